Background: an optimization exercise with open tools, aiming at small area. Do not read the settings as production practice.
Where RTL was checked, it was by simulation tests only, not by an equivalence proof against the original.
Runs are listed by start time; runs that overlapped did not see each other's results, and the first one shown may already differ from the original design.
Some runs may be left out. An edit can pass the tests and still lose a function that they never use.
Function not checked in runs 3 to 5: the RTL went through the layout flow alone.
Power figures rest on the tool's default switching activity, not on a simulated workload.

### design/flow/run.sh
#!/bin/bash
# synth_recipe.tcl (not shown) runs the flow's synth.tcl, then flattens the netlist and writes it again
# the make line also repeats each setting of config.mk as NAME=value (left out here)
make -C /OpenROAD-flow-scripts/flow DESIGN_CONFIG=/design/flow/config.mk WORK_HOME=/design/flow/orfs CLKGATE_MAP_FILE= SYNTH_SCRIPT=/design/flow/synth_recipe.tcl finish
### design/flow/design.v
module ir_rx #(
    parameter CNT_WIDTH = 25
)(
    input clk,
    input rst,
    input rx,
    output rx_edge,
    output reg pulse,
    output reg [CNT_WIDTH-1:0]cnt
);
wire rise = ~pulse && rx;
wire fall = pulse && ~rx;
assign rx_edge = rise || fall;
always @(posedge clk) begin
    if (rst)
        pulse <= 1'b0;
    else if (rise)
        pulse <= 1'b1;
    else if (fall)
        pulse <= 1'b0;
    if (rst)
        cnt <= 0;
    else if (rx_edge)
        cnt <= 0;
    else
        cnt <= cnt + 1;
end
endmodule
module uart_tx #(
    parameter BAUDRATE = 9600,
    parameter F_CLK = 50_000_000
) (
    input clk,
    input rst,
    input start,
    input [7:0]data,
    output idle,
    output reg q
);
reg [32:0]cnt;
reg [3:0]bit_num;
assign idle = (bit_num == 4'hF);
wire bit_start = (cnt == (F_CLK / BAUDRATE) - 1);
always @(posedge clk) begin
    if (rst)
        cnt <= 32'b0;
    else if (start && idle)
        cnt <= 32'b0;
    else if (bit_start)
        cnt <= 32'b0;
    else
        cnt <= cnt + 32'b1;
end
always @(posedge clk) begin
    if (rst) begin
        bit_num <= 4'hF;
        q <= 1'b1;
    end
    else if (start && idle) begin
        bit_num <= 4'h0;
        q <= 1'b0;  
    end
    else if (bit_start) begin
        case (bit_num)
        4'h0: begin bit_num <= 4'h1; q <= data[0]; end
        4'h1: begin bit_num <= 4'h2; q <= data[1]; end
        4'h2: begin bit_num <= 4'h3; q <= data[2]; end
        4'h3: begin bit_num <= 4'h4; q <= data[3]; end
        4'h4: begin bit_num <= 4'h5; q <= data[4]; end
        4'h5: begin bit_num <= 4'h6; q <= data[5]; end
        4'h6: begin bit_num <= 4'h7; q <= data[6]; end
        4'h7: begin bit_num <= 4'h8; q <= data[7]; end
        4'h8: begin bit_num <= 4'h9; q <= 1'b1; end  
        default: begin bit_num <= 4'hF; end
        endcase
    end
end
endmodule
module hex_display (
    input clk,
    input rst,
    input [15:0]data,
    output [3:0]anodes,
    output [6:0]segments
);
reg [11:0]cnt;
reg [1:0]i;
assign anodes = (4'b1 << i);
always @(posedge clk) begin
    if (rst) begin
        cnt <= 0;
        i <= 0;
    end
    else begin
        cnt <= cnt + 'b1;
        if (&cnt)
            i <= i + 2'b1;
    end
end
wire [3:0]b = data[i * 4 +: 4];
hex_to_seg hex_to_seg(.data(b), .segments(segments));
endmodule
module hex_to_seg(
    input [3:0]data,
    output reg [6:0]segments
);
always @(*) begin
    case (data)
        4'h0: segments = 7'b1111110;
        4'h1: segments = 7'b0110000;
        4'h2: segments = 7'b1101101;
        4'h3: segments = 7'b1111001;
        4'h4: segments = 7'b0110011;
        4'h5: segments = 7'b1011011;
        4'h6: segments = 7'b1011111;
        4'h7: segments = 7'b1110000;
        4'h8: segments = 7'b1111111;
        4'h9: segments = 7'b1111011;
        4'hA: segments = 7'b1110111;
        4'hB: segments = 7'b0011111;
        4'hC: segments = 7'b1001110;
        4'hD: segments = 7'b0111101;
        4'hE: segments = 7'b1101111;
        4'hF: segments = 7'b1000111;
    endcase
end
endmodule
module top (
    input CLK,
    input RST,
    input IRDA,
    output DS_EN1, DS_EN2, DS_EN3, DS_EN4,
    output DS_A, DS_B, DS_C, DS_D, DS_E, DS_F, DS_G,
    output TXD
);
assign {DS_EN1, DS_EN2, DS_EN3, DS_EN4} = ~anodes;
assign {DS_A, DS_B, DS_C, DS_D, DS_E, DS_F, DS_G} = segments;
wire [15:0]hd_data = 16'b0;
wire [3:0]anodes;
wire [6:0]segments;
hex_display hex_display (
    .clk(CLK),
    .rst(RST),
    .data(hd_data),
    .anodes(anodes),
    .segments(segments)
);
reg uart_start;
reg [7:0]uart_data;
wire uart_idle;
uart_tx #(.BAUDRATE(5_000_000)) uart_tx (
    .clk(CLK),
    .rst(RST),
    .start(uart_start),
    .data(uart_data),
    .idle(uart_idle),
    .q(TXD)
);
reg ir_in;
always @(posedge CLK)
    if (RST)
        ir_in <= 1'b0;
    else
        ir_in <= ~IRDA;
wire ir_edge;
wire ir_pulse;
wire [24:0]ir_cnt;
ir_rx ir_rx (
    .clk(CLK),
    .rst(RST),
    .rx(ir_in),
    .rx_edge(ir_edge),
    .pulse(ir_pulse),
    .cnt(ir_cnt)
);
reg [19:0]ir_cnt_buf;
wire [39:0]dur_chars;
cnt_to_chars ctc(
    .cnt(ir_cnt_buf / 50),
    .chars(dur_chars)
);
reg pulse_buf;
always @(posedge CLK) begin
    if (RST) begin
        ir_cnt_buf <= 20'b0;
        pulse_buf <= 1'b0;
    end
    else if (ir_edge) begin
        ir_cnt_buf <= ir_cnt;
        pulse_buf <= ir_pulse;
    end
end
reg [2:0]idle_cnt;
always @(posedge CLK) begin
    if (RST)
        idle_cnt <= 0;
    else if (uart_idle)
        idle_cnt <= idle_cnt + 1;
    else
        idle_cnt <= 0;
end
reg [2:0]char_cnt;
always @(posedge CLK) begin
    if (RST) begin
        char_cnt <= 3'h0;
        uart_start <= 1'b0;
        uart_data <= 8'b0;
    end
    else begin
        if (ir_edge)
            char_cnt <= 3'h1;
        if (idle_cnt == 3'b111) begin
            if (char_cnt)
                uart_start <= 1'b1;
            case (char_cnt)
            'h0: begin uart_data <= 8'h2b; end
            'h1: begin char_cnt <= 3'h2; uart_data <= pulse_buf ? 8'h2b : 8'h2d; end
            'h2: begin char_cnt <= 3'h3; uart_data <= dur_chars[31:24]; end
            'h3: begin char_cnt <= 3'h4; uart_data <= dur_chars[23:16]; end
            'h4: begin char_cnt <= 3'h5; uart_data <= dur_chars[15:8]; end
            'h5: begin char_cnt <= 3'h6; uart_data <= dur_chars[7:0]; end
            'h6: begin char_cnt <= 3'h7; uart_data <= 8'b00001101; end
            'h7: begin char_cnt <= 3'h0; uart_data <= 8'b00001010; end
            endcase
        end
        else
            uart_start <= 1'b0;
    end
end
endmodule
module cnt_to_chars (
    input [19:0]cnt,
    output [39:0]chars
);
genvar i;
generate
    for (i = 0; i < 5; i = i + 1) begin : genchar
        assign chars[i * 8 +: 8] = ((cnt[i * 4 +: 4] < 10) ? 8'h30 : 8'h57) + cnt[i * 4 +: 4];
    end
endgenerate
endmodule
### design/flow/config.mk
export PLATFORM = sky130hd
export DESIGN_NAME = top
export DESIGN_NICKNAME = top
export VERILOG_FILES = /design/flow/design.v
export SDC_FILE = /design/flow/constraint.sdc
export NUM_CORES = 4
export LEC_CHECK = 0
export CAP_MARGIN = 20
export CORE_MARGIN = 2
export CORE_UTILIZATION = 40
export PLACE_DENSITY = 0.6
export SLEW_MARGIN = 20
### design/flow/constraint.sdc
create_clock -name core_clock -period 20.0 [get_ports {CLK}]
set_input_delay 4.0000 -clock core_clock [delete_from_list [all_inputs] [get_ports {CLK}]]
set_output_delay 4.0000 -clock core_clock [all_outputs]
set_load 0.01 [all_outputs]
==> results of run 1 <==
==> layout make-up <==
class	instances	area (um^2)
inverters	36	135
fillers	2157	12000
clock buffers	9	225
clock inverters	7	50.0
flip-flops and latches	108	2160
repair buffers	8	72.6
multi-input cells	914	6050
well taps	275	344
==> synthesized netlist by cell type (5+ instances only) <==
cell and instances:
a211o_1 9, a211oi_1 11, a211oi_2 5, a21boi_0 5
a21o_1 12, a21oi_1 77, a31oi_1 18, and2_1 12
and3_1 20, buf_2 15, buf_4 10, clkbuf_1 36
dfxtp_1 108, ha_1 17, inv_1 33, mux2_2 6
mux2i_1 28, nand2_1 82, nand2b_1 8, nand3_1 48
nand4_1 14, nor2_1 149, nor2b_1 7, nor3_1 30
nor4_1 10, nor4_2 5, o211a_1 9, o211ai_1 11
o21a_1 9, o21ai_0 51, o21ai_1 15, o221ai_1 5
o31ai_1 15, or2_2 8, or3_1 28, xnor2_1 20
xor2_1 34
==> routing by layer <==
metal,share of wire [%],wire [um]
met1,50,10400
met2,45,9300
met3,3.8,786
met4,1.6,333
met5,0,0
==> cells by family (layout without fill, tap and decap cells) <==
logic type | after synthesis | after routing | share of synthesized area, %
other | 2 | 7 | 0.0870
flip-flops | 108 | 108 | 25.0
AO/OA/AOI/OAI | 339 | 339 | 29.6
XOR/XNOR | 55 | 55 | 5.67
AND/OR/NAND/NOR | 455 | 455 | 26.6
adder cells (fa/ha/maj) | 21 | 21 | 3.28
buffers and inverters | 99 | 60 | 5.04
multiplexers | 37 | 37 | 4.62
==> worst max-delay path: cells and delay by family (launching register included) <==
kind / cells / cell delay, ns
AO/OA/AOI/OAI: 19 / 6.01
flip-flops: 1 / 0.82
AND/OR/NAND/NOR: 11 / 3.00
adder cells (fa/ha/maj): 2 / 0.71
multiplexers: 2 / 0.47
==> through the flow <==
stage	util (%)	setup slack (ns)	std cells
after floorplan	-	10.92	1121
after global placement	41.6	9.12	1341
after detailed placement	41.6	9.07	1341
after CTS	42.9	9.07	1357
after global routing	42.9	7.90	1357
final	42.9	8.89	1357
==> how the worst max path moves through the flow <==
| stage | slack, ns | depth (start not counted) | endpoint |
|---|---|---|---|
| 6_report | 8.89 | 34 | uart_data[1] |
| 5_1_grt | 7.90 | 33 | uart_data[2] |
| 4_1_cts | 9.07 | 34 | uart_data[1] |
| 3_5_place_dp | 9.07 | 34 | uart_data[1] |
| 3_3_place_gp | 9.12 | 35 | uart_data[1] |
| 2_1_floorplan | 10.92 | 36 | uart_data[1] |
==> sequential cells by signal (all words and copies together) (netlist names), 2 cells and up <==
signal,flops
ir_rx.cnt,20
idle_cnt,3
uart_tx.cnt,33
hex_display.i,2
ir_cnt_buf,19
uart_data,7
uart_tx.bit_num,4
char_cnt,3
hex_display.cnt,12
==> power by group <==
part | internal, mW | total, mW | switching (mW)
Combinational | 0.00561 | 0.0161 | 0.0104
Sequential | 0.218 | 0.220 | 0.00291
Clock | 0.0852 | 0.170 | 0.0844
==> summary.txt, run 1 <==
status=no timing/DRC/antenna violations; first-pass GRT wire length=35.0 mm; GRT overflow=0; Port-buffer cells=7; CP Launch Type=register; setup repair after global routing missed its margin=false; Tmin final=11.11 ns; Avg Cell Area, Syn=7.73 um^2; Die W=151 um; routed len/inst=15.4 um; Design Area, Final=0.00904 mm^2; Slew @ Worst Pin=0.850 ns; Worst-path clk slew=0.08 ns; Worst-Skew Late Latency=0.35 ns; CTS tree=yes; worst hold path class=reg -> reg; met3 Usage GRT=2.47%; Synth area leaders=dfxtp_1, nor2_1, a21oi_1; grt met2 use=28.4%; Leak=3.20 nW; H-tree Lvls=3; CP most frequent cell=a21oi_1; # IOs=15; vias in the first global route=7,035; sink of the worst hold path=idle_cnt[0]; Cell variety after synth=107; commonest non-fill, non-tap cell in the layout=nor2_1; Hold Vio Cnt, Final=0; Worst Clk Skew=0.00995 ns; synthesized area=0.00863 mm^2; postcts setup bufs=0; pin count of the biggest net entering global routing=45; critical path class=reg -> reg; leading area contributor after synthesis=dfxtp_1; nets=1,100; Max Clock Freq=90.0 MHz; CP peak stage delay=0.82 ns; relative slew slack=43.3%; placed cell areas=0.00877 mm^2; CP Max Fanout=22; PostCTS Resize Cnt=0; drt pass-1 iters=5; DP HPWL=15.2 mm; Layout area overhead=4.77%; hold slack=0.431 ns; critical path data required time=20.26 ns; Worst R2R End=uart_data[1]; Critical R2R Launch=ir_cnt_buf[18]; Final Cycle Share=55.6%; yosys warns=6; Final Max Tran Viols=0; Vias/cell=5.85; Crit. Startpoint=ir_cnt_buf[18]; Crit-path slowest cell=dfxtp_1; layout cell share with drive strength beyond 1=7.86%; routability cong.=0.877; # rows=53; Max-Cap Viols=0; min-delay src=idle_cnt[0]; CTS max path bufs=2; flop and latch count out of synthesis=108; initial core utilization=40.9%; area share of the largest cell type after synthesis=25.0%; vias=7,938; Setup TNS=0 ns; ys flop type=dfxtp_1; core area=0.0211 mm^2; Worst setup EP type=register; # diodes=0; Power Total=406 uW; Seq/Total Area, Yosys=25.0%; FF-to-FF setup slack=8.89 ns; Tot GR Track Use=18.5%; clk sink count=108; Remaining DRCs=0; initial DRC count=799; grt met1 use=27.1%; initial antenna violation count=0; height of the die=151 um; CTS Buf Count=9; Worst VDD drop=0.0397 mV; R2R cell count=34; Die Footprint=0.0228 mm^2; Hold Buf Count CTS=0; CTS root buffer=clkbuf_16; Routed Antenna Nets=0; cells after synthesis=1,116; asr flop ratio synth=0%; WHS Path Cells=1; Setup-failing EPs final=0; DRT Wirelength=20.9 mm; pwr/cell area=44.9 mW/mm^2; Post-synth EDFFs=0; Top Usage Layer GRT=met2; critical path arrival=11.37 ns; most frequent cells in the layout=nor2_1, dfxtp_1, nand2_1
==> inputs of run 2 (changes only) <==
==> design/flow/design.v (replaced) <==
module top (
    input CLK,
    input RST,
    input IRDA,
    output DS_EN1, DS_EN2, DS_EN3, DS_EN4,
    output DS_A, DS_B, DS_C, DS_D, DS_E, DS_F, DS_G,
    output TXD
);
reg [13:0] dcnt;
always @(posedge CLK)
    if (RST) dcnt <= 14'd0;
    else     dcnt <= dcnt + 14'd1;
wire [1:0] di = dcnt[13:12];
assign DS_EN1 = ~(di == 2'd3);
assign DS_EN2 = ~(di == 2'd2);
assign DS_EN3 = ~(di == 2'd1);
assign DS_EN4 = ~(di == 2'd0);
assign {DS_A, DS_B, DS_C, DS_D, DS_E, DS_F, DS_G} = 7'b1111110;
reg ir_in, pulse;
always @(posedge CLK)
    if (RST) begin
        ir_in <= 1'b0;
        pulse <= 1'b0;
    end else begin
        ir_in <= ~IRDA;
        pulse <= ir_in;
    end
wire ir_edge = ir_in ^ pulse;
reg [5:0]  cr;
reg [14:0] cq;
wire cr_last = cr[5] & cr[4] & cr[0];                  
wire wrap = cr[4] & cr[3] & cr[0] &                    
            cq[14] & cq[12] & cq[8] & cq[7] & cq[6] &  
            cq[5] & cq[3] & cq[1] & cq[0];
always @(posedge CLK)
    if (RST | ir_edge | wrap) begin
        cr <= 6'd0;
        cq <= 15'd0;
    end else if (cr_last) begin
        cr <= 6'd0;
        cq <= cq + 15'd1;
    end else
        cr <= cr + 6'd1;
reg [14:0] dur;
always @(posedge CLK)
    if (ir_edge)
        dur <= cq;
reg [3:0] b;
reg [3:0] c;
reg [2:0] char_cnt;
reg [6:0] data;
wire idle = (b == 4'd9);
wire load = idle & (c == 4'd7);
wire bit_end = (c == 4'd9);
assign TXD = b[3] ? ~b[1] : (b[2:0] == 3'd7 ? 1'b0 : data[b[2:0]]);
always @(posedge CLK)
    if (RST) begin
        b <= 4'd9;
        c <= 4'd0;
    end else if (idle) begin
        if (c[3]) begin
            b <= 4'd15;
            c <= 4'd0;
        end else
            c <= {load & (char_cnt != 3'd0), c[2:0] + 3'd1};
    end else if (bit_end) begin
        b <= b + 4'd1;
        c <= 4'd0;
    end else
        c <= c + 4'd1;
wire [3:0] nib = char_cnt == 3'd2 ? {1'b0, dur[14:12]} :
                 char_cnt == 3'd3 ? dur[11:8] :
                 char_cnt == 3'd4 ? dur[7:4] : dur[3:0];
wire [6:0] hex = nib < 4'd10 ? {3'b011, nib} : {4'b1100, nib[2:0] + 3'd7};
always @(posedge CLK)
    if (RST)
        char_cnt <= 3'd0;
    else if (load & (char_cnt != 3'd0))
        char_cnt <= char_cnt + 3'd1;
    else if (ir_edge)
        char_cnt <= 3'd1;
always @(posedge CLK)
    if (load)
        case (char_cnt)
        3'd1: data <= pulse ? 7'h2d : 7'h2b;
        3'd6: data <= 7'h0d;
        3'd7: data <= 7'h0a;
        default: data <= hex;
        endcase
endmodule
==> run 2 against run 1 <==
Effect of this change:
- still clean
- hold slack improved by 0.032 ns
- core utilization up 1.8 points
- clock-buffer cell count increased by 3
- wire length fell by 75%
==> summary.txt, run 2 <==
status=no timing/DRC/antenna violations; worst hold path class=reg -> reg; biggest registers after layout=cq: 15 flops, dur: 15 flops, dcnt: 14 flops; setup repair after global routing missed its margin=false; height of the die=94.6 um (-37%); Design Area, Final=0.00361 mm^2 (-60%); critical path arrival=2.05 ns (-9.32 ns); Avg Cell Area, Syn=9.89 um^2 (+28%); routability cong.=0.726 (-17%); cells after synthesis=332 (-70%); relative slew slack=33.9% (-9.4 points); fin cells=449 (-67%); Tot GR Track Use=12.7% (-5.8 points); Tmin final=6.05 ns (-5.06 ns); Vias/cell=4.95 (-15%); routed len/inst=11.6 um (-25%); flop and latch count out of synthesis=70 (-35%); Worst VDD drop=0.0418 mV (+5.1%); P_sw=64.0 uW (-35%); area share of the largest cell type after synthesis=29.3% (+4.2 points); Setup WS pre-CTS=13.84 ns (+4.77 ns); critical path data required time=16.00 ns (-4.26 ns); worst setup margin=13.95 ns (+5.06 ns); # IOs=15 (unchanged); clk sink count=70 (-35%); Clock power frac=40.3% (-1.5 points); pwr/cell area=77.3 mW/mm^2 (+72%); Seq/Total Area, Yosys=49.4% (+24 points); fillcell total=826 (-62%); CP Launch Type=register; Synth area leaders=dfxtp_1, edfxtp_1, xor2_1; CTS tree=yes; vias=2,222 (-72%); H-tree Lvls=3 (unchanged); placed cell areas=0.00341 mm^2 (-61%); Cell variety after synth=44 (-59%); Die Footprint=0.00895 mm^2 (-61%); initial antenna violation count=0 (unchanged); CTS Buf Count=9 (unchanged); layout cell share with drive strength beyond 1=6.69% (-1.2 points); first-pass GRT wire length=8.91 mm (-75%); asr flop ratio synth=0% (unchanged); leading area contributor after synthesis=dfxtp_1; Final Max Tran Viols=0 (unchanged); Hold Buf Count CTS=0 (unchanged); Power Total=279 uW (-31%); hold slack=0.462 ns (+0.0316 ns); critical path class=reg -> out; PostCTS Resize Cnt=0 (unchanged); GRT overflow=0 (unchanged); internal power=215 uW (-30%); Final Cycle Share=30.2% (-25 points); most frequent cells in the layout=dfxtp_1, nor2_1, nand2_1, xor2_1, edfxtp_1; Gate power share=5.1% (+1.1 points); initial core utilization=40.6% (-0.35 points); CP Max Fanout=7 (-68%); Post-synth EDFFs=22 (+22); # rows=33 (-38%); DP Cell Count=433 (-68%); ys flop type=dfxtp_1; Worst Clk Skew=0.0143 ns (+0.00436 ns); Worst-Skew Late Latency=0.35 ns (about the same); Max-Cap Viols=0 (unchanged); sequential power share=54.6% (+0.3 points); initial DRC count=62 (-92%); pin count of the biggest net entering global routing=29 (-36%); Setup-failing EPs final=0 (unchanged); vias in the first global route=2,036 (-71%); Layout area overhead=10.1%; DRT Wirelength=5.21 mm (-75%); Hold Vio Cnt, Final=0 (unchanged); nets=357 (-68%); Max Clock Freq=165 MHz (+84%); Worst-path clk slew=0.07 ns (about the same); Layout Utilization=44.7% (+1.8 points); drt pass-1 iters=4 (-1); Routed Antenna Nets=0 (unchanged); Setup TNS=0 ns (unchanged); Synth top cells by count=dfxtp_1, nor2_1, edfxtp_1, nand2_1, xor2_1; commonest non-fill, non-tap cell in the layout=dfxtp_1; Leak=1.32 nW (-59%); synthesized area=0.00328 mm^2 (-62%); Worst setup EP type=primary output; Port-buffer cells=7 (unchanged); Die W=94.6 um (-37%); core area=0.00809 mm^2 (-62%); Remaining DRCs=0 (unchanged); yosys warns=1 (-5); # diodes=0 (unchanged); switch share=22.9% (-1.2 points); CTS max path bufs=2 (unchanged); most numerous cell in the Yosys netlist=dfxtp_1; CTS root buffer=clkbuf_8; Slew @ Worst Pin=0.988 ns (+0.139 ns); postcts setup bufs=0 (unchanged); DP HPWL=3.73 mm (-76%)
-- run 2: changes by cell type after synthesis, sizes merged, moves of 27 or more --
cell    before  now
dfxtp      108   48
o21ai       67    5
nand2       83   22
nor2       150   44
or3         29    2
clkbuf      36    3
a21oi       79   11
inv         36    9
nand3       48   15
-- run 2: cell families (layout without fill, tap and decap cells) --
kind of cell / count (synthesis) / count (layout) / synth area share, %
AOI/OAI and AO/OA: 32 / 32 / 6.40
other: 2 / 7 / 0.229
adders and majority gates: 15 / 15 / 5.71
and+or+nand+nor: 147 / 147 / 22.8
DFF: 70 / 70 / 49.4
muxes: 9 / 9 / 3.20
buffers and inverters: 26 / 33 / 4.04
xor gates and xnor gates: 31 / 31 / 8.27
-- run 2: power by group through the flow --
stage	combinational (mW)	clock [mW]	sequential, mW
floorplan	0.0127	0	0.155
global placement	0.0140	0	0.156
detailed placement	0.0143	0	0.156
CTS	0.0144	0.115	0.153
global route	0.0163	0.121	0.153
finish	0.0142	0.113	0.153
-- run 2: per-layer routing --
metal,global-route usage [%],share of wire [%],vias to the layer above
li1,-,-,1157
met1,15.0,47,1033
met2,21.0,48,20
met3,4.07,2.9,12
met4,6.04,2.0,0
met5,0,0,-
-- run 2: final cells by class --
type,instances,area (um^2),area share (%)
Sequential cell,70,1620,44.9
Tap cell,105,131,3.63
Inverter,9,33.8,0.935
Multi-Input combinational cell,241,1550,42.9
Clock buffer,12,176,4.88
Timing Repair Buffer,8,77.6,2.15
Clock inverter,4,25.0,0.692
-- run 2: critical path, cell delays in order, from the launching register on --
cell,delay (ns)
dfxtp_1,0.46
mux4_2,0.52
o21ai_0,0.17
o31ai_1,0.08
clkdlybuf4s50_1,0.47
-- run 2: final timing paths --
path | end | start | depth (start not counted) | slack [ns]
worst max register to register | data[2] | char_cnt[2] | 8 | 17.16
worst min-delay path | dcnt[0] | dcnt[0] | 1 | 0.46
worst min register to register | dcnt[0] | dcnt[0] | 1 | 0.46
worst max-delay path | TXD | b[0] | 4 | 13.95
==> inputs of run 3 (changes only) <==
--- a/design/flow/design.v
+++ b/design/flow/design.v
@@ -8,7 +8,14 @@
 );
-reg [13:0] dcnt;
+reg [11:0] dl;
+reg [1:0] di;
+wire dl_z = ~|dl[10:0];
 always @(posedge CLK)
-    if (RST) dcnt <= 14'd0;
-    else     dcnt <= dcnt + 14'd1;
-wire [1:0] di = dcnt[13:12];
+    if (RST) begin
+        dl <= 12'd0;
+        di <= 2'd0;
+    end else begin
+        dl <= {dl[10:0], dl[11] ^ dl[5] ^ dl[3] ^ dl[0] ^ dl_z};
+        if (dl[11] & dl_z)
+            di <= di + 2'd1;
+    end
 assign DS_EN1 = ~(di == 2'd3);
@@ -30,4 +37,4 @@
 reg [14:0] cq;
-wire cr_last = cr[5] & cr[4] & cr[0];                  
-wire wrap = cr[4] & cr[3] & cr[0] &                    
+wire cr_last = cr[5] & cr[4] & cr[1] & cr[0];
+wire wrap = cr[4] & cr[3] & cr[1] &                    
             cq[14] & cq[12] & cq[8] & cq[7] & cq[6] &  
@@ -35,10 +42,11 @@
 always @(posedge CLK)
-    if (RST | ir_edge | wrap) begin
+    if (RST | ir_edge | wrap | cr_last)
         cr <= 6'd0;
+    else
+        cr <= {cr[4:0], ~(cr[5] ^ cr[0])};
+always @(posedge CLK)
+    if (RST | ir_edge | wrap)
         cq <= 15'd0;
-    end else if (cr_last) begin
-        cr <= 6'd0;
+    else if (cr_last)
         cq <= cq + 15'd1;
-    end else
-        cr <= cr + 6'd1;
 reg [14:0] dur;
--- a/design/flow/config.mk
+++ b/design/flow/config.mk
@@ -9,4 +9,7 @@
 export CORE_MARGIN = 2
-export CORE_UTILIZATION = 40
-export PLACE_DENSITY = 0.6
+export CORE_UTILIZATION = 70
+export CTS_BUF_LIST = sky130_fd_sc_hd__clkbuf_4 sky130_fd_sc_hd__clkbuf_8
+export CTS_CLUSTER_DIAMETER = 500
+export CTS_CLUSTER_SIZE = 100
+export PLACE_DENSITY = 0.8
 export SLEW_MARGIN = 20
==> run 3 against run 2 <==
Effect of this change:
- setup slack got worse by 0.050 ns
- still clean
- power grew 10%
- sequential power is essentially flat
- largest cell class unchanged
- core utilization increased by 35 points
- sequential cell count unchanged
- clock power grew 21%
- sequential share of layout area up 2.4 points
- maximum frequency fell by 0.82%
==> summary.txt, run 3 <==
max layer used=met4; # IOs=15 (unchanged); Worst-path clk slew=0.07 ns (about the same); core area=0.00432 mm^2 (-47%); Slew @ Worst Pin=0.929 ns (-0.0590 ns); CP Buf/Inv Count=1 (unchanged); DRT met1 WL=2.31 mm (-5.6%); Layout area overhead=10.4%; Final Cycle Share=30.5% (+0.25 points); asr flop ratio synth=0% (unchanged); met2 routed WL=2.51 mm (+0.56%); post-synthesis mux area share=2.01% (-1.2 points); Max-Cap Viols=0 (unchanged); initial DRC count=90 (+45%); yosys warns=1 (unchanged); Post-synth EDFFs=22 (unchanged); critical path class=reg -> out; CP peak stage delay=0.53 ns (about the same); setup repair after global routing missed its margin=false; initial antenna violation count=0 (unchanged); most frequent cells in the layout=dfxtp_1, nor2_1, nand2_1, edfxtp_1; Worst Clk Skew=0.0103 ns (-0.00399 ns); critical path data required time=16.00 ns (about the same); initial core utilization=71.9% (+31 points); ys flop type=dfxtp_1; layout cell share with drive strength beyond 1=7.86% (+1.2 points); leading area contributor after synthesis=dfxtp_1; Leak=1.36 nW (+2.7%); CP top delay family=multiplexers; vias in the first global route=1,960 (-3.7%); Hold Vio Cnt, Final=0 (unchanged); H-tree Lvls=3 (unchanged); CTS root buffer=clkbuf_8; CP Max Fanout=8 (+1); nets=333 (-6.7%); height of the die=70.6 um (-25%); relative slew slack=37.9% (+3.9 points); CTS max path bufs=2 (unchanged); Tmin final=6.10 ns (+0.0500 ns); Compound-Gate Fraction of Synth Area=7.81% (+1.4 points); Max Clock Freq=164 MHz (-0.82%); Clock power frac=44.3% (+4.0 points); # diodes=0 (unchanged); Synth area leaders=dfxtp_1, edfxtp_1, ha_1; P_sw=65.2 uW (+1.8%); Die W=70.6 um (-25%); flop and latch count out of synthesis=70 (unchanged); largest family of logic cells by synthesized area=simple AND/OR/NAND/NOR gates; Hold Buf Count CTS=0 (unchanged); Port-buffer cells=7 (unchanged); Remaining DRCs=0 (unchanged); PostCTS Resize Cnt=0 (unchanged); cells after synthesis=302 (-9.0%); clk sink count=70 (unchanged); synthesized area=0.00311 mm^2 (-5.4%); critical path arrival=2.10 ns (+0.05 ns); # rows=24 (-27%); worst hold path class=reg -> reg; CTS Buf Count=9 (unchanged); Routed Antenna Nets=0 (unchanged); vias=2,017 (-9.2%); Vias/cell=5.45 (+10%); pin count of the biggest net entering global routing=28 (-3.4%); Layout Utilization=79.4% (+35 points); Final Max Tran Viols=0 (unchanged); CTS tree=yes; CP Launch Type=register; Worst setup EP type=primary output; Avg Cell Area, Syn=10.3 um^2 (+4.0%); commonest non-fill, non-tap cell in the layout=dfxtp_1; DRT Wirelength=5.04 mm (-3.1%); first-pass GRT wire length=8.70 mm (-2.3%); Design Area, Final=0.00343 mm^2 (-5.1%); CP cell instances=mux4_2, o21ai_0, o31ai_1, clkdlybuf4s50_1; GRT overflow=0 (unchanged); biggest registers after layout=cq: 15 flops, dur: 15 flops, dl: 12 flops; placed cell areas=0.00319 mm^2 (-6.5%); Seq/Total Area, Yosys=52.2% (+2.8 points); met3 WL=133 um (-13%); simple-gate portion of the synthesized area=19.6% (-3.2 points); Worst VDD drop=0.0753 mV (+80%); adder-cell share of the synthesized area=6.84% (+1.1 points); status=no timing/DRC/antenna violations; routability cong.=0.840 (+16%); post-synthesis xor/xnor area fraction=6.48% (-1.8 points); most numerous cell in the Yosys netlist=dfxtp_1; Setup TNS=0 ns (unchanged); Gate power share=6.1% (+1.0 points); Synth top cells by count=dfxtp_1, nor2_1, edfxtp_1, nand2_1; drt pass-1 iters=5 (+1); pwr/cell area=89.9 mW/mm^2 (+16%); internal power=243 uW (+13%); Tot GR Track Use=22.4% (+9.7 points); switch share=21.1% (-1.8 points); Worst-Skew Late Latency=0.34 ns (about the same); Die Footprint=0.00499 mm^2 (-44%); Setup-failing EPs final=0 (unchanged); Crit-path slowest cell=mux4_2; routed len/inst=13.6 um (+18%); sequential power share=49.6% (-5.0 points); Cell variety after synth=43 (-2.3%); DP HPWL=3.50 mm (-6.2%); postcts setup bufs=0 (unchanged); area share of the largest cell type after synthesis=30.9% (+1.7 points)
[run 3: cell count changes in the layout (fill, tap and decap cells not counted), sizes merged, moves of 3 or more]
| cell | delta |
|---|---|
| nand3 | -5 |
| nor2b | +10 |
| nand2b | -8 |
| nand4 | -7 |
| inv | +5 |
| nor2 | -10 |
| bufinv | +3 |
| xor2 | -10 |
| nor3 | -4 |
[run 3: power by group through the flow]
stage | Combinational (mW) | Sequential (mW) | Clock, mW
after floorplan | 0.0164 | 0.156 | 0
after global placement | 0.0184 | 0.156 | 0
after detailed placement | 0.0188 | 0.156 | 0
after CTS | 0.0191 | 0.153 | 0.138
after global routing | 0.0214 | 0.154 | 0.143
final | 0.0189 | 0.153 | 0.137
[run 3: path summary, 6_finish.rpt]
kind / from / to / slack [ns] / cells past startpoint
worst max register to register: char_cnt[1] / data[1] / 17.51 / 8
worst min register to register: cr[2] / cr[3] / 0.43 / 1
worst min-delay path: cr[2] / cr[3] / 0.43 / 1
worst max-delay path: b[0] / TXD / 13.90 / 4
[run 3: per-stage QoR]
step / hold slack (ns) / total power [mW] / std cells / worst slack, ns
global placement: 0.409 / 0.175 / 354 / 14.07
detailed placement: 0.412 / 0.175 / 354 / 14.04
floorplan: 0.406 / 0.172 / 307 / 14.80
finish: 0.429 / 0.309 / 370 / 13.90
global route: 0.463 / 0.318 / 370 / 13.80
CTS: 0.432 / 0.311 / 370 / 13.88
[run 3: cells by family (layout without fill, tap and decap cells)]
kind of cell	count (synthesis)	count (layout)
xor+xnor	23	23
flops	70	70
compound gates	33	33
other cells	2	7
simple gates	122	122
fa+ha+maj	17	17
buf+inv	30	41
mux	5	5
[run 3: worst reg2reg max path, stage by stage (launching register included)]
cell and delay [ns]:
dfxtp_1 0.46, ha_1 0.25, nor2b_1 0.48, nand2_1 0.19, o31ai_4 0.11, inv_2 0.06
ha_1 0.27, a211oi_1 0.06, a311o_1 0.36
[run 3: routing by layer]
metal	vias to the layer above	global-route usage [%]
met2	30	37.3
met5	-	0
met1	939	27.3
met3	7	5.13
met4	0	11.7
li1	1041	-
[run 3: final cells by class]
class	count	area [um^2]
clock buffer	10	131
clock inverter	6	110
fill	268	892
inverter	15	56.3
multi-input combinational	207	1360
sequential	70	1620
tap	52	65.1
timing repair buffer	10	92.6
==> inputs of run 4 (changes only) <==
==> design/flow/config.mk (replaced) <==
export PLATFORM = sky130hd
export DESIGN_NAME = top
export DESIGN_NICKNAME = top
export VERILOG_FILES = /design/flow/design.v
export SDC_FILE = /design/flow/constraint.sdc
export NUM_CORES = 4
export LEC_CHECK = 0
export CAP_MARGIN = 20
export CORE_MARGIN = 2
export CORE_UTILIZATION = 40
export PLACE_DENSITY = 0.6
export SLEW_MARGIN = 20
==> run 4 against run 3 <==
Effect of this change:
- still clean on timing, DRC and antenna
- critical path depth unchanged
- synthesized cell count unchanged
- maximum frequency increased by 0.55%
- clock-buffer cell count unchanged
- critical endpoint unchanged
- largest power group unchanged
- highest routed layer unchanged
==> summary.txt, run 4 <==
CTS Buf Count=9 (unchanged); CP Launch Type=register; routed len/inst=11.6 um (-15%); Setup TNS=0 ns (unchanged); initial DRC count=43 (-52%); most frequent cells in the layout=dfxtp_1, nor2_1, nand2_1, edfxtp_1; H-tree Lvls=3 (unchanged); most numerous cell in the Yosys netlist=dfxtp_1; PostCTS Resize Cnt=0 (unchanged); yosys warns=1 (unchanged); Routed Antenna Nets=0 (unchanged); Final Cycle Share=30.3% (-0.17 points); GRT overflow=0 (unchanged); Max-Cap Viols=0 (unchanged); Tot GR Track Use=12.7% (-9.7 points); Layout area overhead=12.1%; cells after synthesis=302 (unchanged); relative slew slack=52.9% (+15 points); Worst-path clk slew=0.08 ns (about the same); drt pass-1 iters=4 (-1); # IOs=15 (unchanged); critical path class=reg -> out; Cell variety after synth=43 (unchanged); Worst setup EP type=primary output; biggest registers after layout=cq: 15 flops, dur: 15 flops, dl: 12 flops; Die W=92.1 um (+30%); CTS root buffer=clkbuf_8; leading area contributor after synthesis=dfxtp_1; Synth top cells by count=dfxtp_1, nor2_1, edfxtp_1, nand2_1; status=no timing/DRC/antenna violations; Power Total=296 uW (-4.0%); Crit-path slowest cell=mux4_2; Die Footprint=0.00849 mm^2 (+70%); Post-synth EDFFs=22 (unchanged); Slew @ Worst Pin=0.701 ns (-0.228 ns); Seq/Total Area, Yosys=52.2% (unchanged); # rows=32 (+33%); Avg Cell Area, Syn=10.3 um^2 (unchanged); pwr/cell area=85.0 mW/mm^2 (-5.5%); Leak=1.35 nW (-0.65%); CTS tree=yes; asr flop ratio synth=0% (unchanged); CP cell instances=mux4_2, o21ai_0, o31ai_1, clkdlybuf4s50_1; Hold Vio Cnt, Final=0 (unchanged); CTS max path bufs=2 (unchanged); routability cong.=0.768 (-8.6%); Remaining DRCs=0 (unchanged); core area=0.00761 mm^2 (+76%); setup repair after global routing missed its margin=false; Port-buffer cells=7 (unchanged); DRT Wirelength=4.90 mm (-2.9%); CP Max Fanout=8 (unchanged); postcts setup bufs=0 (unchanged); layout cell share with drive strength beyond 1=8.15% (+0.29 points); area share of the largest cell type after synthesis=30.9% (unchanged); initial antenna violation count=0 (unchanged); Vias/cell=4.77 (-13%); # diodes=0 (unchanged); Synth area leaders=dfxtp_1, edfxtp_1, ha_1; Hold Buf Count CTS=0 (unchanged); Tmin final=6.06 ns (-0.0331 ns); Worst Clk Skew=0.00953 ns (-0.000794 ns); clk sink count=70 (unchanged); pin count of the biggest net entering global routing=28 (unchanged); Final Max Tran Viols=0 (unchanged); CP peak stage delay=0.53 ns (about the same); ys flop type=dfxtp_1; flop and latch count out of synthesis=70 (unchanged); first-pass GRT wire length=8.47 mm (-2.7%); Worst VDD drop=0.0551 mV (-27%); nets=334 (+0.30%); height of the die=92.1 um (+30%); synthesized area=0.00311 mm^2 (unchanged); Max Clock Freq=165 MHz (+0.55%); initial core utilization=40.9% (-31 points); worst hold path class=reg -> reg; DP HPWL=3.40 mm (-2.8%); vias=2,008 (-0.45%); critical path data required time=16.00 ns (about the same); vias in the first global route=1,820 (-7.1%); critical path arrival=2.06 ns (-0.04 ns); Worst-Skew Late Latency=0.34 ns (about the same); Setup-failing EPs final=0 (unchanged); commonest non-fill, non-tap cell in the layout=dfxtp_1
run 4: path summary, 6_finish.rpt:
kind                                  start       to  slack [ns]  cells after the start
worst min register to register        cr[2]    cr[3]        0.44                      1
worst max-delay path                   b[0]      TXD       13.94                      4
worst max register to register  char_cnt[1]  data[2]       17.54                     10
worst min-delay path                  cr[2]    cr[3]        0.44                      1
run 4: logic make-up after synthesis:
group | after synthesis | synth area share (%)
adders and majority gates | 17 | 6.84
AOI/OAI and AO/OA | 33 | 7.81
xor gates and xnor gates | 23 | 6.48
other | 2 | 0.242
buffers and inverters | 30 | 4.83
DFF | 70 | 52.2
and+or+nand+nor | 122 | 19.6
muxes | 5 | 2.01
run 4: critical path: cells and delay by family, from the launching register on:
kind | cells | cell delay, ns
AO/OA/AOI/OAI | 2 | 0.24
flip-flops | 1 | 0.48
multiplexers | 1 | 0.53
buffers and inverters | 1 | 0.47
run 4: final cells by class:
class | count | area, um^2
inverter | 15 | 56.3
clock buffer | 10 | 149
clock inverter | 6 | 75.1
sequential | 70 | 1620
timing repair buffer | 11 | 100
multi-input combinational | 207 | 1360
tap | 102 | 128
fill | 769 | 4120
run 4: per-stage QoR:
step | cell area [um^2] | instances | util, % | hold WS (ns) | setup slack (ns)
after global placement | 3260 | 405 | 42.9 | 0.411 | 14.31
after detailed placement | 3260 | 405 | 42.9 | 0.419 | 14.29
after floorplan | 3130 | 307 | - | 0.406 | 14.80
after CTS | 3480 | 421 | 45.8 | 0.440 | 13.90
after global routing | 3480 | 421 | 45.8 | 0.458 | 13.77
final | 3480 | 421 | 45.8 | 0.435 | 13.94
run 4: power breakdown:
part | switching (mW) | internal [mW] | leakage, nW
Clock | 0.0571 | 0.0671 | 0.111
Combinational | 0.0103 | 0.00861 | 0.622
Sequential | 0.00263 | 0.150 | 0.616
run 4: layer usage:
metal / GRT usage, % / vias to the layer above / wire [um]
met3: 4.68 / 5 / 139
met5: 0 / - / 0
met2: 19.4 / 14 / 2250
met4: 4.85 / 0 / 61
li1: - / 1045 / -
met1: 16.4 / 944 / 2450
==> inputs of run 5 (changes only) <==
--- a/design/flow/config.mk
+++ b/design/flow/config.mk
@@ -9,4 +9,5 @@
 export CORE_MARGIN = 2
-export CORE_UTILIZATION = 40
-export PLACE_DENSITY = 0.6
+export CORE_UTILIZATION = 60
+export CTS_BUF_LIST = sky130_fd_sc_hd__clkbuf_4
+export PLACE_DENSITY = 0.75
 export SLEW_MARGIN = 20
==> run 5 against run 4 <==
Effect of this change:
- still clean on timing, DRC and antenna
- critical endpoint unchanged
- clock skew is 0.0015 ns higher
- largest cell class unchanged
- non-clock buffer count stayed put
- clock power is 19% lower
==> summary.txt, run 5 <==
status=no timing/DRC/antenna violations; initial antenna violation count=0 (unchanged); sequential power share=56.2% (+4.5 points); vias=1,973 (-1.7%); critical path data required time=16.00 ns (about the same); CP peak stage delay=0.52 ns (about the same); Port-buffer cells=7 (unchanged); Vias/cell=5.07 (+6.3%); GRT overflow=0 (unchanged); first-pass GRT wire length=7.92 mm (-6.4%); Power Total=272 uW (-8.0%); setup repair after global routing missed its margin=false; Setup TNS=0 ns (unchanged); Leak=1.33 nW (-1.6%); Final Cycle Share=30.6% (+0.30 points); Hold Vio Cnt, Final=0 (unchanged); # diodes=0 (unchanged); internal power=211 uW (-6.6%); Seq/Total Area, Yosys=52.2% (unchanged); leading area contributor after synthesis=dfxtp_1; pwr/cell area=80.6 mW/mm^2 (-5.1%); Worst-Skew Late Latency=0.40 ns (+0.06 ns); cells after synthesis=302 (unchanged); H-tree Lvls=3 (unchanged); Avg Cell Area, Syn=10.3 um^2 (unchanged); P_sw=61.2 uW (-12%); routability cong.=0.824 (+7.4%); Worst-path clk slew=0.11 ns (+0.03 ns); DRT met1 WL=2.18 mm (-11%); critical path class=reg -> out; CP cell instances=mux4_2, o21ai_0, o31ai_1, clkdlybuf4s50_1; met2 routed WL=2.18 mm (-3.2%); DRT Wirelength=4.56 mm (-6.8%); worst hold path class=reg -> reg; Synth area leaders=dfxtp_1, edfxtp_1, ha_1; pin count of the biggest net entering global routing=28 (unchanged); max layer used=met4; height of the die=76.0 um (-18%); CP Launch Type=register; Max-Cap Viols=0 (unchanged); Cell variety after synth=43 (unchanged); layout cell share with drive strength beyond 1=7.84% (-0.31 points); area share of the largest cell type after synthesis=30.9% (unchanged); yosys warns=1 (unchanged); postcts setup bufs=0 (unchanged); Max Clock Freq=163 MHz (-0.99%); ys flop type=dfxtp_1; drt pass-1 iters=4 (unchanged); critical path arrival=2.12 ns (+0.06 ns); Worst setup EP type=primary output; Worst Clk Skew=0.0110 ns (+0.00149 ns); CTS tree=yes; biggest registers after layout=cq: 15 flops, dur: 15 flops, dl: 12 flops; initial DRC count=104 (+140%); Crit-path slowest cell=mux4_2; CTS Buf Count=9 (unchanged); Setup-failing EPs final=0 (unchanged); Multi-input gate area=0.00136 mm^2 (unchanged); core area=0.00504 mm^2 (-34%); fin cells=389 (-7.6%); Layout area overhead=8.74%; clk sink count=70 (unchanged); Gate power share=7.0% (+0.6 points); synthesized area=0.00311 mm^2 (unchanged); # IOs=15 (unchanged); CTS max path bufs=2 (unchanged); routed len/inst=11.7 um (+0.87%); most numerous cell in the Yosys netlist=dfxtp_1; asr flop ratio synth=0% (unchanged); PostCTS Resize Cnt=0 (unchanged); CP Max Fanout=8 (unchanged); initial core utilization=61.6% (+21 points); Die Footprint=0.00577 mm^2 (-32%); most frequent cells in the layout=dfxtp_1, nor2_1, nand2_1, edfxtp_1; Hold Buf Count CTS=0 (unchanged); commonest non-fill, non-tap cell in the layout=dfxtp_1; vias in the first global route=1,846 (+1.4%); Post-synth EDFFs=22 (unchanged); fillcell total=395 (-49%); Routed Antenna Nets=0 (unchanged); # rows=26 (-19%); Clock power frac=36.9% (-5.0 points); Worst VDD drop=0.0611 mV (+11%); Tot GR Track Use=17.3% (+4.6 points); met3 WL=126 um (-9.4%); DP Cell Count=373 (-7.9%); Final Max Tran Viols=0 (unchanged); CTS root buffer=clkbuf_4; flop and latch count out of synthesis=70 (unchanged); FF+latch area=0.00162 mm^2 (unchanged); relative slew slack=57.6% (+4.8 points); Tmin final=6.12 ns (+0.0609 ns); switch share=22.5% (-1.1 points); Slew @ Worst Pin=0.630 ns (-0.0708 ns); DP HPWL=3.27 mm (-3.8%); Die W=76.0 um (-18%); Synth top cells by count=dfxtp_1, nor2_1, edfxtp_1, nand2_1; Remaining DRCs=0 (unchanged); nets=334 (unchanged)
[run 5: cell count changes in the layout (fill, tap and decap cells not counted), sizes merged]
cell | before | now
clkinv | 1 | 2
clkinvlp | 1 | 0
inv | 18 | 17
bufinv | 1 | 2
[run 5: worst max-delay path, delay by kind of cell (launching register included)]
| family | cells | cell delay [ns] |
|---|---|---|
| muxes | 1 | 0.52 |
| buffers and inverters | 1 | 0.48 |
| AOI/OAI and AO/OA | 2 | 0.24 |
| DFF | 1 | 0.48 |
[run 5: cells by family (layout without fill, tap and decap cells)]
kind of cell    count (synthesis)  after routing  synth area share, %
flops                          70             70                 52.2
compound gates                 33             33                 7.81
other cells                     2              7                0.242
fa+ha+maj                      17             17                 6.84
simple gates                  122            122                 19.6
xor+xnor                       23             23                 6.48
buf+inv                        30             42                 4.83
mux                             5              5                 2.01
[run 5: final cells by class]
type,instances,area share [%]
Tap cell,70,2.59
Sequential cell,70,48.0
Clock buffer,10,2.22
Multi-Input combinational cell,207,40.1
Inverter,15,1.67
Timing Repair Buffer,11,2.96
Clock inverter,6,2.48
[run 5: path summary, 6_finish.rpt]
kind | startpoint | endpoint | slack, ns | cells past startpoint
worst max-delay path | b[0] | TXD | 13.88 | 4
worst min-delay path | cr[2] | cr[3] | 0.46 | 1
worst min register to register | cr[2] | cr[3] | 0.46 | 1
worst max register to register | char_cnt[1] | data[2] | 17.50 | 10
[run 5: power groups by stage]
| stage | combinational [mW] | sequential, mW | clock [mW] |
|---|---|---|---|
| 3_3_place_gp | 0.0186 | 0.156 | 0 |
| 3_5_place_dp | 0.0190 | 0.156 | 0 |
| 5_1_grt | 0.0216 | 0.154 | 0.109 |
| 2_1_floorplan | 0.0164 | 0.156 | 0 |
| 4_1_cts | 0.0191 | 0.153 | 0.103 |
| 6_report | 0.0190 | 0.153 | 0.100 |
[run 5: stage by stage]
step / hold slack [ns] / instance area (um^2) / setup WS [ns] / utilization (%)
after global routing: 0.481 / 3380 / 13.73 / 67.0
after detailed placement: 0.413 / 3220 / 14.29 / 63.9
after floorplan: 0.406 / 3130 / 14.80 / -
after global placement: 0.411 / 3220 / 14.31 / 63.9
final: 0.462 / 3380 / 13.88 / 67.0
after CTS: 0.458 / 3380 / 13.83 / 67.0
[run 5: per-layer routing]
layer	global-route usage, %	vias to the layer above
met2	28.5	21
met5	0	-
met4	9.82	0
met3	4.27	9
li1	-	1050
met1	20.7	893
==> inputs of run 6 (changes only) <==
==> design/flow/design.v (replaced) <==
module top (
    input CLK,
    input RST,
    input IRDA,
    output DS_EN1, DS_EN2, DS_EN3, DS_EN4,
    output DS_A, DS_B, DS_C, DS_D, DS_E, DS_F, DS_G,
    output TXD
);
reg [11:0] dl;
reg [1:0] dj;
wire [11:0] dv = dl ^ 12'haaa;                  
wire dl_z = ~|dv[10:0];
wire dl_end = dv[11] & dl_z;
always @(posedge CLK) begin
    if (RST)
        dl <= 12'haaa;
    else
        dl <= {~dl[10:0], dv[11] ^ dv[5] ^ dv[3] ^ dv[0] ^ dl_z};
    if (RST)
        dj <= 2'b00;
    else if (dl_end)
        dj <= {dj[0], ~dj[1]};
end
assign DS_EN4 = ~(dj == 2'b00);
assign DS_EN3 = ~(dj == 2'b01);
assign DS_EN2 = ~(dj == 2'b11);
assign DS_EN1 = ~(dj == 2'b10);
assign {DS_A, DS_B, DS_C, DS_D, DS_E, DS_F, DS_G} = 7'b1111110;
reg ir_in, pulse;
always @(posedge CLK)
    if (RST) begin
        ir_in <= 1'b0;
        pulse <= 1'b0;
    end else begin
        ir_in <= ~IRDA;
        pulse <= ir_in;
    end
wire ir_edge = ir_in ^ pulse;
reg [5:0]  cr;
reg [14:0] cq;
wire cr_last = ~cr[5] & cr[4] & ~cr[1] & cr[0];
wire cr_25   = cr[4] & ~cr[3] & ~cr[1];
wire wrap = cr_25 &
            cq[14] & cq[12] & cq[8] & cq[7] & cq[6] &  
            cq[5] & cq[3] & cq[1] & cq[0];
wire cq_clr = RST | ir_edge | wrap;
wire cr_clr = cq_clr | cr_last;
always @(posedge CLK)
    if (cr_clr)
        cr <= 6'b101010;
    else
        cr <= {~cr[4:0], cr[5] ^ cr[0]};
always @(posedge CLK)
    if (cq_clr)
        cq <= 15'd0;
    else if (cr_last)
        cq <= cq + 15'd1;
reg [14:0] dur;
always @(posedge CLK)
    if (ir_edge)
        dur <= cq;
reg [3:0] b;
reg [3:0] c;
reg [2:0] char_cnt;
reg [6:0] data;
wire idle = ~b[3] & ~b[1] & b[0];
wire c_lo7 = c[2] & c[1] & c[0];
wire load = idle & c_lo7;                         
wire bit_end = c[3] & c[0];                       
wire start = idle & c[3];
wire msg = |char_cnt;
wire adv = load & msg;
wire [7:0] tx_bits = {1'b0, data};
assign TXD = b[3] ? tx_bits[b[2:0]] : ~b[1];
always @(posedge CLK) begin
    if (RST | bit_end | start)
        c[2:0] <= 3'd0;
    else
        c[2:0] <= c[2:0] + 3'd1;
    if (RST | bit_end | start)
        c[3] <= 1'b0;
    else
        c[3] <= c[3] | (c_lo7 & (~idle | msg));
end
always @(posedge CLK)
    if (RST)
        b <= 4'd1;
    else if (start)
        b <= 4'd7;
    else if (bit_end)
        b <= b + 4'd1;
always @(posedge CLK)
    if (RST)
        char_cnt <= 3'd0;
    else if (adv)
        char_cnt <= char_cnt + 3'd1;
    else if (ir_edge)
        char_cnt <= 3'd1;
wire [1:0] k = char_cnt[1:0];
wire [3:0] n = k == 2'd2 ? {1'b0, dur[14:12]} :
               k == 2'd3 ? dur[11:8] :
               k == 2'd0 ? dur[7:4] : dur[3:0];
wire ge10 = n[3] & (n[2] | n[1]);
wire hex = char_cnt[2] ^ char_cnt[1];             
wire sign = ~char_cnt[2];                          
wire cr6 = ~char_cnt[0];                           
wire [6:0] nd;
assign nd[6] = hex & ge10;
assign nd[5] = ~(char_cnt[2] & char_cnt[1]);
assign nd[4] = hex & ~ge10;
assign nd[3] = ~hex | (n[3] & ~ge10);
assign nd[2] = hex ? n[2] ^ (ge10 & ~n[1] & ~n[0]) : sign ? pulse : cr6;
assign nd[1] = hex ? n[1] ^ (ge10 & ~n[0]) : sign ? ~pulse : ~cr6;
assign nd[0] = hex ? n[0] ^ ge10 : sign | cr6;
always @(posedge CLK)
    if (load)
        data <= nd;
endmodule
==> run 6 against run 5 <==
Effect of this change:
- still clean
- wire length up 6.6%
- maximum frequency up 1.8%
- clock power about the same
- critical path depth down 1
- core utilization up 1.2 points
- via count up 2.1%
- critical path type is now in -> reg
- critical endpoint is now cr[1]
- largest cell class unchanged
- largest power group unchanged
==> summary.txt, run 6 <==
Slew @ Worst Pin=0.922 ns (+0.292 ns); routability cong.=0.731 (-11%); height of the die=75.2 um (-1.1%); Die Footprint=0.00565 mm^2 (-2.1%); DRT met1 WL=2.20 mm (+0.69%); biggest registers after layout=cq: 15 flops, dur: 15 flops, dl: 12 flops; Hold Buf Count CTS=0 (unchanged); most frequent cells in the layout=dfxtp_1, nor2_1, edfxtp_1; CTS root buffer=clkbuf_4; GRT overflow=0 (unchanged); initial antenna violation count=0 (unchanged); Seq/Total Area, Yosys=53.4% (+1.2 points); postcts setup bufs=0 (unchanged); CP top delay family=simple AND/OR/NAND/NOR gates; H-tree Lvls=3 (unchanged); Final Cycle Share=30.1% (-0.54 points); Synth area leaders=dfxtp_1, edfxtp_1, nor2_1; vias=2,014 (+2.1%); Worst-path clk slew=0.11 ns (about the same); Remaining DRCs=0 (unchanged); max layer used=met4; nets=312 (-6.6%); met3 WL=163 um (+29%); CP peak stage delay=0.88 ns (+0.36 ns); Worst Clk Skew=0.00824 ns (-0.00278 ns); pwr/cell area=82.3 mW/mm^2 (+2.1%); initial core utilization=63.1% (+1.5 points); Worst-Skew Late Latency=0.39 ns (about the same); Avg Cell Area, Syn=10.4 um^2 (+0.79%); pin count of the biggest net entering global routing=30 (+7.1%); synthesized area=0.00304 mm^2 (-2.2%); PostCTS Resize Cnt=0 (unchanged); critical path arrival=6.30 ns (+4.18 ns); Worst VDD drop=0.0595 mV (-2.6%); internal power=210 uW (-0.74%); critical path data required time=20.28 ns (+4.28 ns); relative slew slack=38.3% (-19 points); CTS Buf Count=9 (unchanged); CP Buf/Inv Count=1 (unchanged); ys flop type=dfxtp_1; CP Max Fanout=29 (+21); Setup-failing EPs final=0 (unchanged); setup repair after global routing missed its margin=false; DP HPWL=3.36 mm (+2.7%); Final Max Tran Viols=0 (unchanged); Hold Vio Cnt, Final=0 (unchanged); CP cell instances=clkdlybuf4s50_1, or3_1, or3b_2; Gate power share=7.0% (about the same); switch share=22.5% (-0.029 points); met2 routed WL=2.44 mm (+12%); vias in the first global route=1,833 (-0.70%); Post-synth EDFFs=22 (unchanged); Power Total=270 uW (-0.78%); CTS tree=yes; Setup TNS=0 ns (unchanged); Die W=75.2 um (-1.1%); routed len/inst=13.0 um (+11%); layout cell share with drive strength beyond 1=10.5% (+2.6 points); commonest non-fill, non-tap cell in the layout=dfxtp_1; # diodes=0 (unchanged); Layout Utilization=68.2% (+1.2 points); first-pass GRT wire length=8.09 mm (+2.1%); Setup WS pre-CTS=13.54 ns (-0.750 ns); # IOs=15 (unchanged); Routed Antenna Nets=0 (unchanged); Vias/cell=5.40 (+6.5%); initial DRC count=79 (-24%); CP Launch Type=input port; CTS max path bufs=2 (unchanged); P_sw=60.7 uW (-0.90%); critical path class=in -> reg; DRT Wirelength=4.87 mm (+6.6%); worst hold path class=reg -> reg; yosys warns=1 (unchanged); Port-buffer cells=7 (unchanged); core area=0.00482 mm^2 (-4.5%); status=no timing/DRC/antenna violations; Clock power frac=36.1% (-0.8 points); Tot GR Track Use=19.3% (+2.1 points); clk sink count=70 (unchanged); worst setup margin=13.98 ns (+0.108 ns); cells after synthesis=293 (-3.0%); area share of the largest cell type after synthesis=31.6% (+0.70 points); Synth top cells by count=dfxtp_1, nor2_1, edfxtp_1; Crit-path slowest cell=clkdlybuf4s50_1; Cell variety after synth=49 (+14%); sequential power share=56.9% (+0.7 points); most numerous cell in the Yosys netlist=dfxtp_1; Tmin final=6.02 ns (-0.108 ns); # rows=25 (-3.8%); leading area contributor after synthesis=dfxtp_1; Worst setup EP type=register; fin cells=373 (-4.1%); flop and latch count out of synthesis=70 (unchanged); Max Clock Freq=166 MHz (+1.8%); drt pass-1 iters=4 (unchanged); Max-Cap Viols=0 (unchanged); asr flop ratio synth=0% (unchanged); DP Cell Count=357 (-4.3%); Layout area overhead=8.07%; Leak=1.13 nW (-15%)
run 6: logic make-up (layout without fill, tap and decap cells):
family	after synthesis	count (layout)	share of synthesized area, %
AO/OA/AOI/OAI	35	35	7.16
XOR/XNOR	19	19	5.48
adder cells (fa/ha/maj)	8	8	3.29
flip-flops	70	70	53.4
AND/OR/NAND/NOR	124	124	23.0
other	2	7	0.247
buffers and inverters	26	34	4.32
multiplexers	9	9	3.17
run 6: layout make-up:
| class | instances | area [um^2] |
|---|---|---|
| repair buffers | 9 | 85.1 |
| well taps | 67 | 83.8 |
| clock buffers | 9 | 67.6 |
| clock inverters | 7 | 87.6 |
| fillers | 414 | 1530 |
| inverters | 9 | 33.8 |
| flip-flops and latches | 70 | 1620 |
| multi-input cells | 202 | 1310 |
run 6: stage by stage:
stage | cell area (um^2) | hold WS (ns)
floorplan | 3060 | 0.366
global placement | 3130 | 0.373
detailed placement | 3130 | 0.383
CTS | 3280 | 0.409
global route | 3280 | 0.423
finish | 3280 | 0.400
run 6: worst register-to-register path, stage by stage, from the launching register on:
cell,delay (ns)
dfxtp_1,0.41
inv_1,0.10
ha_1,0.29
or2_2,0.33
o221ai_1,0.27
a21oi_1,0.17
ha_1,0.24
xnor2_1,0.16
a21oi_1,0.08
run 6: power groups by stage:
stage	Sequential, mW	Combinational, mW	Clock [mW]
floorplan	0.156	0.0167	0
global placement	0.157	0.0181	0
detailed placement	0.157	0.0191	0
CTS	0.154	0.0191	0.101
global route	0.155	0.0213	0.107
finish	0.154	0.0188	0.0976
run 6: worst paths after layout:
kind,startpoint,to,slack [ns],cells after the start
setup / recovery,RST,cr[1],13.98,3
hold / removal,dl[4],dl[5],0.40,1
setup reg to reg,char_cnt[0],data[1],17.71,8
hold reg to reg,dl[4],dl[5],0.40,1
run 6: per-layer routing:
layer  GRT usage [%]  vias to the layer above
met2            32.2                       37
met1            23.3                      937
li1                -                     1032
met3            6.16                        8
met5               0                        -
met4            7.99                        0
==> inputs of run 7 (changes only) <==
==> design/flow/flow/run.sh (new file) <==
#!/bin/bash
# Own layout flow: the standard ORFS flow with two changes.
#  1. Synthesis: ORFS's synth.tcl without the extract_fa pass, and ABC run
#     with an area-oriented script (flow/abc.script) instead of the speed one.
#     Registers are mapped before ABC exactly as in the standard synthesis.
#  2. CTS: TritonCTS with clkbuf_4 only and no dummy loads.
# Every tool's output goes to a log file in this folder.
set -euo pipefail
W=$PWD
mkdir -p "$W/own"
sed -e '/^ *extract_fa /d' \
    -e 's|log_cmd abc {\*}\$abc_args|log_cmd abc {*}[lreplace $abc_args 1 1 $::env(OWN_ABC_SCRIPT)]|' \
    "$FLOW_HOME/scripts/synth.tcl" > "$W/own/synth_orfs.tcl"
grep -q 'OWN_ABC_SCRIPT' "$W/own/synth_orfs.tcl"
if grep -q '^ *extract_fa ' "$W/own/synth_orfs.tcl"; then exit 1; fi
export OWN_SYNTH_TCL="$W/own/synth_orfs.tcl"
export OWN_ABC_SCRIPT="$W/flow/abc.script"
make -C "$FLOW_HOME" DESIGN_CONFIG="$W/config.mk" WORK_HOME="$W/orfs" CLKGATE_MAP_FILE= \
    SYNTH_SCRIPT="$W/flow/synth.tcl" ABC_AREA=1 \
    CTS_ARGS="-sink_clustering_enable -repair_clock_nets -buf_list sky130_fd_sc_hd__clkbuf_4 -dont_use_dummy_load" \
    finish > "$W/make.log" 2>&1
R="$W/orfs/results/$FLOW_PLATFORM/top/base"
: # left out here: write the final layout as DEF
==> design/flow/flow/abc.script (new file) <==
strash
dc2
&get -n
&st
&dch -f
&nf -a -F 20 -A 20 -E 100
&put
==> design/flow/flow/synth.tcl (new file) <==
proc synth {args} { yosys synth -nofsm -noshare {*}$args }
source $::env(OWN_SYNTH_TCL)
# left out here: clear keep_hierarchy, flatten, clean up, hide names made inside functions, write 1_2_yosys.v
==> design/flow/standard.sh (new file) <==
#!/bin/bash
# synth_recipe.tcl (not shown) runs the flow's synth.tcl, then flattens the netlist and writes it again
# the make line also repeats each setting of config.mk as NAME=value (left out here)
make -C /OpenROAD-flow-scripts/flow DESIGN_CONFIG=/design/flow/config.mk WORK_HOME=/design/flow/orfs CLKGATE_MAP_FILE= SYNTH_SCRIPT=/design/flow/synth_recipe.tcl "${@:-finish}"
--- a/design/flow/config.mk
+++ b/design/flow/config.mk
@@ -10,3 +10,2 @@
 export CORE_UTILIZATION = 60
-export CTS_BUF_LIST = sky130_fd_sc_hd__clkbuf_4
 export PLACE_DENSITY = 0.75
removed: design/flow/run.sh
==> run 7 against run 6 <==
Effect of this change:
- critical path depth increased by 1
- setup slack lost 0.0082 ns
- still clean on timing, DRC and antenna
- final cell count fell by 17%
- wire length down 11%
- power fell by 16%
- critical endpoint is now TXD
- global-route usage is essentially flat
- critical path type is now reg -> out
==> summary.txt, run 7 <==
status=no timing/DRC/antenna violations; DP Cell Count=302 (-15%); leading area contributor after synthesis=dfxtp_1; most numerous cell in the Yosys netlist=dfxtp_1; Post-synth EDFFs=22 (unchanged); commonest non-fill, non-tap cell in the layout=dfxtp_1; relative slew slack=29.6% (-8.8 points); Worst-path clk slew=0.12 ns (about the same); DP HPWL=3.06 mm (-8.9%); Layout area overhead=6.84%; Design Area, Final=0.00286 mm^2 (-13%); Layout Utilization=66.0% (-2.2 points); Power Total=227 uW (-16%); pin count of the biggest net entering global routing=25 (-17%); Die W=70.7 um (-5.9%); FF+latch area=0.00162 mm^2 (unchanged); Seq/Total Area, Yosys=60.7% (+7.3 points); Synth top cells by count=dfxtp_1, nor2_1, edfxtp_1, a21oi_1, nor3_1; cells after synthesis=244 (-17%); critical path data required time=16.00 ns (-4.28 ns); # diodes=0 (unchanged); vias in the first global route=1,609 (-12%); Tmin final=6.02 ns (+0.00820 ns); flop and latch count out of synthesis=70 (unchanged); ys flop type=dfxtp_1; asr flop ratio synth=0% (unchanged); Avg Cell Area, Syn=11.0 um^2 (+5.6%); layout cell share with drive strength beyond 1=5.41% (-5.1 points); GRT overflow=0 (unchanged); Max Clock Freq=166 MHz (-0.14%); PostCTS Resize Cnt=0 (unchanged); initial DRC count=93 (+18%); Vias/cell=5.61 (+4.0%); Setup-failing EPs final=0 (unchanged); # rows=24 (-4.0%); initial antenna violation count=0 (unchanged); # IOs=15 (unchanged); Setup TNS=0 ns (unchanged); initial core utilization=61.8% (-1.3 points); Worst VDD drop=0.0459 mV (-23%); Final Cycle Share=30.1% (+0.041 points); pwr/cell area=79.7 mW/mm^2 (-3.2%); CP Max Fanout=7 (-76%); postcts setup bufs=0 (unchanged); H-tree Lvls=3 (unchanged); core area=0.00432 mm^2 (-10%); Hold Vio Cnt, Final=0 (unchanged); Hold Buf Count CTS=0 (unchanged); Leak=1.02 nW (-9.5%); vias=1,746 (-13%); Tot GR Track Use=19.3% (-0.028 points); Routed Antenna Nets=0 (unchanged); worst hold path class=reg -> reg; fillcell total=361 (-13%); placed cell areas=0.00279 mm^2 (-11%); critical path class=reg -> out; Synth area leaders=dfxtp_1, edfxtp_1, nor2_1; Port-buffer cells=7 (unchanged); setup repair after global routing missed its margin=false; clk sink count=70 (unchanged); fin cells=311 (-17%); DRT Wirelength=4.35 mm (-11%); Remaining DRCs=0 (unchanged); Worst setup EP type=primary output; nets=264 (-15%); Worst Clk Skew=0.0354 ns (+0.0272 ns); critical path arrival=2.02 ns (-4.28 ns); drt pass-1 iters=5 (+1); CTS tree=yes; Final Max Tran Viols=0 (unchanged); biggest registers after layout=cq: 15 flops, dur: 15 flops, dl: 12 flops; Max-Cap Viols=0 (unchanged); synthesized area=0.00267 mm^2 (-12%); CTS max path bufs=2 (unchanged); yosys warns=1 (unchanged); most frequent cells in the layout=dfxtp_1, nor2_1, edfxtp_1; Multi-input gate area=0.00101 mm^2 (-22%); CP Launch Type=register; first-pass GRT wire length=7.27 mm (-10%); height of the die=70.7 um (-5.9%); Die Footprint=0.00500 mm^2 (-11%); Cell variety after synth=38 (-22%); area share of the largest cell type after synthesis=36.0% (+4.3 points); CTS root buffer=clkbuf_4; Worst-Skew Late Latency=0.42 ns (+0.03 ns); routed len/inst=14.0 um (+7.2%); Slew @ Worst Pin=1.05 ns (+0.132 ns); routability cong.=0.786 (+7.5%); CTS Buf Count=9 (unchanged)
==> run 7: cell count changes after synthesis, sizes merged, moves of 5 or more <==
cell	change
mux2	-5
inv	-9
ha	-8
xnor2	-8
buf	-7
and3	+5
nor4	-5
==> run 7: path summary, 6_finish.rpt <==
kind         start     end  slack [ns]  depth (start not counted)
max           b[0]     TXD       13.98                          4
min          dl[8]   dl[9]        0.38                          1
max reg2reg  cr[4]  cq[14]       17.25                          7
min reg2reg  dl[8]   dl[9]        0.38                          1
==> run 7: cell families after synthesis <==
group / count (synthesis) / synth area share (%)
AO/OA/AOI/OAI: 46 / 10.5
XOR/XNOR: 10 / 3.28
buffers and inverters: 10 / 2.39
flip-flops: 70 / 60.7
multiplexers: 3 / 2.53
other: 2 / 0.281
AND/OR/NAND/NOR: 103 / 20.4
==> run 7: area by class of cell <==
| type | count | area share, % |
|---|---|---|
| repair buffers | 8 | 2.72 |
| well taps | 52 | 2.28 |
| inverters | 3 | 0.394 |
| multi-input cells | 169 | 35.5 |
| flip-flops and latches | 70 | 56.8 |
| clock buffers | 9 | 2.37 |
==> run 7: worst max-delay path, cell delays in order, from the launching register on <==
cell and delay (ns):
dfxtp_1 0.45, mux4_2 0.52, nor2_1 0.10, a22oi_1 0.07, clkdlybuf4s50_1 0.49
==> run 7: power by group <==
group          switching, mW  internal, mW  total (mW)
Clock                 0.0415        0.0209      0.0624
Sequential           0.00268         0.150       0.152
Combinational        0.00736       0.00542      0.0128
Total                 0.0515         0.176       0.227
==> run 7: stage by stage <==
| step | hold slack [ns] | setup WS [ns] |
|---|---|---|
| floorplan | 0.343 | 14.92 |
| global placement | 0.359 | 14.12 |
| detailed placement | 0.353 | 14.10 |
| CTS | 0.386 | 13.95 |
| global route | 0.402 | 13.88 |
| finish | 0.383 | 13.98 |
==> run 7: metal layers <==
metal  wire, um  up-vias  track usage (%)
met3        184        6             6.13
met4         60        0             11.5
met1       1970      814             23.9
met2       2140       27             29.7
met5          0        -                0
li1           -      899                -
==> inputs of run 8 (changes only) <==
--- a/design/flow/design.v
+++ b/design/flow/design.v
@@ -64,3 +64,4 @@
 reg [2:0] char_cnt;
-reg [6:0] data;
+reg [4:0] ch;
+wire [6:0] data;
 wire idle = ~b[3] & ~b[1] & b[0];
@@ -102,17 +103,20 @@
                k == 2'd0 ? dur[7:4] : dur[3:0];
-wire ge10 = n[3] & (n[2] | n[1]);
 wire hex = char_cnt[2] ^ char_cnt[1];             
 wire sign = ~char_cnt[2];                          
-wire cr6 = ~char_cnt[0];                           
-wire [6:0] nd;
-assign nd[6] = hex & ge10;
-assign nd[5] = ~(char_cnt[2] & char_cnt[1]);
-assign nd[4] = hex & ~ge10;
-assign nd[3] = ~hex | (n[3] & ~ge10);
-assign nd[2] = hex ? n[2] ^ (ge10 & ~n[1] & ~n[0]) : sign ? pulse : cr6;
-assign nd[1] = hex ? n[1] ^ (ge10 & ~n[0]) : sign ? ~pulse : ~cr6;
-assign nd[0] = hex ? n[0] ^ ge10 : sign | cr6;
+wire [4:0] nch = hex ? {1'b1, n} : {3'b000, sign, sign ? pulse : ~char_cnt[0]};
 always @(posedge CLK)
     if (load)
-        data <= nd;
+        ch <= nch;
+wire ch_hex = ch[4];
+wire [3:0] cn = ch[3:0];
+wire ge10 = cn[3] & (cn[2] | cn[1]);
+wire ch_sign = ch[1];
+wire ch_v = ch[0];
+assign data[6] = ch_hex & ge10;
+assign data[5] = ch_hex | ch_sign;
+assign data[4] = ch_hex & ~ge10;
+assign data[3] = ~ch_hex | (cn[3] & ~ge10);
+assign data[2] = ch_hex ? cn[2] ^ (ge10 & ~cn[1] & ~cn[0]) : ch_v;
+assign data[1] = ch_hex ? cn[1] ^ (ge10 & ~cn[0]) : ~ch_v;
+assign data[0] = ch_hex ? cn[0] ^ ge10 : ch_sign | ch_v;
 endmodule
--- a/design/flow/flow/run.sh
+++ b/design/flow/flow/run.sh
@@ -6,2 +6,3 @@
 #  2. CTS: TritonCTS with clkbuf_4 only and no dummy loads.
+#  3. Port buffers are buf_1 (the smallest buffer) instead of the resizer's pick.
 # Every tool's output goes to a log file in this folder.
@@ -19,2 +20,3 @@
     SYNTH_SCRIPT="$W/flow/synth.tcl" ABC_AREA=1 \
+    BUFFER_PORTS_ARGS="-buffer_cell sky130_fd_sc_hd__buf_1" \
     CTS_ARGS="-sink_clustering_enable -repair_clock_nets -buf_list sky130_fd_sc_hd__clkbuf_4 -dont_use_dummy_load" \
==> run 8 against run 7 <==
Effect of this change:
- global-route usage down 0.65 points
- wire length down 6.1%
- first-iteration DRC count fell by 4.3%
- setup slack worse by 0.17 ns
- highest routed layer unchanged
==> summary.txt, run 8 <==
Vias/cell=5.65 (+0.72%); first-pass GRT wire length=7.14 mm (-1.8%); asr flop ratio synth=0% (unchanged); Layout area overhead=5.56%; worst hold path class=reg -> reg; height of the die=70.0 um (-1.1%); PostCTS Resize Cnt=0 (unchanged); Remaining DRCs=0 (unchanged); Hold Vio Cnt, Final=0 (unchanged); setup repair after global routing missed its margin=false; Die W=70.0 um (-1.1%); Hold Buf Count CTS=0 (unchanged); worst setup margin=13.81 ns (-0.166 ns); CP cell instances=o21ai_0, a21oi_1, xor2_1, a221oi_1, a311o_1, a31o_1, buf_1; initial DRC count=89 (-4.3%); status=no timing/DRC/antenna violations; Worst Clk Skew=0.0115 ns (-0.0239 ns); pwr/cell area=79.0 mW/mm^2 (-0.80%); Multi-input gate area=0.00101 mm^2 (+0.12%); DRT Wirelength=4.08 mm (-6.1%); CP peak stage delay=0.45 ns (-0.07 ns); CTS max path bufs=2 (unchanged); Setup WS pre-CTS=14.23 ns (+0.138 ns); # IOs=15 (unchanged); critical path class=reg -> out; vias in the first global route=1,673 (+4.0%); vias=1,753 (+0.40%); nets=265 (+0.38%); drt pass-1 iters=4 (-1); Max Clock Freq=162 MHz (-2.7%); DP HPWL=2.83 mm (-7.6%); critical path arrival=2.19 ns (+0.17 ns); clk sink count=68 (-2.9%); FF+latch area=0.00156 mm^2 (-3.7%); Tmin final=6.19 ns (+0.166 ns); flop and latch count out of synthesis=68 (-2.9%); most numerous cell in the Yosys netlist=dfxtp_1; commonest non-fill, non-tap cell in the layout=dfxtp_1; # diodes=0 (unchanged); Setup-failing EPs final=0 (unchanged); Power Total=218 uW (-4.2%); H-tree Lvls=3 (unchanged); routed len/inst=13.2 um (-5.8%); Leak=1.01 nW (-1.1%); Worst setup EP type=primary output; Seq/Total Area, Yosys=59.8% (-0.90 points); Tot GR Track Use=18.7% (-0.65 points); core area=0.00409 mm^2 (-5.5%); Setup TNS=0 ns (unchanged); routability cong.=0.794 (+1.0%); Max-Cap Viols=0 (unchanged); Final Max Tran Viols=0 (unchanged); CP Max Fanout=6 (-1); Die Footprint=0.00490 mm^2 (-2.1%); critical path data required time=16.00 ns (about the same); placed cell areas=0.00269 mm^2 (-3.5%); CP Launch Type=register; FF-to-FF setup slack=17.80 ns (+0.55 ns); relative slew slack=56.6% (+27 points); leading area contributor after synthesis=dfxtp_1; Crit-path slowest cell=edfxtp_1; initial core utilization=63.9% (+2.1 points); Final Cycle Share=31.0% (+0.83 points); cells after synthesis=243 (-0.41%); initial antenna violation count=0 (unchanged); # rows=23 (-4.2%); Cell variety after synth=40 (+5.3%); Synth top cells by count=dfxtp_1, nor2_1, edfxtp_1, a21oi_1, nand2_1; Routed Antenna Nets=0 (unchanged); CTS root buffer=clkbuf_4; Layout Utilization=67.5% (+1.5 points); Post-synth EDFFs=20 (-9.1%); biggest registers after layout=cq: 15 flops, dur: 15 flops, dl: 12 flops; fin cells=310 (-0.32%); most frequent cells in the layout=dfxtp_1, nor2_1, edfxtp_1; Avg Cell Area, Syn=10.8 um^2 (-1.8%); CTS tree=yes; ys flop type=dfxtp_1; Slew @ Worst Pin=0.650 ns (-0.403 ns); fillcell total=319 (-12%); Worst VDD drop=0.0579 mV (+26%); synthesized area=0.00261 mm^2 (-2.2%); postcts setup bufs=0 (unchanged); hold slack=0.376 ns (-0.00703 ns); area share of the largest cell type after synthesis=36.8% (+0.83 points); Synth area leaders=dfxtp_1, edfxtp_1, nor2_1; Worst-Skew Late Latency=0.38 ns (-0.04 ns); Port-buffer cells=7 (unchanged); DP Cell Count=301 (-0.33%); pin count of the biggest net entering global routing=24 (-4.0%); GRT overflow=0 (unchanged); layout cell share with drive strength beyond 1=4.62% (-0.79 points); Worst-path clk slew=0.09 ns (-0.03 ns); Design Area, Final=0.00276 mm^2 (-3.4%); yosys warns=1 (unchanged); CTS Buf Count=9 (unchanged)
-- run 8: cell families (layout without fill, tap and decap cells) --
kind of cell	Yosys count	in the layout	synth area share (%)
AND/OR/NAND/NOR	97	97	18.9
buffers and inverters	8	20	2.16
other	2	7	0.287
XOR/XNOR	12	12	4.02
flip-flops	68	68	59.8
AO/OA/AOI/OAI	56	56	14.9
-- run 8: power breakdown --
part / internal [mW] / switching [mW]
logic: 0.00425 / 0.00634
clock network: 0.0209 / 0.0387
registers: 0.145 / 0.00238
total: 0.171 / 0.0474
-- run 8: final timing paths --
check / end / depth (start not counted) / start
setup / recovery: TXD / 7 / ch[1]
hold / removal: cr[3] / 1 / cr[2]
setup reg to reg: cq[13] / 7 / cr[4]
hold reg to reg: cr[3] / 1 / cr[2]
-- run 8: layer usage --
metal	routed length [um]	vias up	track usage, %
li1	-	922	-
met3	127	8	6.06
met5	0	-	0
met2	1870	25	28.5
met1	2020	798	23.5
met4	68	0	10.0
-- run 8: final cells by class --
class / instances / share of cell area, %
Sequential cell: 68 / 56.6
Multi-Input combinational cell: 172 / 36.8
Clock buffer: 9 / 2.45
Tap cell: 50 / 2.27
Timing Repair Buffer: 10 / 1.77
Inverter: 1 / 0.136
-- run 8: critical path, delay by kind of cell, from the launching register on --
kind	cells	cell delay, ns
xor+xnor	1	0.18
compound gates	5	1.06
buf+inv	1	0.12
flops	1	0.45
==> inputs of run 9 (changes only) <==
--- a/design/flow/design.v
+++ b/design/flow/design.v
@@ -38,11 +38,14 @@
 wire ir_edge = ir_in ^ pulse;
+reg [2:0] char_cnt;
+wire load, adv;
 reg [5:0]  cr;
-reg [14:0] cq;
+reg [3:0]  cl;                  
+reg [10:0] cu;                  
+reg [3:0]  dl4;                 
 wire cr_last = ~cr[5] & cr[4] & ~cr[1] & cr[0];
 wire cr_25   = cr[4] & ~cr[3] & ~cr[1];
-wire wrap = cr_25 &
-            cq[14] & cq[12] & cq[8] & cq[7] & cq[6] &  
-            cq[5] & cq[3] & cq[1] & cq[0];
-wire cq_clr = RST | ir_edge | wrap;
-wire cr_clr = cq_clr | cr_last;
+wire wrap = cr_25 &                                     
+            cu[10] & cu[8] & cu[4] & cu[3] & cu[2] & cu[1] &
+            cl[3] & cl[1] & cl[0];
+wire cr_clr = RST | ir_edge | wrap | cr_last;
 always @(posedge CLK)
@@ -52,14 +55,24 @@
         cr <= {~cr[4:0], cr[5] ^ cr[0]};
+wire win = (char_cnt != 3'd0) & (~char_cnt[2] | (char_cnt[1:0] == 2'd0));
+wire cl_clr = RST | ir_edge | wrap;
 always @(posedge CLK)
-    if (cq_clr)
-        cq <= 15'd0;
+    if (cl_clr)
+        cl <= 4'd0;
     else if (cr_last)
-        cq <= cq + 15'd1;
-reg [14:0] dur;
+        cl <= cl + 4'd1;
+always @(posedge CLK)
+    if (RST)
+        cu <= 11'd0;
+    else if (ir_edge) begin
+        if (win | adv)
+            cu <= 11'd0;
+    end else if (wrap | (load & (char_cnt == 3'd4)))
+        cu <= 11'd0;
+    else if (cr_last & (&cl))
+        cu <= cu + 11'd1;
 always @(posedge CLK)
     if (ir_edge)
-        dur <= cq;
+        dl4 <= cl;
 reg [3:0] b;
 reg [3:0] c;
-reg [2:0] char_cnt;
 reg [4:0] ch;
@@ -68,3 +81,3 @@
 wire c_lo7 = c[2] & c[1] & c[0];
-wire load = idle & c_lo7;                         
+assign load = idle & c_lo7;                         
 wire bit_end = c[3] & c[0];                       
@@ -72,3 +85,3 @@
 wire msg = |char_cnt;
-wire adv = load & msg;
+assign adv = load & msg;
 wire [7:0] tx_bits = {1'b0, data};
@@ -100,5 +113,5 @@
 wire [1:0] k = char_cnt[1:0];
-wire [3:0] n = k == 2'd2 ? {1'b0, dur[14:12]} :
-               k == 2'd3 ? dur[11:8] :
-               k == 2'd0 ? dur[7:4] : dur[3:0];
+wire [3:0] n = k == 2'd2 ? {1'b0, cu[10:8]} :
+               k == 2'd3 ? cu[7:4] :
+               k == 2'd0 ? cu[3:0] : dl4;
 wire hex = char_cnt[2] ^ char_cnt[1];             
--- a/design/flow/flow/run.sh
+++ b/design/flow/flow/run.sh
@@ -1,3 +1,3 @@
 #!/bin/bash
-# Own layout flow: the standard ORFS flow with two changes.
+# Own layout flow: the standard ORFS flow with three changes.
 #  1. Synthesis: ORFS's synth.tcl without the extract_fa pass, and ABC run
==> run 9 against run 8 <==
Effect of this change:
- clock-buffer cell count stayed put
- still clean
- clock power is 7.7% lower
- highest routed layer unchanged
- wire length shrank 0.37%
==> summary.txt, run 9 <==
nets=272 (+2.6%); CTS root buffer=clkbuf_4; R2R cell count=8 (+1); Worst R2R End=cu[10]; Worst-path clk slew=0.07 ns (-0.02 ns); Worst Clk Skew=0.0209 ns (+0.00942 ns); worst hold path class=reg -> reg; Routed Antenna Nets=0 (unchanged); Critical R2R Launch=cr[0]; setup repair after global routing missed its margin=false; DRT Wirelength=4.07 mm (-0.37%); worst setup margin=13.90 ns (+0.0952 ns); critical path data required time=16.00 ns (about the same); Setup-failing EPs final=0 (unchanged); sink of the worst hold path=cr[3]; critical path class=reg -> out; synthesized area=0.00236 mm^2 (-9.8%); Cell variety after synth=42 (+5.0%); Leak=0.880 nW (-13%); Top reg by flops=dl; Crit. Startpoint=ch[1]; min-delay src=cr[2]; layout cell share with drive strength beyond 1=4.12% (-0.50 points); initial DRC count=57 (-36%); Final Max Tran Viols=0 (unchanged); H-tree Lvls=3 (unchanged); most numerous cell in the Yosys netlist=dfxtp_1; Post-synth EDFFs=9 (-55%); biggest registers after layout=dl: 12 flops, cu: 11 flops, cr: 6 flops; Setup WS pre-CTS=14.30 ns (+0.0677 ns); initial antenna violation count=0 (unchanged); core area=0.00372 mm^2 (-9.1%); Worst setup EP type=primary output; clk sink count=57 (-16%); Die Footprint=0.00445 mm^2 (-9.2%); drt pass-1 iters=4 (unchanged); Hold Buf Count CTS=0 (unchanged); Synth top cells by count=dfxtp_1, nor2_1, a21oi_1, nand2_1, nand2b_1; height of the die=66.7 um (-4.7%); first-pass GRT wire length=6.65 mm (-6.9%); PostCTS Resize Cnt=0 (unchanged); CP Launch Type=register; # IOs=15 (unchanged); Worst VDD drop=0.0539 mV (-7.0%); Port-buffer cells=7 (unchanged); routability cong.=0.777 (-2.2%); Layout Utilization=67.1% (-0.41 points); ys flop type=dfxtp_1; Setup TNS=0 ns (unchanged); pwr/cell area=74.7 mW/mm^2 (-5.4%); Layout area overhead=5.73%; WHS Path Cells=1 (unchanged); # rows=22 (-4.3%); relative slew slack=53.0% (-3.7 points); # diodes=0 (unchanged); Hold Vio Cnt, Final=0 (unchanged); Max Clock Freq=164 MHz (+1.6%); Remaining DRCs=0 (unchanged); Synth area leaders=dfxtp_1, edfxtp_1, nor2_1; Tmin final=6.10 ns (-0.0952 ns); GRT overflow=0 (unchanged); Seq/Total Area, Yosys=52.2% (-7.5 points); postcts setup bufs=0 (unchanged); pin count of the biggest net entering global routing=28 (+17%); flop and latch count out of synthesis=57 (-16%); leading area contributor after synthesis=dfxtp_1; Vias/cell=5.75 (+1.6%); Final Cycle Share=30.5% (-0.48 points); DP HPWL=2.88 mm (+1.8%); Max-Cap Viols=0 (unchanged); max reg flops=12; Tot GR Track Use=20.7% (+2.1 points); vias in the first global route=1,553 (-7.2%); CTS tree=yes; asr flop ratio synth=0% (unchanged); Slew @ Worst Pin=0.696 ns (+0.0456 ns); area share of the largest cell type after synthesis=40.8% (+4.0 points); initial core utilization=63.4% (-0.50 points); cells after synthesis=251 (+3.3%); routed len/inst=12.9 um (-1.9%); vias=1,810 (+3.3%); commonest non-fill, non-tap cell in the layout=dfxtp_1; CTS Buf Count=9 (unchanged); critical path arrival=2.10 ns (-0.09 ns); Avg Cell Area, Syn=9.39 um^2 (-13%); Worst-Skew Late Latency=0.39 ns (about the same); status=no timing/DRC/antenna violations; most frequent cells in the layout=dfxtp_1, nor2_1, a21oi_1; Die W=66.7 um (-4.7%); CP Max Fanout=6 (unchanged); CTS max path bufs=2 (unchanged); yosys warns=1 (unchanged); FF-to-FF setup slack=17.04 ns (-0.76 ns)
[run 9: changes by cell type in the layout (fill, tap and decap cells not counted), moves of 4 or more]
cell	change
a21oi_1	+6
edfxtp_1	-11
nand2_1	+6
nor2_1	-6
nor3_1	+4
o21ai_0	+8
[run 9: final cells by class]
type	count	area, um^2
clock buffers	9	67.6
well taps	48	60.1
multi-input cells	189	1080
fillers	303	1220
repair buffers	9	41.3
flip-flops and latches	57	1230
inverters	3	11.3
[run 9: how the worst max path moves through the flow]
stage          end  slack (ns)
3_3_place_gp   TXD       14.38
2_1_floorplan  TXD       14.51
6_report       TXD       13.90
3_5_place_dp   TXD       14.30
5_1_grt        TXD       13.67
4_1_cts        TXD       13.88
[run 9: per-stage QoR]
step	hold WS, ns	cells	instance area (um^2)	total power, mW
finish	0.366	315	2490	0.186
global route	0.396	315	2490	0.195
CTS	0.370	315	2490	0.188
detailed placement	0.353	306	2420	0.134
global placement	0.347	306	2420	0.134
floorplan	0.343	256	2380	0.132
[run 9: cells by family (layout without fill, tap and decap cells)]
logic type / after synthesis / count (layout) / synth area share [%]
and+or+nand+nor: 108 / 108 / 23.7
AOI/OAI and AO/OA: 61 / 61 / 16.2
DFF: 57 / 57 / 52.2
xor gates and xnor gates: 12 / 12 / 4.46
buffers and inverters: 10 / 21 / 2.71
other: 2 / 7 / 0.319
muxes: 1 / 1 / 0.425
[run 9: metal layers]
layer	wire length, um	global-route usage (%)
met1	2050	24.8
met2	1790	32.3
met3	128	7.60
met4	98	11.5
met5	0	0
[run 9: power by group]
| group | switching [mW] | total (mW) | internal [mW] | leakage, nW |
|---|---|---|---|---|
| Combinational | 0.00642 | 0.0106 | 0.00418 | 0.361 |
| Sequential | 0.00193 | 0.121 | 0.119 | 0.478 |
| Clock | 0.0342 | 0.0550 | 0.0208 | 0.0414 |
[run 9: worst max-delay path: stages, from the launching register on]
cell and delay, ns:
edfxtp_1 0.43, o21ai_0 0.15, a21oi_1 0.27, o21ai_0 0.13, a21oi_1 0.14, a211oi_1 0.06, o311ai_0 0.29, o21ai_0 0.12
buf_1 0.14
==> inputs of run 10 (changes only) <==
--- a/design/flow/flow/run.sh
+++ b/design/flow/flow/run.sh
@@ -20,3 +20,3 @@
     SYNTH_SCRIPT="$W/flow/synth.tcl" ABC_AREA=1 \
-    BUFFER_PORTS_ARGS="-buffer_cell sky130_fd_sc_hd__buf_1" \
+    SKIP_REPAIR_TIE_FANOUT=1 BUFFER_PORTS_ARGS="-buffer_cell sky130_fd_sc_hd__buf_1" \
     CTS_ARGS="-sink_clustering_enable -repair_clock_nets -buf_list sky130_fd_sc_hd__clkbuf_4 -dont_use_dummy_load" \
==> run 10 against run 9 <==
Effect of this change:
- register-to-register slack about the same
- power decreased by 0.25%
- highest routed layer unchanged
- global-route usage increased by 0.69 points
- wire length is 2.9% lower
- area after synthesis is the same
- combinational power about the same
- critical path type unchanged
- via count decreased by 2.5%
- final area down 0.75%
- sequential cell count unchanged
==> summary.txt, run 10 <==
DRT Wirelength=3.95 mm (-2.9%); Die W=66.7 um (unchanged); status=no timing/DRC/antenna violations; vias in the first global route=1,650 (+6.2%); # IOs=15 (unchanged); Final Max Tran Viols=0 (unchanged); Worst Clk Skew=0.0183 ns (-0.00258 ns); switch share=22.6% (-0.21 points); area share of the largest cell type after synthesis=40.8% (unchanged); Remaining DRCs=0 (unchanged); CP top delay family=compound AO/OA/AOI/OAI gates; biggest registers after layout=dl: 12 flops, cu: 11 flops, cr: 6 flops; pwr/cell area=75.1 mW/mm^2 (+0.51%); P_sw=42.0 uW (-1.2%); relative slew slack=49.3% (-3.6 points); Design Area, Final=0.00247 mm^2 (-0.75%); Synth area leaders=dfxtp_1, edfxtp_1, nor2_1; Final Cycle Share=30.8% (+0.30 points); flop and latch count out of synthesis=57 (unchanged); Setup TNS=0 ns (unchanged); postcts setup bufs=0 (unchanged); CP most frequent cell=o21ai_0; Tmin final=6.16 ns (+0.0605 ns); worst hold path class=reg -> reg; Crit-path slowest cell=edfxtp_1; clk sink count=57 (unchanged); H-tree Lvls=3 (unchanged); height of the die=66.7 um (unchanged); ys flop type=dfxtp_1; PostCTS Resize Cnt=0 (unchanged); Avg Cell Area, Syn=9.39 um^2 (unchanged); CP cell instances=o21ai_0, a21oi_1, o21ai_0, a21oi_1, a211oi_1, o311ai_0, o21ai_0, buf_1; Cell variety after synth=42 (unchanged); most frequent cells in the layout=dfxtp_1, nor2_1, a21oi_1; asr flop ratio synth=0% (unchanged); Seq/Total Area, Yosys=52.2% (unchanged); Die Footprint=0.00445 mm^2 (unchanged); Tot GR Track Use=21.4% (+0.69 points); Clock power frac=29.3% (-0.2 points); critical path class=reg -> out; initial DRC count=90 (+58%); GRT overflow=0 (unchanged); routability cong.=0.773 (-0.45%); CTS tree=yes; core area=0.00372 mm^2 (unchanged); initial core utilization=63.4% (unchanged); internal power=144 uW (about the same); drt pass-1 iters=4 (unchanged); Max-Cap Viols=0 (unchanged); commonest non-fill, non-tap cell in the layout=dfxtp_1; Slew @ Worst Pin=0.750 ns (+0.0539 ns); Max Clock Freq=162 MHz (-0.98%); Worst-path clk slew=0.07 ns (about the same); critical path data required time=16.00 ns (about the same); Setup-failing EPs final=0 (unchanged); Synth top cells by count=dfxtp_1, nor2_1, a21oi_1, nand2_1, nand2b_1; Layout area overhead=4.94%; leading area contributor after synthesis=dfxtp_1; pin count of the biggest net entering global routing=28 (unchanged); CTS max path bufs=2 (unchanged); routed len/inst=12.7 um (-1.4%); layout cell share with drive strength beyond 1=4.20% (+0.079 points); # rows=22 (unchanged); Leak=0.864 nW (-1.8%); CTS root buffer=clkbuf_4; cells after synthesis=251 (unchanged); vias=1,765 (-2.5%); Post-synth EDFFs=9 (unchanged); most numerous cell in the Yosys netlist=dfxtp_1; yosys warns=1 (unchanged); max reg flops=12 (unchanged); DP HPWL=2.76 mm (-4.3%); # diodes=0 (unchanged); first-pass GRT wire length=7.02 mm (+5.5%); sequential power share=65.0% (+0.2 points); Worst VDD drop=0.0440 mV (-18%); placed cell areas=0.00241 mm^2 (-0.77%); Hold Vio Cnt, Final=0 (unchanged); initial antenna violation count=0 (unchanged); Worst setup EP type=primary output; setup repair after global routing missed its margin=false; Routed Antenna Nets=0 (unchanged); Worst-Skew Late Latency=0.38 ns (about the same); Gate power share=5.7% (about the same); nets=267 (-1.8%); CTS Buf Count=9 (unchanged); Power Total=186 uW (-0.25%); CP Max Fanout=6 (unchanged); Top reg by flops=dl; CP Buf/Inv Count=1 (unchanged); Hold Buf Count CTS=0 (unchanged); synthesized area=0.00236 mm^2 (unchanged); Vias/cell=5.69 (-0.91%); CP Launch Type=register; critical path arrival=2.16 ns (+0.06 ns); Port-buffer cells=7 (unchanged); CP peak stage delay=0.42 ns (about the same)
## run 10: cell counts after synthesis
Identical to the previous run, type by type.
## run 10: cells by family after synthesis
family | Yosys count | share of synthesized area [%]
simple gates | 108 | 23.7
compound gates | 61 | 16.2
flops | 57 | 52.2
xor+xnor | 12 | 4.46
buf+inv | 10 | 2.71
other cells | 2 | 0.319
mux | 1 | 0.425
## run 10: area by class of cell
cell class / count / area (um^2)
flip-flops and latches: 57 / 1230
clock buffers: 9 / 67.6
multi-input cells: 184 / 1060
well taps: 48 / 60.1
fillers: 320 / 1240
repair buffers: 9 / 41.3
inverters: 3 / 11.3
## run 10: worst paths after layout
check / startpoint / endpoint / slack (ns) / depth (start not counted)
min: cr[2] / cr[3] / 0.39 / 1
min reg2reg: cr[2] / cr[3] / 0.39 / 1
max reg2reg: cr[0] / cu[10] / 17.03 / 8
max: ch[1] / TXD / 13.84 / 8
## run 10: routing by layer
layer	global-route usage [%]	routed length [um]	up-vias
met5	0	0	-
met4	12.8	57	0
met3	5.57	138	7
met2	31.6	1690	31
met1	28.1	2070	797
li1	-	-	930
## run 10: worst reg2reg max path, stage by stage, from the launching register on
cell	delay (ns)
dfxtp_1	0.36
nor4bb_1	0.68
and4_1	0.35
o311ai_0	0.23
a2111oi_0	0.46
buf_4	0.21
and4_1	0.32
and4_1	0.22
nor3_1	0.05
## run 10: power groups by stage
stage	sequential, mW	combinational, mW	clock [mW]
4_1_cts	0.121	0.0107	0.0562
2_1_floorplan	0.123	0.00918	0
6_report	0.121	0.0106	0.0544
3_3_place_gp	0.123	0.0105	0
3_5_place_dp	0.123	0.0106	0
5_1_grt	0.121	0.0122	0.0611
## run 10: through the flow
stage | cells | worst slack [ns] | util, % | hold WS [ns]
4_1_cts | 310 | 13.83 | 66.6 | 0.385
2_1_floorplan | 251 | 14.51 | - | 0.343
3_3_place_gp | 301 | 14.38 | 64.7 | 0.347
5_1_grt | 310 | 13.64 | 66.6 | 0.400
6_report | 310 | 13.84 | 66.6 | 0.385
3_5_place_dp | 301 | 14.23 | 64.7 | 0.357
==> inputs of run 11 (changes only) <==
--- a/design/flow/config.mk
+++ b/design/flow/config.mk
@@ -9,4 +9,4 @@
 export CORE_MARGIN = 2
-export CORE_UTILIZATION = 60
-export PLACE_DENSITY = 0.75
+export CORE_UTILIZATION = 75
+export PLACE_DENSITY = 0.9
 export SLEW_MARGIN = 20
==> run 11 against run 10 <==
Effect of this change:
- critical path type unchanged
- final cell count shrank 1.3%
- sequential share of layout area grew 0.10 points
- still clean on timing, DRC and antenna
- sequential power is essentially flat
- largest cell class unchanged
- critical endpoint unchanged
- highest routed layer unchanged
- setup slack gained 0.0046 ns
- clock skew grew 0.0093 ns
- clock-buffer cell count is the same
- clock power shrank 0.9%
- register-to-register slack is essentially flat
- final area shrank 0.20%
==> summary.txt, run 11 <==
Worst-Skew Late Latency=0.39 ns (about the same); CP Launch Type=register; first-pass GRT wire length=6.56 mm (-6.5%); Hold Buf Count CTS=0 (unchanged); simple-gate portion of the synthesized area=23.7% (unchanged); synthesized area=0.00236 mm^2 (unchanged); Remaining DRCs=0 (unchanged); Hold Vio Cnt, Final=0 (unchanged); Crit. Startpoint=ch[1]; Final Cycle Share=30.8% (about the same); DRT Wirelength=4.06 mm (+2.8%); Crit-path slowest cell=edfxtp_1; Tot GR Track Use=25.9% (+4.4 points); hold slack=0.384 ns (-0.00144 ns); status=no timing/DRC/antenna violations; Routed Antenna Nets=0 (unchanged); Synth area leaders=dfxtp_1, edfxtp_1, nor2_1; adder-cell share of the synthesized area=0% (unchanged); Top reg by flops=dl; initial DRC count=94 (+4.4%); Critical R2R Launch=cr[0]; min-delay src=cr[2]; area share of the largest cell type after synthesis=40.8% (unchanged); vias=1,823 (+3.3%); leading area contributor after synthesis=dfxtp_1; commonest non-fill, non-tap cell in the layout=dfxtp_1; height of the die=60.1 um (-9.9%); Setup TNS=0 ns (unchanged); CTS tree=yes; worst hold path class=reg -> reg; Final Max Tran Viols=0 (unchanged); most numerous cell in the Yosys netlist=dfxtp_1; initial antenna violation count=0 (unchanged); routability cong.=0.808 (+4.5%); CP most frequent cell=o21ai_0; # diodes=0 (unchanged); most frequent cells in the layout=dfxtp_1, nor2_1, a21oi_1; Vias/cell=5.96 (+4.6%); layout cell share with drive strength beyond 1=4.20% (unchanged); Layout area overhead=4.72%; setup repair after global routing missed its margin=false; relative slew slack=53.5% (+4.2 points); pin count of the biggest net entering global routing=28 (unchanged); Max-Cap Viols=0 (unchanged); Worst VDD drop=0.0616 mV (+40%); PostCTS Resize Cnt=0 (unchanged); CP Max Fanout=6 (unchanged); Worst-path clk slew=0.10 ns (+0.03 ns); Port-buffer cells=7 (unchanged); DP HPWL=2.87 mm (+4.2%); cells after synthesis=251 (unchanged); Max Clock Freq=163 MHz (about the same); Die W=60.1 um (-9.9%); Leak=0.864 nW (unchanged); asr flop ratio synth=0% (unchanged); critical path arrival=2.15 ns (about the same); post-synthesis mux area share=0.425% (unchanged); Compound-Gate Fraction of Synth Area=16.2% (unchanged); Worst setup EP type=primary output; CP top delay family=compound AO/OA/AOI/OAI gates; Synth top cells by count=dfxtp_1, nor2_1, a21oi_1, nand2_1, nand2b_1; biggest registers after layout=dl: 12 flops, cu: 11 flops, cr: 6 flops; drt pass-1 iters=5 (+1); fillcell total=189 (-41%); CTS Buf Count=9 (unchanged); GRT overflow=0 (unchanged); grt met2 use=41.3% (+9.7 points); Top Usage Layer GRT=met2; Avg Cell Area, Syn=9.39 um^2 (unchanged); Slew @ Worst Pin=0.688 ns (-0.0624 ns); Worst Clk Skew=0.0277 ns (+0.00933 ns); initial core utilization=77.9% (+14 points); Tmin final=6.15 ns (-0.00460 ns); # rows=20 (-9.1%); routed len/inst=13.3 um (+4.2%); grt met1 use=28.7% (+0.54 points); ys flop type=dfxtp_1; core area=0.00303 mm^2 (-19%); post-synthesis xor/xnor area fraction=4.46% (unchanged); nets=267 (unchanged); CP Buf/Inv Count=1 (unchanged); Seq/Total Area, Yosys=52.2% (unchanged); critical path data required time=16.00 ns (about the same); # IOs=15 (unchanged); met3 Usage GRT=11.3% (+5.7 points); pwr/cell area=75.0 mW/mm^2 (-0.17%); postcts setup bufs=0 (unchanged); Cell variety after synth=42 (unchanged); CTS root buffer=clkbuf_4; max reg flops=12 (unchanged); CTS max path bufs=2 (unchanged); Post-synth EDFFs=9 (unchanged); vias in the first global route=1,569 (-4.9%); largest family of logic cells by synthesized area=simple AND/OR/NAND/NOR gates; Setup-failing EPs final=0 (unchanged); clk sink count=57 (unchanged); H-tree Lvls=3 (unchanged); CP cell instances=o21ai_0, a21oi_1, o21ai_0, a21oi_1, a211oi_1, o311ai_0, o21ai_0, buf_1; yosys warns=1 (unchanged); CP peak stage delay=0.43 ns (about the same); flop and latch count out of synthesis=57 (unchanged); FF-to-FF setup slack=17.03 ns (about the same); Die Footprint=0.00361 mm^2 (-19%); critical path class=reg -> out
run 11: cell counts after synthesis:
Identical to the previous run, type by type.
run 11: worst paths after layout:
path,end,cells after the start
hold / removal,cr[3],1
setup reg to reg,cu[9],8
setup / recovery,TXD,8
hold reg to reg,cr[3],1
run 11: cells by family after synthesis:
logic type	after synthesis
XOR/XNOR	12
AND/OR/NAND/NOR	108
flip-flops	57
AO/OA/AOI/OAI	61
multiplexers	1
other	2
buffers and inverters	10
run 11: power breakdown:
part | switching (mW) | total [mW] | leakage [nW] | internal [mW]
Clock | 0.0331 | 0.0539 | 0.0414 | 0.0208
Sequential | 0.00195 | 0.121 | 0.478 | 0.119
Combinational | 0.00635 | 0.0105 | 0.345 | 0.00418
run 11: final cells by class:
type	count	area [um^2]	area share (%)
Clock buffer	9	67.6	2.74
Sequential cell	57	1230	49.9
Timing Repair Buffer	9	41.3	1.67
Inverter	3	11.3	0.456
Tap cell	44	55.1	2.23
Multi-Input combinational cell	184	1060	43.0
run 11: routing by layer:
| metal | wire (um) | part of all wire, % |
|---|---|---|
| met1 | 1840 | 45 |
| met2 | 1890 | 47 |
| met3 | 219 | 5.4 |
| met4 | 106 | 2.6 |
| met5 | 0 | 0 |
run 11: per-stage QoR:
| stage | util (%) | total power [mW] | cells | instance area (um^2) | setup WS [ns] |
|---|---|---|---|---|---|
| CTS | 81.5 | 0.187 | 306 | 2470 | 13.85 |
| global route | 81.5 | 0.193 | 306 | 2470 | 13.64 |
| detailed placement | 79.3 | 0.134 | 297 | 2400 | 14.27 |
| finish | 81.5 | 0.185 | 306 | 2470 | 13.85 |
| global placement | 79.3 | 0.133 | 297 | 2400 | 14.38 |
| floorplan | - | 0.132 | 251 | 2360 | 14.51 |
==> inputs of run 12 (changes only) <==
--- a/design/flow/config.mk
+++ b/design/flow/config.mk
@@ -7,6 +7,6 @@
 export LEC_CHECK = 0
-export CAP_MARGIN = 20
+export CAP_MARGIN = 10
 export CORE_MARGIN = 2
-export CORE_UTILIZATION = 75
-export PLACE_DENSITY = 0.9
-export SLEW_MARGIN = 20
+export CORE_UTILIZATION = 60
+export PLACE_DENSITY = 0.75
+export SLEW_MARGIN = 10
==> run 12 against run 11 <==
Effect of this change:
- register-to-register slack hardly changed
- combinational power hardly changed
- maximum frequency hardly changed
- setup slack worse by 0.0046 ns
- area after synthesis stayed put
- clock power is 0.9% higher
- critical path type unchanged
- largest power group unchanged
- highest routed layer unchanged
==> summary.txt, run 12 <==
Setup WS pre-CTS=14.23 ns (-0.0367 ns); first-pass GRT wire length=7.02 mm (+7.0%); Worst R2R End=cu[10]; flop and latch count out of synthesis=57 (unchanged); Die W=66.7 um (+11%); Crit-path slowest cell=edfxtp_1; DP HPWL=2.76 mm (-4.1%); layout cell share with drive strength beyond 1=4.20% (unchanged); vias=1,765 (-3.2%); Layout Utilization=66.6% (-15 points); CTS max path bufs=2 (unchanged); relative slew slack=49.3% (-4.2 points); Vias/cell=5.69 (-4.4%); # IOs=15 (unchanged); routed len/inst=12.7 um (-4.0%); biggest registers after layout=dl: 12 flops, cu: 11 flops, cr: 6 flops; nets=267 (unchanged); CP cell instances=o21ai_0, a21oi_1, o21ai_0, a21oi_1, a211oi_1, o311ai_0, o21ai_0, buf_1; min-delay src=cr[2]; Worst setup EP type=primary output; PostCTS Resize Cnt=0 (unchanged); Worst Clk Skew=0.0183 ns (-0.00933 ns); Routed Antenna Nets=0 (unchanged); vias in the first global route=1,650 (+5.2%); # rows=22 (+10%); # diodes=0 (unchanged); Worst VDD drop=0.0440 mV (-29%); Port-buffer cells=7 (unchanged); ys flop type=dfxtp_1; yosys warns=1 (unchanged); Synth top cells by count=dfxtp_1, nor2_1, a21oi_1, nand2_1, nand2b_1; Tot GR Track Use=21.4% (-4.4 points); CP Max Fanout=6 (unchanged); WHS Path Cells=1 (unchanged); core area=0.00372 mm^2 (+23%); initial core utilization=63.4% (-14 points); synthesized area=0.00236 mm^2 (unchanged); asr flop ratio synth=0% (unchanged); pwr/cell area=75.1 mW/mm^2 (+0.17%); FF-to-FF setup slack=17.03 ns (about the same); Final Max Tran Viols=0 (unchanged); CP peak stage delay=0.42 ns (about the same); CP Launch Type=register; Layout area overhead=4.94%; Slew @ Worst Pin=0.750 ns (+0.0624 ns); Avg Cell Area, Syn=9.39 um^2 (unchanged); sink of the worst hold path=cr[3]; initial DRC count=90 (-4.3%); Critical R2R Launch=cr[0]; worst hold path class=reg -> reg; postcts setup bufs=0 (unchanged); Hold Buf Count CTS=0 (unchanged); placed cell areas=0.00241 mm^2 (+0.21%); Max-Cap Viols=0 (unchanged); R2R cell count=8 (unchanged); CTS root buffer=clkbuf_4; Setup TNS=0 ns (unchanged); commonest non-fill, non-tap cell in the layout=dfxtp_1; Setup-failing EPs final=0 (unchanged); Cell variety after synth=42 (unchanged); Seq/Total Area, Yosys=52.2% (unchanged); H-tree Lvls=3 (unchanged); CTS tree=yes; CTS Buf Count=9 (unchanged); DRT Wirelength=3.95 mm (-2.8%); Worst-Skew Late Latency=0.38 ns (about the same); initial antenna violation count=0 (unchanged); CP most frequent cell=o21ai_0; height of the die=66.7 um (+11%); drt pass-1 iters=4 (-1); Remaining DRCs=0 (unchanged); most frequent cells in the layout=dfxtp_1, nor2_1, a21oi_1; Post-synth EDFFs=9 (unchanged); critical path class=reg -> out; critical path data required time=16.00 ns (about the same); clk sink count=57 (unchanged); Design Area, Final=0.00247 mm^2 (+0.20%); area share of the largest cell type after synthesis=40.8% (unchanged); Leak=0.864 nW (unchanged); Top reg by flops=dl; cells after synthesis=251 (unchanged); Worst-path clk slew=0.07 ns (-0.03 ns); Synth area leaders=dfxtp_1, edfxtp_1, nor2_1; routability cong.=0.773 (-4.3%); Tmin final=6.16 ns (+0.00460 ns); max reg flops=12 (unchanged); most numerous cell in the Yosys netlist=dfxtp_1; Hold Vio Cnt, Final=0 (unchanged); leading area contributor after synthesis=dfxtp_1; pin count of the biggest net entering global routing=28 (unchanged); setup repair after global routing missed its margin=false; Max Clock Freq=162 MHz (about the same); Final Cycle Share=30.8% (about the same); critical path arrival=2.16 ns (about the same); worst setup margin=13.84 ns (-0.00460 ns); GRT overflow=0 (unchanged); Die Footprint=0.00445 mm^2 (+23%); status=no timing/DRC/antenna violations
[run 12: layout make-up]
| class | count | area, um^2 |
|---|---|---|
| sequential | 57 | 1230 |
| inverter | 3 | 11.3 |
| tap | 48 | 60.1 |
| clock buffer | 9 | 67.6 |
| timing repair buffer | 9 | 41.3 |
| fill | 320 | 1240 |
| multi-input combinational | 184 | 1060 |
[run 12: how the worst max path moves through the flow]
stage | depth (start not counted) | start | to
finish | 8 | ch[1] | TXD
global route | 8 | ch[1] | TXD
CTS | 8 | ch[1] | TXD
detailed placement | 8 | ch[1] | TXD
global placement | 8 | ch[1] | TXD
floorplan | 7 | ch[1] | TXD
[run 12: routing by layer]
| metal | part of all wire [%] | GRT usage (%) | vias up | wire, um |
|---|---|---|---|---|
| met5 | 0 | 0 | - | 0 |
| met4 | 1.4 | 12.8 | 0 | 57 |
| met3 | 3.5 | 5.57 | 7 | 138 |
| met2 | 43 | 31.6 | 31 | 1690 |
| met1 | 52 | 28.1 | 797 | 2070 |
| li1 | - | - | 930 | - |
[run 12: critical path: cells and delay by family, from the launching register on]
kind	cells	cell delay, ns
buf+inv	1	0.14
flops	1	0.42
compound gates	7	1.23
[run 12: report_power, final]
| group | internal, mW | switching (mW) | total [mW] | leakage [nW] |
|---|---|---|---|---|
| combinational | 0.00418 | 0.00646 | 0.0106 | 0.345 |
| clock | 0.0209 | 0.0336 | 0.0544 | 0.0414 |
| sequential | 0.119 | 0.00200 | 0.121 | 0.478 |
[run 12: per-stage QoR]
stage               total power [mW]  std cells  hold slack, ns
floorplan                      0.132        251           0.343
global placement               0.134        301           0.347
detailed placement             0.134        301           0.357
CTS                            0.188        310           0.385
global route                   0.194        310           0.400
finish                         0.186        310           0.385
[run 12: logic make-up (layout without fill, tap and decap cells)]
| group | count (synthesis) | count (layout) | share of synthesized area [%] |
|---|---|---|---|
| and+or+nand+nor | 108 | 108 | 23.7 |
| AOI/OAI and AO/OA | 61 | 61 | 16.2 |
| DFF | 57 | 57 | 52.2 |
| xor gates and xnor gates | 12 | 12 | 4.46 |
| buffers and inverters | 10 | 21 | 2.71 |
| other | 2 | 2 | 0.319 |
| muxes | 1 | 1 | 0.425 |
==> inputs of run 13 (changes only) <==
--- a/design/flow/flow/run.sh
+++ b/design/flow/flow/run.sh
@@ -1,3 +1,3 @@
 #!/bin/bash
-# Own layout flow: the standard ORFS flow with three changes.
+# Own layout flow: the standard ORFS flow with four changes.
 #  1. Synthesis: ORFS's synth.tcl without the extract_fa pass, and ABC run
@@ -7,2 +7,3 @@
 #  3. Port buffers are buf_1 (the smallest buffer) instead of the resizer's pick.
+#  4. Tie cells are not split per load (SKIP_REPAIR_TIE_FANOUT=1).
 # Every tool's output goes to a log file in this folder.
==> design/flow/flow/abc.script (replaced) <==
strash
dc2
&get -n
&st
&dch -f
&nf -a -F 20 -A 20 -E 100 -R 100
&put
--- a/design/flow/config.mk
+++ b/design/flow/config.mk
@@ -7,3 +7,3 @@
 export LEC_CHECK = 0
-export CAP_MARGIN = 10
+export CAP_MARGIN = 20
 export CORE_MARGIN = 2
@@ -11,2 +11,2 @@
 export PLACE_DENSITY = 0.75
-export SLEW_MARGIN = 10
+export SLEW_MARGIN = 20
==> run 13 against run 12 <==
Effect of this change:
- setup slack got worse by 0.0025 ns
- sequential power about the same
- non-clock buffer count fell by 1
- clock power increased by 1%
==> summary.txt, run 13 <==
critical path class=reg -> out; # IOs=15 (unchanged); leading area contributor after synthesis=dfxtp_1; vias in the first global route=1,622 (-1.7%); vias=1,777 (+0.68%); post-synthesis xor/xnor area fraction=5.25% (+0.79 points); flop and latch count out of synthesis=57 (unchanged); max reg flops=12 (unchanged); most numerous cell in the Yosys netlist=dfxtp_1; Post-synth EDFFs=9 (unchanged); Critical R2R Launch=c[0]; nets=264 (-1.1%); Die W=66.4 um (-0.40%); CP Buf/Inv Count=1 (unchanged); initial core utilization=62.9% (-0.54 points); biggest registers after layout=dl: 12 flops, cu: 11 flops, cr: 6 flops; core area=0.00372 mm^2 (unchanged); postcts setup bufs=0 (unchanged); Setup-failing EPs final=0 (unchanged); Tmin final=6.16 ns (+0.00250 ns); Final Max Tran Viols=0 (unchanged); first-pass GRT wire length=6.90 mm (-1.7%); Leak=0.866 nW (+0.18%); CP cell instances=o21ai_0, and2_0, nor3_1, a211oi_1, a211oi_1, o311ai_0, o21ai_0, buf_1; Crit. Startpoint=ch[1]; Cell variety after synth=37 (-12%); commonest non-fill, non-tap cell in the layout=dfxtp_1; routability cong.=0.833 (+7.7%); Crit-path slowest cell=edfxtp_1; CP Max Fanout=6 (unchanged); internal power=144 uW (+0.10%); PostCTS Resize Cnt=0 (unchanged); Compound-Gate Fraction of Synth Area=13.8% (-2.4 points); Worst setup EP type=primary output; pwr/cell area=76.2 mW/mm^2 (+1.4%); Port-buffer cells=7 (unchanged); switch share=23.0% (+0.35 points); fillcell total=319 (-0.31%); Synth top cells by count=dfxtp_1, nor2_1, nand2_1, a21oi_1, nor3_1; Hold Vio Cnt, Final=0 (unchanged); initial DRC count=46 (-49%); Vias/cell=5.79 (+1.7%); Slew @ Worst Pin=1.05 ns (+0.295 ns); Clock power frac=29.5% (+0.2 points); Gate power share=5.8% (about the same); ys flop type=dfxtp_1; pin count of the biggest net entering global routing=27 (-3.6%); relative slew slack=30.1% (-19 points); Multi-input gate area=0.00105 mm^2 (-0.94%); synthesized area=0.00234 mm^2 (-0.85%); CTS max path bufs=2 (unchanged); GRT overflow=0 (unchanged); CP Launch Type=register; critical path arrival=2.16 ns (about the same); Top reg by flops=dl; Worst VDD drop=0.0497 mV (+13%); CTS Buf Count=9 (unchanged); status=no timing/DRC/antenna violations; largest family of logic cells by synthesized area=simple AND/OR/NAND/NOR gates; Hold Buf Count CTS=0 (unchanged); Final Cycle Share=30.8% (about the same); Tot GR Track Use=21.4% (about the same); # rows=22 (unchanged); adder-cell share of the synthesized area=0% (unchanged); clk sink count=57 (unchanged); CP Capture Point=TXD; # diodes=0 (unchanged); layout cell share with drive strength beyond 1=4.25% (+0.049 points); H-tree Lvls=3 (unchanged); Synth area leaders=dfxtp_1, edfxtp_1, nor2_1; setup repair after global routing missed its margin=false; most frequent cells in the layout=dfxtp_1, nor2_1, nand2_1; Worst R2R End=cu[10]; cells after synthesis=249 (-0.80%); asr flop ratio synth=0% (unchanged); Routed Antenna Nets=0 (unchanged); Layout Utilization=66.0% (-0.57 points); Max Clock Freq=162 MHz (about the same); Layout area overhead=4.92% (about the same); routed len/inst=13.4 um (+4.9%); sequential power share=64.7% (-0.3 points); Worst-Skew Late Latency=0.39 ns (about the same); Seq/Total Area, Yosys=52.7% (+0.45 points); CTS root buffer=clkbuf_4; yosys warns=1 (unchanged); height of the die=66.4 um (-0.40%); DRT Wirelength=4.10 mm (+3.9%); Remaining DRCs=0 (unchanged); CP top delay family=compound AO/OA/AOI/OAI gates; Setup TNS=0 ns (unchanged); R2R cell count=13 (+5); area share of the largest cell type after synthesis=41.1% (+0.35 points); Max-Cap Viols=0 (unchanged); worst hold path class=reg -> reg; Power Total=187 uW (+0.56%); Die Footprint=0.00441 mm^2 (-0.79%); simple-gate portion of the synthesized area=24.9% (+1.3 points); drt pass-1 iters=4 (unchanged); Worst Clk Skew=0.0220 ns (+0.00369 ns); Crit path depth=8 (unchanged); Avg Cell Area, Syn=9.39 um^2 (about the same); P_sw=42.9 uW (+2.1%); CTS tree=yes; DP HPWL=2.82 mm (+2.5%); CP peak stage delay=0.46 ns (+0.04 ns); FF+latch area=0.00123 mm^2 (unchanged); FF-to-FF setup slack=16.21 ns (-0.82 ns); critical path data required time=16.00 ns (about the same); initial antenna violation count=0 (unchanged); post-synthesis mux area share=0.428% (+0.0036 points); Worst-path clk slew=0.09 ns (+0.02 ns)
run 13: how the worst min path moves through the flow:
stage,start,to,slack [ns],cells past startpoint
after floorplan,cr[2],cr[3],0.34,1
after global placement,cr[2],cr[3],0.35,1
after detailed placement,cr[2],cr[3],0.36,1
after CTS,cr[2],cr[3],0.38,1
after global routing,cr[2],cr[3],0.39,1
final,cr[2],cr[3],0.37,1
run 13: through the flow:
stage | cells | worst slack, ns | hold slack, ns | instance area (um^2)
detailed placement | 298 | 14.24 | 0.358 | 2380
global route | 307 | 13.56 | 0.386 | 2450
finish | 307 | 13.84 | 0.370 | 2450
floorplan | 249 | 14.42 | 0.343 | 2340
CTS | 307 | 13.80 | 0.376 | 2450
global placement | 298 | 14.26 | 0.347 | 2380
run 13: worst register-to-register path, stage by stage, from the launching register on:
cell and delay [ns]:
dfxtp_1 0.46, nand3_1 0.17, nor4b_2 0.88, nor2b_1 0.32
nor3_1 0.10, nor3b_1 0.28, o21a_1 0.20, and3_1 0.25
and3_1 0.26, and3_1 0.26, and3_1 0.22, nand2_1 0.09
xor2_1 0.13, nor2_1 0.05
run 13: power groups by stage:
stage / Combinational (mW) / Sequential [mW] / Clock, mW
global route: 0.0126 / 0.121 / 0.0610
CTS: 0.0109 / 0.121 / 0.0566
finish: 0.0109 / 0.121 / 0.0551
detailed placement: 0.0108 / 0.124 / 0
global placement: 0.0106 / 0.123 / 0
floorplan: 0.00940 / 0.123 / 0
run 13: metal layers:
| metal | track usage [%] | wire, um | vias to the layer above |
|---|---|---|---|
| li1 | - | - | 904 |
| met3 | 5.28 | 149 | 16 |
| met1 | 23.6 | 1860 | 820 |
| met2 | 35.9 | 1940 | 37 |
| met5 | 0 | 0 | - |
| met4 | 15.1 | 155 | 0 |
run 13: kinds of logic after synthesis:
| kind of cell | after synthesis |
|---|---|
| muxes | 1 |
| AOI/OAI and AO/OA | 51 |
| DFF | 57 |
| and+or+nand+nor | 115 |
| xor gates and xnor gates | 14 |
| buffers and inverters | 9 |
| other | 2 |
run 13: area by class of cell:
cell class / count / share of cell area, %
well taps: 48 / 2.45
flip-flops and latches: 57 / 50.2
repair buffers: 8 / 1.38
inverters: 2 / 0.306
multi-input cells: 183 / 42.9
clock buffers: 9 / 2.76

==> re-timing with driven ports <==
How much do the figures lean on ideal ports? The routed layouts below were timed once more, with nothing changed but the port constraints.
Step 1 assumes that a clkbuf_16 drives the clock port and a buf_2 every other input.
Step 2 also shifts input and output timing later by t, the mid clock arrival at the registers, as if the neighbouring blocks saw the same clock.
Three values: no drivers, after step 1, after step 2; two values: the first two.
run	shift t [ns]	setup slack, ns	worst hold slack (ns)	worst setup path at the end	worst register clock-pin slew, ns
run 1	0.390	8.889 / 8.889 / 8.889	0.431 / 0.431 / 0.431	register to register	0.08 / 0.08
run 2	0.367	13.953 / 13.926 / 13.888	0.462 / 0.462 / 0.462	input to register	0.08 / 0.08
run 3	0.363	13.903 / 13.877 / 14.001	0.429 / 0.429 / 0.429	input to register	0.08 / 0.08
run 4	0.367	13.936 / 13.905 / 14.273	0.435 / 0.435 / 0.435	register to output	0.08 / 0.08
run 5	0.423	13.876 / 13.852 / 14.275	0.462 / 0.462 / 0.462	register to output	0.11 / 0.11
run 6	0.415	13.983 / 13.984 / 13.571	0.400 / 0.400 / 0.400	input to register	0.11 / 0.11
run 7	0.425	13.975 / 13.951 / 14.116	0.383 / 0.383 / 0.383	input to register	0.12 / 0.12
run 8	0.401	13.809 / 13.787 / 14.188	0.376 / 0.376 / 0.376	register to output	0.09 / 0.09
run 9	0.397	13.904 / 13.882 / 14.280	0.366 / 0.366 / 0.366	register to output	0.09 / 0.09
run 10	0.394	13.844 / 13.818 / 14.212	0.385 / 0.385 / 0.385	register to output	0.09 / 0.09
run 11	0.403	13.848 / 13.822 / 14.226	0.384 / 0.384 / 0.384	register to output	0.10 / 0.10
run 12	0.394	13.844 / 13.818 / 14.212	0.385 / 0.385 / 0.385	register to output	0.09 / 0.09
run 13	0.400	13.841 / 13.817 / 14.217	0.370 / 0.370 / 0.370	register to output	0.09 / 0.09
After both steps every run listed still meets setup and hold. The setup slack of run 6, which loses most, moves by +0.001 ns with the drivers and by -0.412 ns with both steps.
